What follows belongs to an exercise in optimizing a design on an open flow for small area; a production flow would make more cautious choices. Only simulation tests tie the RTL to the original design; equivalence was not proved. The runs stand in the order in which they began. Some may have run side by side, so a run need not build on the results above it, and the first need not be the original design. Not every run is shown, and edits may drop behaviour that the tests do not exercise. Power figures rest on the tool's default switching activity, not on a simulated workload.

<file path="design.v">
module ws_sta_4x4x1x4x1(
  input         clock,
                reset,
  input  [7:0]  io_inputA_0,
                io_inputA_1,
                io_inputA_2,
                io_inputA_3,
                io_inputB_0,
                io_inputB_1,
                io_inputB_2,
                io_inputB_3,
                io_inputB_4,
                io_inputB_5,
                io_inputB_6,
                io_inputB_7,
                io_inputB_8,
                io_inputB_9,
                io_inputB_10,
                io_inputB_11,
                io_inputB_12,
                io_inputB_13,
                io_inputB_14,
                io_inputB_15,
  input         io_propagateB_0,
                io_propagateB_1,
                io_propagateB_2,
                io_propagateB_3,
  output [17:0] io_outputC_0,
                io_outputC_1,
                io_outputC_2,
                io_outputC_3,
                io_outputC_4,
                io_outputC_5,
                io_outputC_6,
                io_outputC_7,
                io_outputC_8,
                io_outputC_9,
                io_outputC_10,
                io_outputC_11,
                io_outputC_12,
                io_outputC_13,
                io_outputC_14,
                io_outputC_15
);
  wire [7:0] a_in [0:3];
  wire [7:0] b_in [0:15];
  wire       p_in [0:3];
  wire [17:0] c_out [0:15];
  assign a_in[0] = io_inputA_0;
  assign a_in[1] = io_inputA_1;
  assign a_in[2] = io_inputA_2;
  assign a_in[3] = io_inputA_3;
  assign b_in[0] = io_inputB_0;
  assign b_in[1] = io_inputB_1;
  assign b_in[2] = io_inputB_2;
  assign b_in[3] = io_inputB_3;
  assign b_in[4] = io_inputB_4;
  assign b_in[5] = io_inputB_5;
  assign b_in[6] = io_inputB_6;
  assign b_in[7] = io_inputB_7;
  assign b_in[8] = io_inputB_8;
  assign b_in[9] = io_inputB_9;
  assign b_in[10] = io_inputB_10;
  assign b_in[11] = io_inputB_11;
  assign b_in[12] = io_inputB_12;
  assign b_in[13] = io_inputB_13;
  assign b_in[14] = io_inputB_14;
  assign b_in[15] = io_inputB_15;
  assign p_in[0] = io_propagateB_0;
  assign p_in[1] = io_propagateB_1;
  assign p_in[2] = io_propagateB_2;
  assign p_in[3] = io_propagateB_3;
  assign io_outputC_0 = c_out[0];
  assign io_outputC_1 = c_out[1];
  assign io_outputC_2 = c_out[2];
  assign io_outputC_3 = c_out[3];
  assign io_outputC_4 = c_out[4];
  assign io_outputC_5 = c_out[5];
  assign io_outputC_6 = c_out[6];
  assign io_outputC_7 = c_out[7];
  assign io_outputC_8 = c_out[8];
  assign io_outputC_9 = c_out[9];
  assign io_outputC_10 = c_out[10];
  assign io_outputC_11 = c_out[11];
  assign io_outputC_12 = c_out[12];
  assign io_outputC_13 = c_out[13];
  assign io_outputC_14 = c_out[14];
  assign io_outputC_15 = c_out[15];
  wire [3:0] one [0:3];
  wire [3:0] two [0:3];
  wire [3:0] neg [0:3];
  genvar r, j, k;
  generate
    for (r = 0; r < 4; r = r + 1) begin : g_act
      localparam integer N = (r == 0) ? 9 : 8;
      reg [8*N-1:0] d;
      always @(posedge clock)
        d <= {d[8*N-9:0], reset ? 8'h00 : a_in[r]};
      wire [7:0] x = d[8*N-1 -: 8];
      wire [8:0] xe = {x, 1'b0};
      reg [3:0] one_r, two_r, neg_r;
      for (k = 0; k < 4; k = k + 1) begin : g_dig
        always @(posedge clock) begin
          one_r[k] <= xe[2*k+1] ^ xe[2*k];
          two_r[k] <= (xe[2*k+2] & ~xe[2*k+1] & ~xe[2*k]) | (~xe[2*k+2] & xe[2*k+1] & xe[2*k]);
          neg_r[k] <= xe[2*k+2];
        end
      end
      assign one[r] = one_r;
      assign two[r] = two_r;
      assign neg[r] = neg_r;
    end
    for (r = 0; r < 4; r = r + 1) begin : g_prop
      reg [9-r:0] d;
      always @(posedge clock)
        d <= {d[8-r:0], reset | p_in[r]};
    end
    for (j = 0; j < 16; j = j + 1) begin : g_col
      localparam integer G = j / 4;
      localparam integer NB = 10 - G;
      reg [8*NB-1:0] bd;
      always @(posedge clock)
        bd <= {bd[8*NB-9:0], reset ? 8'h00 : b_in[j]};
      wire p0 = g_prop[0].d[9 - G];
      wire p1 = g_prop[1].d[8 - G];
      wire p2 = g_prop[2].d[7 - G];
      wire p3 = g_prop[3].d[6 - G];
      reg  [7:0] w0, w1, w2, w3;
      wire [7:0] w0n = p0 ? bd[8*NB-1 -: 8] : w0;
      wire [7:0] w1n = p1 ? w0n : w1;
      wire [7:0] w2n = p2 ? w1n : w2;
      wire [7:0] w3n = p3 ? w2n : w3;
      always @(posedge clock) begin
        w0 <= w0n;
        w1 <= w1n;
        w2 <= w2n;
        w3 <= w3n;
      end
      mac_col u_mac (
        .clock (clock),
        .one0 (one[0]), .two0 (two[0]), .neg0 (neg[0]),
        .one1 (one[1]), .two1 (two[1]), .neg1 (neg[1]),
        .one2 (one[2]), .two2 (two[2]), .neg2 (neg[2]),
        .one3 (one[3]), .two3 (two[3]), .neg3 (neg[3]),
        .w0 (w0), .w1n (w1n), .w2n (w2n), .w3n (w3n),
        .c (c_out[j])
      );
    end
  endgenerate
endmodule
module mac_col(
  input         clock,
  input  [3:0]  one0, two0, neg0, one1, two1, neg1,
                one2, two2, neg2, one3, two3, neg3,
  input  [7:0]  w0, w1n, w2n, w3n,
  output [17:0] c
);
  reg [16:0] s0;
  reg [2:0] s0c;
  reg [16:0] s1;
  reg [2:0] s1c;
  reg [17:0] s2;
  reg [2:0] s2c;
  reg [17:0] c_r;
  wire pp1;
  wire pp2;
  wire pp3;
  wire pp4;
  wire pp5;
  wire pp6;
  wire pp7;
  wire pp8;
  wire pp9;
  wire pp10;
  wire pp11;
  wire pp12;
  wire pp13;
  wire pp14;
  wire pp15;
  wire pp16;
  wire pp17;
  wire pp18;
  wire pp19;
  wire pp20;
  wire pp21;
  wire pp22;
  wire pp23;
  wire pp24;
  wire pp25;
  wire pp26;
  wire pp27;
  wire pp28;
  wire pp29;
  wire pp30;
  wire pp31;
  wire pp32;
  wire pp33;
  wire pp34;
  wire pp35;
  wire pp36;
  wire pp37;
  wire pp38;
  wire pp39;
  wire pp40;
  wire pp41;
  wire pp42;
  wire pp43;
  wire pp44;
  wire pp45;
  wire pp46;
  wire pp47;
  wire pp48;
  wire pp49;
  wire pp50;
  wire pp51;
  wire pp52;
  wire pp53;
  wire pp54;
  wire pp55;
  wire pp56;
  wire pp57;
  wire pp58;
  wire pp59;
  wire pp60;
  wire pp61;
  wire pp62;
  wire pp63;
  wire pp64;
  wire pp65;
  wire pp66;
  wire pp67;
  wire pp68;
  wire pp69;
  wire pp70;
  wire pp71;
  wire pp72;
  wire n73;
  wire n74;
  wire n75;
  wire n76;
  wire n77;
  wire n78;
  wire n79;
  wire n80;
  wire n81;
  wire n82;
  wire n83;
  wire n84;
  wire n85;
  wire n86;
  wire n87;
  wire n88;
  wire n89;
  wire n90;
  wire n91;
  wire n92;
  wire n93;
  wire n94;
  wire n95;
  wire n96;
  wire n97;
  wire n98;
  wire n99;
  wire n100;
  wire n101;
  wire n102;
  wire n103;
  wire n104;
  wire n105;
  wire n106;
  wire n107;
  wire n108;
  wire n109;
  wire n110;
  wire n111;
  wire n112;
  wire n113;
  wire n114;
  wire n115;
  wire n116;
  wire n117;
  wire n118;
  wire n119;
  wire n120;
  wire n121;
  wire n122;
  wire n123;
  wire n124;
  wire n125;
  wire n126;
  wire n127;
  wire n128;
  wire n129;
  wire n130;
  wire n131;
  wire n132;
  wire n133;
  wire n134;
  wire n135;
  wire n136;
  wire n137;
  wire n138;
  wire n139;
  wire n140;
  wire n141;
  wire n142;
  wire n143;
  wire n144;
  wire n145;
  wire n146;
  wire n147;
  wire n148;
  wire n149;
  wire n150;
  wire n151;
  wire n152;
  wire n153;
  wire n154;
  wire n155;
  wire n156;
  wire n157;
  wire n158;
  wire n159;
  wire n160;
  wire n161;
  wire n162;
  wire n163;
  wire n164;
  wire n165;
  wire n166;
  wire n167;
  wire n168;
  wire n169;
  wire n170;
  wire n171;
  wire n172;
  wire n173;
  wire n174;
  wire n175;
  wire n176;
  wire n177;
  wire n178;
  wire n179;
  wire n180;
  wire n181;
  wire n182;
  wire n183;
  wire n184;
  wire n185;
  wire n186;
  wire n187;
  wire n188;
  wire n189;
  wire n190;
  wire n191;
  wire n192;
  wire n193;
  wire n194;
  wire n195;
  wire n196;
  wire n197;
  wire n198;
  wire n199;
  wire n200;
  wire n201;
  wire n202;
  wire n203;
  wire n204;
  wire n205;
  wire n206;
  wire n207;
  wire n208;
  wire n209;
  wire n210;
  wire n211;
  wire n212;
  wire n213;
  wire n214;
  wire n215;
  wire n216;
  wire n217;
  wire n218;
  wire n219;
  wire n220;
  wire n221;
  wire n222;
  wire n223;
  wire n224;
  wire n225;
  wire n226;
  wire pp227;
  wire pp228;
  wire pp229;
  wire pp230;
  wire pp231;
  wire pp232;
  wire pp233;
  wire pp234;
  wire pp235;
  wire pp236;
  wire pp237;
  wire pp238;
  wire pp239;
  wire pp240;
  wire pp241;
  wire pp242;
  wire pp243;
  wire pp244;
  wire pp245;
  wire pp246;
  wire pp247;
  wire pp248;
  wire pp249;
  wire pp250;
  wire pp251;
  wire pp252;
  wire pp253;
  wire pp254;
  wire pp255;
  wire pp256;
  wire pp257;
  wire pp258;
  wire pp259;
  wire pp260;
  wire pp261;
  wire pp262;
  wire n263;
  wire n264;
  wire n265;
  wire n266;
  wire n267;
  wire n268;
  wire n269;
  wire n270;
  wire n271;
  wire n272;
  wire n273;
  wire n274;
  wire n275;
  wire n276;
  wire n277;
  wire n278;
  wire n279;
  wire n280;
  wire n281;
  wire n282;
  wire n283;
  wire n284;
  wire n285;
  wire n286;
  wire n287;
  wire n288;
  wire n289;
  wire n290;
  wire n291;
  wire n292;
  wire n293;
  wire n294;
  wire n295;
  wire n296;
  wire n297;
  wire n298;
  wire n299;
  wire n300;
  wire n301;
  wire n302;
  wire n303;
  wire n304;
  wire n305;
  wire n306;
  wire n307;
  wire n308;
  wire n309;
  wire n310;
  wire n311;
  wire n312;
  wire n313;
  wire n314;
  wire n315;
  wire n316;
  wire n317;
  wire n318;
  wire n319;
  wire n320;
  wire n321;
  wire n322;
  wire n323;
  wire n324;
  wire n325;
  wire n326;
  wire n327;
  wire n328;
  wire n329;
  wire n330;
  wire n331;
  wire n332;
  wire n333;
  wire n334;
  wire n335;
  wire n336;
  wire n337;
  wire n338;
  wire n339;
  wire n340;
  wire n341;
  wire n342;
  wire n343;
  wire n344;
  wire n345;
  wire n346;
  wire n347;
  wire n348;
  wire n349;
  wire n350;
  wire n351;
  wire n352;
  wire n353;
  wire n354;
  wire n355;
  wire n356;
  wire n357;
  wire n358;
  wire n359;
  wire n360;
  wire n361;
  wire n362;
  wire n363;
  wire n364;
  wire n365;
  wire n366;
  wire n367;
  wire n368;
  wire n369;
  wire n370;
  wire pp371;
  wire pp372;
  wire pp373;
  wire pp374;
  wire pp375;
  wire pp376;
  wire pp377;
  wire pp378;
  wire pp379;
  wire pp380;
  wire pp381;
  wire pp382;
  wire pp383;
  wire pp384;
  wire pp385;
  wire pp386;
  wire pp387;
  wire pp388;
  wire pp389;
  wire pp390;
  wire pp391;
  wire pp392;
  wire pp393;
  wire pp394;
  wire pp395;
  wire pp396;
  wire pp397;
  wire pp398;
  wire pp399;
  wire pp400;
  wire pp401;
  wire pp402;
  wire pp403;
  wire pp404;
  wire pp405;
  wire pp406;
  wire n407;
  wire n408;
  wire n409;
  wire n410;
  wire n411;
  wire n412;
  wire n413;
  wire n414;
  wire n415;
  wire n416;
  wire n417;
  wire n418;
  wire n419;
  wire n420;
  wire n421;
  wire n422;
  wire n423;
  wire n424;
  wire n425;
  wire n426;
  wire n427;
  wire n428;
  wire n429;
  wire n430;
  wire n431;
  wire n432;
  wire n433;
  wire n434;
  wire n435;
  wire n436;
  wire n437;
  wire n438;
  wire n439;
  wire n440;
  wire n441;
  wire n442;
  wire n443;
  wire n444;
  wire n445;
  wire n446;
  wire n447;
  wire n448;
  wire n449;
  wire n450;
  wire n451;
  wire n452;
  wire n453;
  wire n454;
  wire n455;
  wire n456;
  wire n457;
  wire n458;
  wire n459;
  wire n460;
  wire n461;
  wire n462;
  wire n463;
  wire n464;
  wire n465;
  wire n466;
  wire n467;
  wire n468;
  wire n469;
  wire n470;
  wire n471;
  wire n472;
  wire n473;
  wire n474;
  wire n475;
  wire n476;
  wire n477;
  wire n478;
  wire n479;
  wire n480;
  wire n481;
  wire n482;
  wire n483;
  wire n484;
  wire n485;
  wire n486;
  wire n487;
  wire n488;
  wire n489;
  wire n490;
  wire n491;
  wire n492;
  wire n493;
  wire n494;
  wire n495;
  wire n496;
  wire n497;
  wire n498;
  wire n499;
  wire n500;
  wire n501;
  wire n502;
  wire n503;
  wire n504;
  wire n505;
  wire n506;
  wire n507;
  wire n508;
  wire n509;
  wire n510;
  wire n511;
  wire n512;
  wire n513;
  wire n514;
  wire n515;
  wire n516;
  wire n517;
  wire n518;
  wire n519;
  wire n520;
  wire n521;
  wire n522;
  wire n523;
  wire n524;
  wire n525;
  wire n526;
  wire n527;
  wire n528;
  wire n529;
  wire n530;
  wire n531;
  wire n532;
  wire n533;
  wire n534;
  wire n535;
  wire n536;
  wire n537;
  wire n538;
  wire n539;
  wire n540;
  wire n541;
  wire n542;
  wire n543;
  wire n544;
  assign pp1 = neg0[0] ^ (one0[0] & w0[0]);
  assign pp2 = neg0[0] ^ ((one0[0] & w0[1]) | (two0[0] & w0[0]));
  assign pp3 = neg0[0] ^ ((one0[0] & w0[2]) | (two0[0] & w0[1]));
  assign pp4 = neg0[0] ^ ((one0[0] & w0[3]) | (two0[0] & w0[2]));
  assign pp5 = neg0[0] ^ ((one0[0] & w0[4]) | (two0[0] & w0[3]));
  assign pp6 = neg0[0] ^ ((one0[0] & w0[5]) | (two0[0] & w0[4]));
  assign pp7 = neg0[0] ^ ((one0[0] & w0[6]) | (two0[0] & w0[5]));
  assign pp8 = neg0[0] ^ ((one0[0] & w0[7]) | (two0[0] & w0[6]));
  assign pp9 = ~(neg0[0] ^ ((one0[0] & w0[7]) | (two0[0] & w0[7])));
  assign pp10 = neg0[1] ^ (one0[1] & w0[0]);
  assign pp11 = neg0[1] ^ ((one0[1] & w0[1]) | (two0[1] & w0[0]));
  assign pp12 = neg0[1] ^ ((one0[1] & w0[2]) | (two0[1] & w0[1]));
  assign pp13 = neg0[1] ^ ((one0[1] & w0[3]) | (two0[1] & w0[2]));
  assign pp14 = neg0[1] ^ ((one0[1] & w0[4]) | (two0[1] & w0[3]));
  assign pp15 = neg0[1] ^ ((one0[1] & w0[5]) | (two0[1] & w0[4]));
  assign pp16 = neg0[1] ^ ((one0[1] & w0[6]) | (two0[1] & w0[5]));
  assign pp17 = neg0[1] ^ ((one0[1] & w0[7]) | (two0[1] & w0[6]));
  assign pp18 = ~(neg0[1] ^ ((one0[1] & w0[7]) | (two0[1] & w0[7])));
  assign pp19 = neg0[2] ^ (one0[2] & w0[0]);
  assign pp20 = neg0[2] ^ ((one0[2] & w0[1]) | (two0[2] & w0[0]));
  assign pp21 = neg0[2] ^ ((one0[2] & w0[2]) | (two0[2] & w0[1]));
  assign pp22 = neg0[2] ^ ((one0[2] & w0[3]) | (two0[2] & w0[2]));
  assign pp23 = neg0[2] ^ ((one0[2] & w0[4]) | (two0[2] & w0[3]));
  assign pp24 = neg0[2] ^ ((one0[2] & w0[5]) | (two0[2] & w0[4]));
  assign pp25 = neg0[2] ^ ((one0[2] & w0[6]) | (two0[2] & w0[5]));
  assign pp26 = neg0[2] ^ ((one0[2] & w0[7]) | (two0[2] & w0[6]));
  assign pp27 = ~(neg0[2] ^ ((one0[2] & w0[7]) | (two0[2] & w0[7])));
  assign pp28 = neg0[3] ^ (one0[3] & w0[0]);
  assign pp29 = neg0[3] ^ ((one0[3] & w0[1]) | (two0[3] & w0[0]));
  assign pp30 = neg0[3] ^ ((one0[3] & w0[2]) | (two0[3] & w0[1]));
  assign pp31 = neg0[3] ^ ((one0[3] & w0[3]) | (two0[3] & w0[2]));
  assign pp32 = neg0[3] ^ ((one0[3] & w0[4]) | (two0[3] & w0[3]));
  assign pp33 = neg0[3] ^ ((one0[3] & w0[5]) | (two0[3] & w0[4]));
  assign pp34 = neg0[3] ^ ((one0[3] & w0[6]) | (two0[3] & w0[5]));
  assign pp35 = neg0[3] ^ ((one0[3] & w0[7]) | (two0[3] & w0[6]));
  assign pp36 = ~(neg0[3] ^ ((one0[3] & w0[7]) | (two0[3] & w0[7])));
  assign pp37 = neg1[0] ^ (one1[0] & w1n[0]);
  assign pp38 = neg1[0] ^ ((one1[0] & w1n[1]) | (two1[0] & w1n[0]));
  assign pp39 = neg1[0] ^ ((one1[0] & w1n[2]) | (two1[0] & w1n[1]));
  assign pp40 = neg1[0] ^ ((one1[0] & w1n[3]) | (two1[0] & w1n[2]));
  assign pp41 = neg1[0] ^ ((one1[0] & w1n[4]) | (two1[0] & w1n[3]));
  assign pp42 = neg1[0] ^ ((one1[0] & w1n[5]) | (two1[0] & w1n[4]));
  assign pp43 = neg1[0] ^ ((one1[0] & w1n[6]) | (two1[0] & w1n[5]));
  assign pp44 = neg1[0] ^ ((one1[0] & w1n[7]) | (two1[0] & w1n[6]));
  assign pp45 = ~(neg1[0] ^ ((one1[0] & w1n[7]) | (two1[0] & w1n[7])));
  assign pp46 = neg1[1] ^ (one1[1] & w1n[0]);
  assign pp47 = neg1[1] ^ ((one1[1] & w1n[1]) | (two1[1] & w1n[0]));
  assign pp48 = neg1[1] ^ ((one1[1] & w1n[2]) | (two1[1] & w1n[1]));
  assign pp49 = neg1[1] ^ ((one1[1] & w1n[3]) | (two1[1] & w1n[2]));
  assign pp50 = neg1[1] ^ ((one1[1] & w1n[4]) | (two1[1] & w1n[3]));
  assign pp51 = neg1[1] ^ ((one1[1] & w1n[5]) | (two1[1] & w1n[4]));
  assign pp52 = neg1[1] ^ ((one1[1] & w1n[6]) | (two1[1] & w1n[5]));
  assign pp53 = neg1[1] ^ ((one1[1] & w1n[7]) | (two1[1] & w1n[6]));
  assign pp54 = ~(neg1[1] ^ ((one1[1] & w1n[7]) | (two1[1] & w1n[7])));
  assign pp55 = neg1[2] ^ (one1[2] & w1n[0]);
  assign pp56 = neg1[2] ^ ((one1[2] & w1n[1]) | (two1[2] & w1n[0]));
  assign pp57 = neg1[2] ^ ((one1[2] & w1n[2]) | (two1[2] & w1n[1]));
  assign pp58 = neg1[2] ^ ((one1[2] & w1n[3]) | (two1[2] & w1n[2]));
  assign pp59 = neg1[2] ^ ((one1[2] & w1n[4]) | (two1[2] & w1n[3]));
  assign pp60 = neg1[2] ^ ((one1[2] & w1n[5]) | (two1[2] & w1n[4]));
  assign pp61 = neg1[2] ^ ((one1[2] & w1n[6]) | (two1[2] & w1n[5]));
  assign pp62 = neg1[2] ^ ((one1[2] & w1n[7]) | (two1[2] & w1n[6]));
  assign pp63 = ~(neg1[2] ^ ((one1[2] & w1n[7]) | (two1[2] & w1n[7])));
  assign pp64 = neg1[3] ^ (one1[3] & w1n[0]);
  assign pp65 = neg1[3] ^ ((one1[3] & w1n[1]) | (two1[3] & w1n[0]));
  assign pp66 = neg1[3] ^ ((one1[3] & w1n[2]) | (two1[3] & w1n[1]));
  assign pp67 = neg1[3] ^ ((one1[3] & w1n[3]) | (two1[3] & w1n[2]));
  assign pp68 = neg1[3] ^ ((one1[3] & w1n[4]) | (two1[3] & w1n[3]));
  assign pp69 = neg1[3] ^ ((one1[3] & w1n[5]) | (two1[3] & w1n[4]));
  assign pp70 = neg1[3] ^ ((one1[3] & w1n[6]) | (two1[3] & w1n[5]));
  assign pp71 = neg1[3] ^ ((one1[3] & w1n[7]) | (two1[3] & w1n[6]));
  assign pp72 = ~(neg1[3] ^ ((one1[3] & w1n[7]) | (two1[3] & w1n[7])));
  assign n73 = neg0[3] ^ neg1[3];
  assign n74 = neg0[3] & neg1[3];
  assign n75 = neg0[2] ^ neg1[2] ^ pp5;
  assign n76 = (neg0[2] & neg1[2]) | (pp5 & (neg0[2] ^ neg1[2]));
  assign n77 = pp6 ^ pp13;
  assign n78 = pp6 & pp13;
  assign n79 = n73 ^ pp7 ^ pp14;
  assign n80 = (n73 & pp7) | (pp14 & (n73 ^ pp7));
  assign n81 = pp21 ^ pp28 ^ pp43;
  assign n82 = (pp21 & pp28) | (pp43 & (pp21 ^ pp28));
  assign n83 = n74 ^ pp8 ^ pp15;
  assign n84 = (n74 & pp8) | (pp15 & (n74 ^ pp8));
  assign n85 = pp22 ^ pp29 ^ pp44;
  assign n86 = (pp22 & pp29) | (pp44 & (pp22 ^ pp29));
  assign n87 = pp51 ^ pp58;
  assign n88 = pp51 & pp58;
  assign n89 = pp9 ^ pp16 ^ pp23;
  assign n90 = (pp9 & pp16) | (pp23 & (pp9 ^ pp16));
  assign n91 = pp30 ^ pp45 ^ pp52;
  assign n92 = (pp30 & pp45) | (pp52 & (pp30 ^ pp45));
  assign n93 = pp59 ^ pp66;
  assign n94 = pp59 & pp66;
  assign n95 = pp17 ^ pp24 ^ pp31;
  assign n96 = (pp17 & pp24) | (pp31 & (pp17 ^ pp24));
  assign n97 = pp53 ^ pp60;
  assign n98 = pp53 & pp60;
  assign n99 = pp18 ^ pp25 ^ pp32;
  assign n100 = (pp18 & pp25) | (pp32 & (pp18 ^ pp25));
  assign n101 = neg0[1] ^ neg1[1] ^ pp3;
  assign n102 = (neg0[1] & neg1[1]) | (pp3 & (neg0[1] ^ neg1[1]));
  assign n103 = pp4 ^ pp11;
  assign n104 = pp4 & pp11;
  assign n105 = pp12 ^ pp19 ^ pp41;
  assign n106 = (pp12 & pp19) | (pp41 & (pp12 ^ pp19));
  assign n107 = pp48 ^ pp55;
  assign n108 = pp48 & pp55;
  assign n109 = pp20 ^ pp42 ^ pp49;
  assign n110 = (pp20 & pp42) | (pp49 & (pp20 ^ pp42));
  assign n111 = pp56 ^ n77 ^ n76;
  assign n112 = (pp56 & n77) | (n76 & (pp56 ^ n77));
  assign n113 = pp50 ^ pp57 ^ pp64;
  assign n114 = (pp50 & pp57) | (pp64 & (pp50 ^ pp57));
  assign n115 = n78 ^ n79 ^ n81;
  assign n116 = (n78 & n79) | (n81 & (n78 ^ n79));
  assign n117 = pp65 ^ n80 ^ n83;
  assign n118 = (pp65 & n80) | (n83 & (pp65 ^ n80));
  assign n119 = n87 ^ n82 ^ n85;
  assign n120 = (n87 & n82) | (n85 & (n87 ^ n82));
  assign n121 = n84 ^ n88 ^ n89;
  assign n122 = (n84 & n88) | (n89 & (n84 ^ n88));
  assign n123 = n93 ^ n86 ^ n91;
  assign n124 = (n93 & n86) | (n91 & (n93 ^ n86));
  assign n125 = pp67 ^ n90 ^ n94;
  assign n126 = (pp67 & n90) | (n94 & (pp67 ^ n90));
  assign n127 = n95 ^ n97 ^ n92;
  assign n128 = (n95 & n97) | (n92 & (n95 ^ n97));
  assign n129 = pp54 ^ pp61 ^ pp68;
  assign n130 = (pp54 & pp61) | (pp68 & (pp54 ^ pp61));
  assign n131 = n96 ^ n98 ^ n99;
  assign n132 = (n96 & n98) | (n99 & (n96 ^ n98));
  assign n133 = pp26 ^ pp33 ^ pp62;
  assign n134 = (pp26 & pp33) | (pp62 & (pp26 ^ pp33));
  assign n135 = pp69 ^ n100;
  assign n136 = pp69 & n100;
  assign n137 = pp27 ^ pp34 ^ pp63;
  assign n138 = (pp27 & pp34) | (pp63 & (pp27 ^ pp34));
  assign n139 = neg0[0] ^ neg1[0];
  assign n140 = neg0[0] & neg1[0];
  assign n141 = pp10 ^ pp39;
  assign n142 = pp10 & pp39;
  assign n143 = pp40 ^ pp47 ^ n103;
  assign n144 = (pp40 & pp47) | (n103 & (pp40 ^ pp47));
  assign n145 = n104 ^ n75 ^ n107;
  assign n146 = (n104 & n75) | (n107 & (n104 ^ n75));
  assign n147 = n108 ^ n106 ^ n109;
  assign n148 = (n108 & n106) | (n109 & (n108 ^ n106));
  assign n149 = n110 ^ n113 ^ n112;
  assign n150 = (n110 & n113) | (n112 & (n110 ^ n113));
  assign n151 = n114 ^ n117 ^ n116;
  assign n152 = (n114 & n117) | (n116 & (n114 ^ n117));
  assign n153 = n118 ^ n121 ^ n120;
  assign n154 = (n118 & n121) | (n120 & (n118 ^ n121));
  assign n155 = n122 ^ n125 ^ n124;
  assign n156 = (n122 & n125) | (n124 & (n122 ^ n125));
  assign n157 = n129 ^ n126 ^ n131;
  assign n158 = (n129 & n126) | (n131 & (n129 ^ n126));
  assign n159 = n130 ^ n133 ^ n135;
  assign n160 = (n130 & n133) | (n135 & (n130 ^ n133));
  assign n161 = pp70 ^ n134 ^ n136;
  assign n162 = (pp70 & n134) | (n136 & (pp70 ^ n134));
  assign n163 = pp35 ^ pp71;
  assign n164 = pp35 & pp71;
  assign n165 = n139 ^ pp1;
  assign n166 = n139 & pp1;
  assign n167 = n140 ^ pp2 ^ pp38;
  assign n168 = (n140 & pp2) | (pp38 & (n140 ^ pp2));
  assign n169 = pp46 ^ n101 ^ n141;
  assign n170 = (pp46 & n101) | (n141 & (pp46 ^ n101));
  assign n171 = n142 ^ n102 ^ n143;
  assign n172 = (n142 & n102) | (n143 & (n142 ^ n102));
  assign n173 = n105 ^ n144 ^ n145;
  assign n174 = (n105 & n144) | (n145 & (n105 ^ n144));
  assign n175 = n111 ^ n146 ^ n147;
  assign n176 = (n111 & n146) | (n147 & (n111 ^ n146));
  assign n177 = n148 ^ n115 ^ n149;
  assign n178 = (n148 & n115) | (n149 & (n148 ^ n115));
  assign n179 = n119 ^ n150 ^ n151;
  assign n180 = (n119 & n150) | (n151 & (n119 ^ n150));
  assign n181 = n123 ^ n152 ^ n153;
  assign n182 = (n123 & n152) | (n153 & (n123 ^ n152));
  assign n183 = n127 ^ n154 ^ n155;
  assign n184 = (n127 & n154) | (n155 & (n127 ^ n154));
  assign n185 = n128 ^ n157 ^ n156;
  assign n186 = (n128 & n157) | (n156 & (n128 ^ n157));
  assign n187 = n132 ^ n159 ^ n158;
  assign n188 = (n132 & n159) | (n158 & (n132 ^ n159));
  assign n189 = n137 ^ n161 ^ n160;
  assign n190 = (n137 & n161) | (n160 & (n137 ^ n161));
  assign n191 = n163 ^ n138 ^ n162;
  assign n192 = (n163 & n138) | (n162 & (n163 ^ n138));
  assign n193 = pp36 ^ pp72 ^ n164;
  assign n194 = (pp36 & pp72) | (n164 & (pp36 ^ pp72));
  assign n195 = pp37 ^ n165;
  assign n196 = pp37 & n165;
  assign n197 = n166 ^ n167 ^ n196;
  assign n198 = (n166 & n167) | (n196 & (n166 ^ n167));
  assign n199 = n168 ^ n169 ^ n198;
  assign n200 = (n168 & n169) | (n198 & (n168 ^ n169));
  assign n201 = n170 ^ n171 ^ n200;
  assign n202 = (n170 & n171) | (n200 & (n170 ^ n171));
  assign n203 = n172 ^ n173 ^ n202;
  assign n204 = (n172 & n173) | (n202 & (n172 ^ n173));
  assign n205 = n174 ^ n175 ^ n204;
  assign n206 = (n174 & n175) | (n204 & (n174 ^ n175));
  assign n207 = n176 ^ n177 ^ n206;
  assign n208 = (n176 & n177) | (n206 & (n176 ^ n177));
  assign n209 = n178 ^ n179;
  assign n210 = n178 & n179;
  assign n211 = n180 ^ n181 ^ n210;
  assign n212 = (n180 & n181) | (n210 & (n180 ^ n181));
  assign n213 = n182 ^ n183 ^ n212;
  assign n214 = (n182 & n183) | (n212 & (n182 ^ n183));
  assign n215 = n184 ^ n185;
  assign n216 = n184 & n185;
  assign n217 = n187 ^ n186 ^ n216;
  assign n218 = (n187 & n186) | (n216 & (n187 ^ n186));
  assign n219 = n189 ^ n188 ^ n218;
  assign n220 = (n189 & n188) | (n218 & (n189 ^ n188));
  assign n221 = n191 ^ n190;
  assign n222 = n191 & n190;
  assign n223 = n193 ^ n192 ^ n222;
  assign n224 = (n193 & n192) | (n222 & (n193 ^ n192));
  assign n225 = n194 ^ n224;
  assign n226 = n194 & n224;
  always @(posedge clock) s0 <= {n226, n225, n223, n221, n219, n217, n215, n213, n211, n209, n207, n205, n203, n201, n199, n197, n195};
  always @(posedge clock) s0c <= {n220, n214, n208};
  assign pp227 = neg2[0] ^ (one2[0] & w2n[0]);
  assign pp228 = neg2[0] ^ ((one2[0] & w2n[1]) | (two2[0] & w2n[0]));
  assign pp229 = neg2[0] ^ ((one2[0] & w2n[2]) | (two2[0] & w2n[1]));
  assign pp230 = neg2[0] ^ ((one2[0] & w2n[3]) | (two2[0] & w2n[2]));
  assign pp231 = neg2[0] ^ ((one2[0] & w2n[4]) | (two2[0] & w2n[3]));
  assign pp232 = neg2[0] ^ ((one2[0] & w2n[5]) | (two2[0] & w2n[4]));
  assign pp233 = neg2[0] ^ ((one2[0] & w2n[6]) | (two2[0] & w2n[5]));
  assign pp234 = neg2[0] ^ ((one2[0] & w2n[7]) | (two2[0] & w2n[6]));
  assign pp235 = ~(neg2[0] ^ ((one2[0] & w2n[7]) | (two2[0] & w2n[7])));
  assign pp236 = neg2[1] ^ (one2[1] & w2n[0]);
  assign pp237 = neg2[1] ^ ((one2[1] & w2n[1]) | (two2[1] & w2n[0]));
  assign pp238 = neg2[1] ^ ((one2[1] & w2n[2]) | (two2[1] & w2n[1]));
  assign pp239 = neg2[1] ^ ((one2[1] & w2n[3]) | (two2[1] & w2n[2]));
  assign pp240 = neg2[1] ^ ((one2[1] & w2n[4]) | (two2[1] & w2n[3]));
  assign pp241 = neg2[1] ^ ((one2[1] & w2n[5]) | (two2[1] & w2n[4]));
  assign pp242 = neg2[1] ^ ((one2[1] & w2n[6]) | (two2[1] & w2n[5]));
  assign pp243 = neg2[1] ^ ((one2[1] & w2n[7]) | (two2[1] & w2n[6]));
  assign pp244 = ~(neg2[1] ^ ((one2[1] & w2n[7]) | (two2[1] & w2n[7])));
  assign pp245 = neg2[2] ^ (one2[2] & w2n[0]);
  assign pp246 = neg2[2] ^ ((one2[2] & w2n[1]) | (two2[2] & w2n[0]));
  assign pp247 = neg2[2] ^ ((one2[2] & w2n[2]) | (two2[2] & w2n[1]));
  assign pp248 = neg2[2] ^ ((one2[2] & w2n[3]) | (two2[2] & w2n[2]));
  assign pp249 = neg2[2] ^ ((one2[2] & w2n[4]) | (two2[2] & w2n[3]));
  assign pp250 = neg2[2] ^ ((one2[2] & w2n[5]) | (two2[2] & w2n[4]));
  assign pp251 = neg2[2] ^ ((one2[2] & w2n[6]) | (two2[2] & w2n[5]));
  assign pp252 = neg2[2] ^ ((one2[2] & w2n[7]) | (two2[2] & w2n[6]));
  assign pp253 = ~(neg2[2] ^ ((one2[2] & w2n[7]) | (two2[2] & w2n[7])));
  assign pp254 = neg2[3] ^ (one2[3] & w2n[0]);
  assign pp255 = neg2[3] ^ ((one2[3] & w2n[1]) | (two2[3] & w2n[0]));
  assign pp256 = neg2[3] ^ ((one2[3] & w2n[2]) | (two2[3] & w2n[1]));
  assign pp257 = neg2[3] ^ ((one2[3] & w2n[3]) | (two2[3] & w2n[2]));
  assign pp258 = neg2[3] ^ ((one2[3] & w2n[4]) | (two2[3] & w2n[3]));
  assign pp259 = neg2[3] ^ ((one2[3] & w2n[5]) | (two2[3] & w2n[4]));
  assign pp260 = neg2[3] ^ ((one2[3] & w2n[6]) | (two2[3] & w2n[5]));
  assign pp261 = neg2[3] ^ ((one2[3] & w2n[7]) | (two2[3] & w2n[6]));
  assign pp262 = ~(neg2[3] ^ ((one2[3] & w2n[7]) | (two2[3] & w2n[7])));
  assign n263 = s0[4] ^ neg2[2];
  assign n264 = s0[4] & neg2[2];
  assign n265 = s0[5] ^ pp232;
  assign n266 = s0[5] & pp232;
  assign n267 = s0[6] ^ neg2[3] ^ pp233;
  assign n268 = (s0[6] & neg2[3]) | (pp233 & (s0[6] ^ neg2[3]));
  assign n269 = pp240 ^ pp247;
  assign n270 = pp240 & pp247;
  assign n271 = s0[7] ^ s0c[0] ^ pp234;
  assign n272 = (s0[7] & s0c[0]) | (pp234 & (s0[7] ^ s0c[0]));
  assign n273 = pp241 ^ pp248 ^ pp255;
  assign n274 = (pp241 & pp248) | (pp255 & (pp241 ^ pp248));
  assign n275 = s0[8] ^ pp235 ^ pp242;
  assign n276 = (s0[8] & pp235) | (pp242 & (s0[8] ^ pp235));
  assign n277 = pp249 ^ pp256;
  assign n278 = pp249 & pp256;
  assign n279 = s0[9] ^ pp243 ^ pp250;
  assign n280 = (s0[9] & pp243) | (pp250 & (s0[9] ^ pp243));
  assign n281 = s0[10] ^ s0c[1] ^ pp244;
  assign n282 = (s0[10] & s0c[1]) | (pp244 & (s0[10] ^ s0c[1]));
  assign n283 = s0[2] ^ neg2[1];
  assign n284 = s0[2] & neg2[1];
  assign n285 = s0[3] ^ pp230;
  assign n286 = s0[3] & pp230;
  assign n287 = n263 ^ pp231 ^ pp238;
  assign n288 = (n263 & pp231) | (pp238 & (n263 ^ pp231));
  assign n289 = n264 ^ pp239 ^ pp246;
  assign n290 = (n264 & pp239) | (pp246 & (n264 ^ pp239));
  assign n291 = pp254 ^ n266 ^ n269;
  assign n292 = (pp254 & n266) | (n269 & (pp254 ^ n266));
  assign n293 = n270 ^ n268 ^ n271;
  assign n294 = (n270 & n268) | (n271 & (n270 ^ n268));
  assign n295 = n277 ^ n272 ^ n274;
  assign n296 = (n277 & n272) | (n274 & (n277 ^ n272));
  assign n297 = pp257 ^ n278 ^ n276;
  assign n298 = (pp257 & n278) | (n276 & (pp257 ^ n278));
  assign n299 = pp251 ^ pp258 ^ n280;
  assign n300 = (pp251 & pp258) | (n280 & (pp251 ^ pp258));
  assign n301 = s0[11] ^ pp252 ^ pp259;
  assign n302 = (s0[11] & pp252) | (pp259 & (s0[11] ^ pp252));
  assign n303 = s0[12] ^ pp253;
  assign n304 = s0[12] & pp253;
  assign n305 = s0[13] ^ s0c[2];
  assign n306 = s0[13] & s0c[2];
  assign n307 = s0[0] ^ neg2[0];
  assign n308 = s0[0] & neg2[0];
  assign n309 = s0[1] ^ pp228;
  assign n310 = s0[1] & pp228;
  assign n311 = n283 ^ pp229 ^ pp236;
  assign n312 = (n283 & pp229) | (pp236 & (n283 ^ pp229));
  assign n313 = n284 ^ pp237 ^ n285;
  assign n314 = (n284 & pp237) | (n285 & (n284 ^ pp237));
  assign n315 = pp245 ^ n286 ^ n287;
  assign n316 = (pp245 & n286) | (n287 & (pp245 ^ n286));
  assign n317 = n265 ^ n288 ^ n289;
  assign n318 = (n265 & n288) | (n289 & (n265 ^ n288));
  assign n319 = n290 ^ n267 ^ n291;
  assign n320 = (n290 & n267) | (n291 & (n290 ^ n267));
  assign n321 = n273 ^ n292 ^ n293;
  assign n322 = (n273 & n292) | (n293 & (n273 ^ n292));
  assign n323 = n275 ^ n295 ^ n294;
  assign n324 = (n275 & n295) | (n294 & (n275 ^ n295));
  assign n325 = n279 ^ n296 ^ n297;
  assign n326 = (n279 & n296) | (n297 & (n279 ^ n296));
  assign n327 = n281 ^ n298 ^ n299;
  assign n328 = (n281 & n298) | (n299 & (n281 ^ n298));
  assign n329 = n282 ^ n301 ^ n300;
  assign n330 = (n282 & n301) | (n300 & (n282 ^ n301));
  assign n331 = pp260 ^ n303 ^ n302;
  assign n332 = (pp260 & n303) | (n302 & (pp260 ^ n303));
  assign n333 = n305 ^ pp261 ^ n304;
  assign n334 = (n305 & pp261) | (n304 & (n305 ^ pp261));
  assign n335 = s0[14] ^ n306 ^ pp262;
  assign n336 = (s0[14] & n306) | (pp262 & (s0[14] ^ n306));
  assign n337 = n307 ^ pp227;
  assign n338 = n307 & pp227;
  assign n339 = n308 ^ n309 ^ n338;
  assign n340 = (n308 & n309) | (n338 & (n308 ^ n309));
  assign n341 = n310 ^ n311 ^ n340;
  assign n342 = (n310 & n311) | (n340 & (n310 ^ n311));
  assign n343 = n312 ^ n313 ^ n342;
  assign n344 = (n312 & n313) | (n342 & (n312 ^ n313));
  assign n345 = n314 ^ n315 ^ n344;
  assign n346 = (n314 & n315) | (n344 & (n314 ^ n315));
  assign n347 = n316 ^ n317 ^ n346;
  assign n348 = (n316 & n317) | (n346 & (n316 ^ n317));
  assign n349 = n318 ^ n319 ^ n348;
  assign n350 = (n318 & n319) | (n348 & (n318 ^ n319));
  assign n351 = n320 ^ n321;
  assign n352 = n320 & n321;
  assign n353 = n322 ^ n323 ^ n352;
  assign n354 = (n322 & n323) | (n352 & (n322 ^ n323));
  assign n355 = n324 ^ n325 ^ n354;
  assign n356 = (n324 & n325) | (n354 & (n324 ^ n325));
  assign n357 = n326 ^ n327 ^ n356;
  assign n358 = (n326 & n327) | (n356 & (n326 ^ n327));
  assign n359 = n328 ^ n329;
  assign n360 = n328 & n329;
  assign n361 = n331 ^ n330 ^ n360;
  assign n362 = (n331 & n330) | (n360 & (n331 ^ n330));
  assign n363 = n333 ^ n332 ^ n362;
  assign n364 = (n333 & n332) | (n362 & (n333 ^ n332));
  assign n365 = n335 ^ n334 ^ n364;
  assign n366 = (n335 & n334) | (n364 & (n335 ^ n334));
  assign n367 = s0[15] ^ n336;
  assign n368 = s0[15] & n336;
  assign n369 = s0[16] ^ n368;
  assign n370 = s0[16] & n368;
  always @(posedge clock) s1 <= {n369, n367, n365, n363, n361, n359, n357, n355, n353, n351, n349, n347, n345, n343, n341, n339, n337};
  always @(posedge clock) s1c <= {n366, n358, n350};
  assign pp371 = neg3[0] ^ (one3[0] & w3n[0]);
  assign pp372 = neg3[0] ^ ((one3[0] & w3n[1]) | (two3[0] & w3n[0]));
  assign pp373 = neg3[0] ^ ((one3[0] & w3n[2]) | (two3[0] & w3n[1]));
  assign pp374 = neg3[0] ^ ((one3[0] & w3n[3]) | (two3[0] & w3n[2]));
  assign pp375 = neg3[0] ^ ((one3[0] & w3n[4]) | (two3[0] & w3n[3]));
  assign pp376 = neg3[0] ^ ((one3[0] & w3n[5]) | (two3[0] & w3n[4]));
  assign pp377 = neg3[0] ^ ((one3[0] & w3n[6]) | (two3[0] & w3n[5]));
  assign pp378 = neg3[0] ^ ((one3[0] & w3n[7]) | (two3[0] & w3n[6]));
  assign pp379 = ~(neg3[0] ^ ((one3[0] & w3n[7]) | (two3[0] & w3n[7])));
  assign pp380 = neg3[1] ^ (one3[1] & w3n[0]);
  assign pp381 = neg3[1] ^ ((one3[1] & w3n[1]) | (two3[1] & w3n[0]));
  assign pp382 = neg3[1] ^ ((one3[1] & w3n[2]) | (two3[1] & w3n[1]));
  assign pp383 = neg3[1] ^ ((one3[1] & w3n[3]) | (two3[1] & w3n[2]));
  assign pp384 = neg3[1] ^ ((one3[1] & w3n[4]) | (two3[1] & w3n[3]));
  assign pp385 = neg3[1] ^ ((one3[1] & w3n[5]) | (two3[1] & w3n[4]));
  assign pp386 = neg3[1] ^ ((one3[1] & w3n[6]) | (two3[1] & w3n[5]));
  assign pp387 = neg3[1] ^ ((one3[1] & w3n[7]) | (two3[1] & w3n[6]));
  assign pp388 = ~(neg3[1] ^ ((one3[1] & w3n[7]) | (two3[1] & w3n[7])));
  assign pp389 = neg3[2] ^ (one3[2] & w3n[0]);
  assign pp390 = neg3[2] ^ ((one3[2] & w3n[1]) | (two3[2] & w3n[0]));
  assign pp391 = neg3[2] ^ ((one3[2] & w3n[2]) | (two3[2] & w3n[1]));
  assign pp392 = neg3[2] ^ ((one3[2] & w3n[3]) | (two3[2] & w3n[2]));
  assign pp393 = neg3[2] ^ ((one3[2] & w3n[4]) | (two3[2] & w3n[3]));
  assign pp394 = neg3[2] ^ ((one3[2] & w3n[5]) | (two3[2] & w3n[4]));
  assign pp395 = neg3[2] ^ ((one3[2] & w3n[6]) | (two3[2] & w3n[5]));
  assign pp396 = neg3[2] ^ ((one3[2] & w3n[7]) | (two3[2] & w3n[6]));
  assign pp397 = ~(neg3[2] ^ ((one3[2] & w3n[7]) | (two3[2] & w3n[7])));
  assign pp398 = neg3[3] ^ (one3[3] & w3n[0]);
  assign pp399 = neg3[3] ^ ((one3[3] & w3n[1]) | (two3[3] & w3n[0]));
  assign pp400 = neg3[3] ^ ((one3[3] & w3n[2]) | (two3[3] & w3n[1]));
  assign pp401 = neg3[3] ^ ((one3[3] & w3n[3]) | (two3[3] & w3n[2]));
  assign pp402 = neg3[3] ^ ((one3[3] & w3n[4]) | (two3[3] & w3n[3]));
  assign pp403 = neg3[3] ^ ((one3[3] & w3n[5]) | (two3[3] & w3n[4]));
  assign pp404 = neg3[3] ^ ((one3[3] & w3n[6]) | (two3[3] & w3n[5]));
  assign pp405 = neg3[3] ^ ((one3[3] & w3n[7]) | (two3[3] & w3n[6]));
  assign pp406 = ~(neg3[3] ^ ((one3[3] & w3n[7]) | (two3[3] & w3n[7])));
  assign n407 = s1[4] ^ neg3[2];
  assign n408 = s1[4] & neg3[2];
  assign n409 = s1[5] ^ pp376;
  assign n410 = s1[5] & pp376;
  assign n411 = s1[6] ^ neg3[3] ^ pp377;
  assign n412 = (s1[6] & neg3[3]) | (pp377 & (s1[6] ^ neg3[3]));
  assign n413 = pp384 ^ pp391;
  assign n414 = pp384 & pp391;
  assign n415 = s1[7] ^ s1c[0] ^ pp378;
  assign n416 = (s1[7] & s1c[0]) | (pp378 & (s1[7] ^ s1c[0]));
  assign n417 = pp385 ^ pp392 ^ pp399;
  assign n418 = (pp385 & pp392) | (pp399 & (pp385 ^ pp392));
  assign n419 = s1[8] ^ pp379 ^ pp386;
  assign n420 = (s1[8] & pp379) | (pp386 & (s1[8] ^ pp379));
  assign n421 = pp393 ^ pp400;
  assign n422 = pp393 & pp400;
  assign n423 = s1[9] ^ pp387 ^ pp394;
  assign n424 = (s1[9] & pp387) | (pp394 & (s1[9] ^ pp387));
  assign n425 = s1[10] ^ pp388;
  assign n426 = s1[10] & pp388;
  assign n427 = s1[11] ^ s1c[1];
  assign n428 = s1[11] & s1c[1];
  assign n429 = s1[2] ^ neg3[1];
  assign n430 = s1[2] & neg3[1];
  assign n431 = s1[3] ^ pp374;
  assign n432 = s1[3] & pp374;
  assign n433 = n407 ^ pp375 ^ pp382;
  assign n434 = (n407 & pp375) | (pp382 & (n407 ^ pp375));
  assign n435 = n408 ^ pp383 ^ pp390;
  assign n436 = (n408 & pp383) | (pp390 & (n408 ^ pp383));
  assign n437 = pp398 ^ n410 ^ n413;
  assign n438 = (pp398 & n410) | (n413 & (pp398 ^ n410));
  assign n439 = n414 ^ n412 ^ n415;
  assign n440 = (n414 & n412) | (n415 & (n414 ^ n412));
  assign n441 = n421 ^ n416 ^ n418;
  assign n442 = (n421 & n416) | (n418 & (n421 ^ n416));
  assign n443 = pp401 ^ n422 ^ n420;
  assign n444 = (pp401 & n422) | (n420 & (pp401 ^ n422));
  assign n445 = pp395 ^ pp402 ^ n425;
  assign n446 = (pp395 & pp402) | (n425 & (pp395 ^ pp402));
  assign n447 = n427 ^ pp396 ^ pp403;
  assign n448 = (n427 & pp396) | (pp403 & (n427 ^ pp396));
  assign n449 = s1[12] ^ n428 ^ pp397;
  assign n450 = (s1[12] & n428) | (pp397 & (s1[12] ^ n428));
  assign n451 = s1[0] ^ neg3[0];
  assign n452 = s1[0] & neg3[0];
  assign n453 = s1[1] ^ pp372;
  assign n454 = s1[1] & pp372;
  assign n455 = n429 ^ pp373 ^ pp380;
  assign n456 = (n429 & pp373) | (pp380 & (n429 ^ pp373));
  assign n457 = n430 ^ pp381 ^ n431;
  assign n458 = (n430 & pp381) | (n431 & (n430 ^ pp381));
  assign n459 = pp389 ^ n432 ^ n433;
  assign n460 = (pp389 & n432) | (n433 & (pp389 ^ n432));
  assign n461 = n409 ^ n434 ^ n435;
  assign n462 = (n409 & n434) | (n435 & (n409 ^ n434));
  assign n463 = n436 ^ n411 ^ n437;
  assign n464 = (n436 & n411) | (n437 & (n436 ^ n411));
  assign n465 = n417 ^ n438 ^ n439;
  assign n466 = (n417 & n438) | (n439 & (n417 ^ n438));
  assign n467 = n419 ^ n440 ^ n441;
  assign n468 = (n419 & n440) | (n441 & (n419 ^ n440));
  assign n469 = n423 ^ n442 ^ n443;
  assign n470 = (n423 & n442) | (n443 & (n423 ^ n442));
  assign n471 = n424 ^ n445 ^ n444;
  assign n472 = (n424 & n445) | (n444 & (n424 ^ n445));
  assign n473 = n426 ^ n447 ^ n446;
  assign n474 = (n426 & n447) | (n446 & (n426 ^ n447));
  assign n475 = pp404 ^ n448 ^ n449;
  assign n476 = (pp404 & n448) | (n449 & (pp404 ^ n448));
  assign n477 = s1[13] ^ pp405 ^ n450;
  assign n478 = (s1[13] & pp405) | (n450 & (s1[13] ^ pp405));
  assign n479 = s1[14] ^ pp406;
  assign n480 = s1[14] & pp406;
  assign n481 = s1[15] ^ s1c[2];
  assign n482 = s1[15] & s1c[2];
  assign n483 = n451 ^ pp371;
  assign n484 = n451 & pp371;
  assign n485 = n452 ^ n453 ^ n484;
  assign n486 = (n452 & n453) | (n484 & (n452 ^ n453));
  assign n487 = n454 ^ n455 ^ n486;
  assign n488 = (n454 & n455) | (n486 & (n454 ^ n455));
  assign n489 = n456 ^ n457 ^ n488;
  assign n490 = (n456 & n457) | (n488 & (n456 ^ n457));
  assign n491 = n458 ^ n459 ^ n490;
  assign n492 = (n458 & n459) | (n490 & (n458 ^ n459));
  assign n493 = n460 ^ n461 ^ n492;
  assign n494 = (n460 & n461) | (n492 & (n460 ^ n461));
  assign n495 = n462 ^ n463;
  assign n496 = n462 & n463;
  assign n497 = n464 ^ n465 ^ n496;
  assign n498 = (n464 & n465) | (n496 & (n464 ^ n465));
  assign n499 = n466 ^ n467 ^ n498;
  assign n500 = (n466 & n467) | (n498 & (n466 ^ n467));
  assign n501 = n468 ^ n469 ^ n500;
  assign n502 = (n468 & n469) | (n500 & (n468 ^ n469));
  assign n503 = n470 ^ n471;
  assign n504 = n470 & n471;
  assign n505 = n473 ^ n472 ^ n504;
  assign n506 = (n473 & n472) | (n504 & (n473 ^ n472));
  assign n507 = n475 ^ n474 ^ n506;
  assign n508 = (n475 & n474) | (n506 & (n475 ^ n474));
  assign n509 = n476 ^ n477 ^ n508;
  assign n510 = (n476 & n477) | (n508 & (n476 ^ n477));
  assign n511 = n479 ^ n478;
  assign n512 = n479 & n478;
  assign n513 = n481 ^ n480 ^ n512;
  assign n514 = (n481 & n480) | (n512 & (n481 ^ n480));
  assign n515 = s1[16] ^ n482 ^ n514;
  assign n516 = (s1[16] & n482) | (n514 & (s1[16] ^ n482));
  always @(posedge clock) s2 <= {n516, n515, n513, n511, n509, n507, n505, n503, n501, n499, n497, n495, n493, n491, n489, n487, n485, n483};
  always @(posedge clock) s2c <= {n510, n502, n494};
  assign n517 = 1'b1 ^ s2[10];
  assign n518 = 1'b1 & s2[10];
  assign n519 = 1'b1 ^ s2[11];
  assign n520 = 1'b1 & s2[11];
  assign n521 = s2[6] ^ s2c[0];
  assign n522 = s2[6] & s2c[0];
  assign n523 = s2[7] ^ n522;
  assign n524 = s2[7] & n522;
  assign n525 = s2[8] ^ n524;
  assign n526 = s2[8] & n524;
  assign n527 = s2[9] ^ n526;
  assign n528 = s2[9] & n526;
  assign n529 = s2c[1] ^ n517 ^ n528;
  assign n530 = (s2c[1] & n517) | (n528 & (s2c[1] ^ n517));
  assign n531 = n518 ^ n519 ^ n530;
  assign n532 = (n518 & n519) | (n530 & (n518 ^ n519));
  assign n533 = s2[12] ^ n520 ^ n532;
  assign n534 = (s2[12] & n520) | (n532 & (s2[12] ^ n520));
  assign n535 = 1'b1 ^ s2[13] ^ n534;
  assign n536 = (1'b1 & s2[13]) | (n534 & (1'b1 ^ s2[13]));
  assign n537 = s2[14] ^ s2c[2] ^ n536;
  assign n538 = (s2[14] & s2c[2]) | (n536 & (s2[14] ^ s2c[2]));
  assign n539 = 1'b1 ^ s2[15] ^ n538;
  assign n540 = (1'b1 & s2[15]) | (n538 & (1'b1 ^ s2[15]));
  assign n541 = s2[16] ^ n540;
  assign n542 = s2[16] & n540;
  assign n543 = 1'b1 ^ s2[17] ^ n542;
  assign n544 = (1'b1 & s2[17]) | (n542 & (1'b1 ^ s2[17]));
  always @(posedge clock) c_r <= {n543, n541, n539, n537, n535, n533, n531, n529, n527, n525, n523, n521, s2[5], s2[4], s2[3], s2[2], s2[1], s2[0]};
  assign c = c_r;
endmodule
</file>
<file path="run.sh">
#!/bin/bash
# synth_recipe.tcl (not shown) runs the flow's synth.tcl, then flattens the netlist and writes it again
# the make line also repeats each setting of config.mk as NAME=value (left out here)
make -C /OpenROAD-flow-scripts/flow DESIGN_CONFIG=/design/flow/config.mk WORK_HOME=/design/flow/orfs CLKGATE_MAP_FILE= SYNTH_SCRIPT=/design/flow/synth_recipe.tcl finish
</file>
<file path="config.mk">
export PLATFORM = sky130hd
export DESIGN_NAME = ws_sta_4x4x1x4x1
export DESIGN_NICKNAME = ws_sta_4x4x1x4x1
export VERILOG_FILES = /design/flow/design.v
export SDC_FILE = /design/flow/constraint.sdc
export NUM_CORES = 4
export LEC_CHECK = 0
export CAP_MARGIN = 20
export CORE_MARGIN = 2
export CORE_UTILIZATION = 40
export SLEW_MARGIN = 20
</file>
<file path="constraint.sdc">
create_clock -name core_clock -period 5.5 [get_ports {clock}]
set_input_delay 1.1000 -clock core_clock [delete_from_list [all_inputs] [get_ports {clock}]]
set_output_delay 1.1000 -clock core_clock [all_outputs]
set_load 0.01 [all_outputs]
</file>
==> results of run 1 <==
sequential cells by signal (all words and copies together), names as in the netlist:
signal	cells
g_col.w1	128
g_col.u_mac.s2	288
g_col.u_mac.c_r	288
g_col.w3	128
g_col.w2	128
g_act.d	264
g_col.u_mac.s0	272
g_col.bd	1088
g_act.one_r	16
g_col.u_mac.s2c	48
g_col.u_mac.s1c	48
g_col.u_mac.s1	272
g_col.w0	128
g_act.two_r	16
g_act.neg_r	16
g_col.u_mac.s0c	48
g_prop.d	34
where the power goes:
| part | leakage, nW | switching, mW | internal (mW) |
|---|---|---|---|
| Clock | 6.24 | 10.7 | 15.4 |
| Combinational | 60.2 | 39.6 | 27.7 |
| Sequential | 26.9 | 3.85 | 30.9 |
synthesized netlist by cell type (all sizes together) (3+ instances only):
| cell | count |
|---|---|
| a22oi | 1282 |
| xor2 | 686 |
| a22o | 232 |
| nand3 | 4 |
| a221o | 4 |
| a21oi | 287 |
| xnor2 | 1593 |
| o21a | 14 |
| o22a | 114 |
| o21ai | 256 |
| nor2 | 358 |
| inv | 2987 |
| and2 | 32 |
| mux2 | 344 |
| nand2b | 27 |
| or2 | 18 |
| fa | 2272 |
| and3 | 13 |
| a222oi | 301 |
| nand3b | 12 |
| mux2i | 16 |
| buf | 259 |
| ha | 834 |
| clkbuf | 1098 |
| nor2b | 312 |
| nand2 | 409 |
| a221oi | 75 |
| dfxtp | 3210 |
| o211ai | 3 |
| o21ba | 31 |
worst max-delay path by stage:
stage / slack [ns] / depth (start not counted) / endpoint
floorplan: 0.06 / 15 / g_col[10].u_mac.s0[12]$_DFF_P_
global placement: 0.14 / 16 / g_col[11].u_mac.s1[10]$_DFF_P_
detailed placement: 0.18 / 16 / g_col[11].u_mac.s1[10]$_DFF_P_
CTS: 0.17 / 16 / g_col[11].u_mac.s1[10]$_DFF_P_
global route: 0.003 / 16 / g_col[11].u_mac.s1[10]$_DFF_P_
finish: 0.21 / 17 / g_col[8].u_mac.s1[10]$_DFF_P_
kinds of logic (layout without fill, tap and decap cells):
family / Yosys count / count (layout) / synth area share
compound gates: 2599 / 2599 / 0.1056
xor+xnor: 2279 / 2279 / 0.1073
fa+ha+maj: 3106 / 3106 / 0.3006
buf+inv: 4345 / 4946 / 0.08859
flops: 3210 / 3210 / 0.3455
mux: 360 / 360 / 0.02286
other cells: 0 / 82 / 0
simple gates: 1185 / 1185 / 0.02959
area by class of cell:
| class | instances | area share |
|---|---|---|
| antenna | 82 | 0.0009563 |
| clock buffer | 477 | 0.04718 |
| clock inverter | 188 | 0.01316 |
| inverter | 2988 | 0.05230 |
| multi-input combinational | 9529 | 0.4908 |
| sequential | 3210 | 0.3004 |
| tap | 6174 | 0.03600 |
| timing repair buffer | 1293 | 0.05922 |
timing repair:
item / 4_1_cts / 5_1_grt
setup buffers: 0 / 9
gates resized for setup: 0 / 2
endpoints found under the setup margin: 0 / 2
worst register-to-register path: stages, from the launching register on:
cell and delay (ns):
dfxtp_4 0.42, buf_12 0.19, buf_12 0.16, mux2_4 0.33, mux2_4 0.35, a21oi_2 0.31, inv_1 0.17, a222oi_1 0.37
xnor2_1 0.16, fa_1 0.58, fa_1 0.43, fa_1 0.45, ha_1 0.20, inv_1 0.06, fa_1 0.15, inv_1 0.05
fa_1 0.37, fa_1 0.46
layer usage:
metal / vias up / global-route usage / wire [um]
met3: 896 / 0.1228 / 99040
li1: 54660 / - / -
met1: 62510 / 0.4081 / 292800
met5: - / 0 / 148
met2: 7474 / 0.3212 / 222600
met4: 22 / 0.05917 / 16050
==> run summary, run 1 <==
- Outcome: no timing/DRC/antenna violations
- R2R depth: 17
- Max VDD drop: 0.0003474 V
- Yosys cell types: 39
- Unrepaired setup endpoints after global routing: false
- P&R area growth vs syn: 15.35%
- DRC viols: 0
- Nets: 20,650
- Worst Hold Slack: 0.2895 ns
- Bufs and invs on worst path: 5
- Async set-reset flop share out of synthesis: 0
- WS Path Type: register to register
- Design area: 0.2146 mm^2
- Most frequent cells in the layout: dfxtp_1 (3,150), inv_1 (2,982), fa_1 (2,272)
- Dominant synthesized flop cell: dfxtp_1
- First-pass GRT wire length: 907.4 mm
- I/O Buffers: 453
- Post-synthesis sequential area ratio: 0.3455
- Dpl ws: 0.1781 ns
- RR Endpoint: g_col[8].u_mac.s1[10]$_DFF_P_
- Cell mode on critical path: fa_1
- Commonest non-fill, non-tap cell in the layout: dfxtp_1
- WL/cell: 26.34 um
- Worst Skew: 0.07957 ns
- Slowest-stage cell, CP: fa_1
- Largest net degree at the start of global routing: 129
- Synth top area cells: dfxtp_1 (35%), fa_1 (24%), xnor2_1 (7.5%)
- Maxcap violations: 0
- PwrDens: 597.0 mW/mm^2
- Antenna viol nets, final: 0
- Tcrit/Tclk final: 0.9620
- Clock sinks: 3,210
- Min-delay worst type: register to register
- Io pins: 454
- Initial core utilization: 0.4015
- Routed WL: 630.7 mm
- Crit-path leading delay family: adder cells
- Max frequency: 189.0 MHz
- Startpoint of the worst hold path: g_col[12].u_mac.s2[3]$_DFF_P_
- Finished Core Util: 0.4632
- Die area: 0.4705 mm^2
- Total CTS buffers: 359
- Detail Placement HPWL: 473.6 mm
- Number of synthesized flops with an enable pin: 0
- CP peak stage delay: 0.58 ns
- Pwr Total: 128.1 mW
- Seq cells post-synth: 3,210
- Top cell type's share of synthesized area: 0.3455
- Worst-Margin Slew: 1.184 ns
- Gr usage total: 0.2636
- Placed instance count: 23,180
- CTS tree: built
- Fin crit period: 5.291 ns
- Worst flop-to-flop path startpoint: g_prop[0].d[7]$_DFF_P_
- Hold path cells: 0
- Clk slew on worst S/H paths: 0.06 ns
- Relative slew slack: 0.2075
- Crit path DAT: 6.19 ns
- Setup TNS: 0 ns
- Htree depth: 5
- CP Cell Sequence: buf_12 -> buf_12 -> mux2_4 -> mux2_4 -> a21oi_2 -> inv_1 -> a222oi_1 -> xnor2_1 -> fa_1 -> fa_1 -> fa_1 -> ha_1 -> inv_1 -> fa_1 -> inv_1 -> fa_1 -> fa_1
- Final std cells w/o fill: 23,940
- Hold Violations, Final: 0
- Startpoint Class: register
- Syn. warnings: 2
- Post-layout worst setup margin: 0.2090 ns
- Hold Buf Count CTS: 0
- Syn avg cell area: 10.89 um^2
- Multi-input gate area: 0.1053 mm^2
- Drt pass-1 iters: 17
- Critical Path RT: 6.40 ns
- Via count: 125,600
- Crit path launch: g_prop[0].d[7]$_DFF_P_
- Reg-to-reg slack, setup: 0.21 ns
- Yosys top cell by area: dfxtp_1
- Area post-placement: 0.2013 mm^2
- Clock Latency Late Sink: 1.03 ns
- Global placer's final weighted congestion: 0.9660
- Clk buf depth: 4
- Area of the mapped netlist: 0.1860 mm^2
- CTS root buffer: clkbuf_16
- CP max FO: 13
- Fillers: 42,540
- P_leak: 93.34 nW
- Hold EP: g_col[12].u_mac.c_r[3]$_DFF_P_
- Share of layout cells above drive strength 1: 0.1092
- Final setup vio count: 0
- Sequential Area: 0.06446 mm^2
- CP endpoint kind: register
- Final Max Tran Viols: 0
- Core Region: 0.4633 mm^2
- Vias per cell: 5.244
- Die width: 685.9 um
- Grt ovf: 0
- FP Rows: 250
- Die Span Y: 685.9 um
- DR iter-0 viols: 17,200
- Initial antenna violation count: 50
- Synthesized Nets: 20,360
- Synth Instances: 17,080
- Number of global-route vias before repair: 124,400
==> inputs of run 2 (changes only) <==
--- a/design.v
+++ b/design.v
@@ -87,4 +87,5 @@
   assign io_outputC_14 = c_out[14];
   assign io_outputC_15 = c_out[15];
+  localparam integer XO = 1;
   wire [3:0] one [0:3];
   wire [3:0] two [0:3];
@@ -93,5 +94,5 @@
   generate
     for (r = 0; r < 4; r = r + 1) begin : g_act
-      localparam integer N = (r == 0) ? 9 : 8;
+      localparam integer N = (r == 0) ? 9 + XO : 8 + XO;
       reg [8*N-1:0] d;
       always @(posedge clock)
@@ -112,18 +113,18 @@
     end
     for (r = 0; r < 4; r = r + 1) begin : g_prop
-      reg [9-r:0] d;
+      reg [9+XO-r:0] d;
       always @(posedge clock)
-        d <= {d[8-r:0], reset | p_in[r]};
+        d <= {d[8+XO-r:0], reset | p_in[r]};
     end
     for (j = 0; j < 16; j = j + 1) begin : g_col
       localparam integer G = j / 4;
-      localparam integer NB = 10 - G;
+      localparam integer NB = 10 + XO - G;
       reg [8*NB-1:0] bd;
       always @(posedge clock)
         bd <= {bd[8*NB-9:0], reset ? 8'h00 : b_in[j]};
-      wire p0 = g_prop[0].d[9 - G];
-      wire p1 = g_prop[1].d[8 - G];
-      wire p2 = g_prop[2].d[7 - G];
-      wire p3 = g_prop[3].d[6 - G];
+      wire p0 = g_prop[0].d[9 + XO - G];
+      wire p1 = g_prop[1].d[8 + XO - G];
+      wire p2 = g_prop[2].d[7 + XO - G];
+      wire p3 = g_prop[3].d[6 + XO - G];
       reg  [7:0] w0, w1, w2, w3;
       wire [7:0] w0n = p0 ? bd[8*NB-1 -: 8] : w0;
@@ -162,5 +163,4 @@
   reg [17:0] s2;
   reg [2:0] s2c;
-  reg [17:0] c_r;
   wire pp1;
   wire pp2;
@@ -1135,8 +1135,8 @@
   assign n423 = s1[9] ^ pp387 ^ pp394;
   assign n424 = (s1[9] & pp387) | (pp394 & (s1[9] ^ pp387));
-  assign n425 = s1[10] ^ pp388;
-  assign n426 = s1[10] & pp388;
-  assign n427 = s1[11] ^ s1c[1];
-  assign n428 = s1[11] & s1c[1];
+  assign n425 = 1'b1 ^ s1[10] ^ pp388;
+  assign n426 = (1'b1 & s1[10]) | (pp388 & (1'b1 ^ s1[10]));
+  assign n427 = 1'b1 ^ s1[11] ^ s1c[1];
+  assign n428 = (1'b1 & s1[11]) | (s1c[1] & (1'b1 ^ s1[11]));
   assign n429 = s1[2] ^ neg3[1];
   assign n430 = s1[2] & neg3[1];
@@ -1155,46 +1155,46 @@
   assign n443 = pp401 ^ n422 ^ n420;
   assign n444 = (pp401 & n422) | (n420 & (pp401 ^ n422));
-  assign n445 = pp395 ^ pp402 ^ n425;
-  assign n446 = (pp395 & pp402) | (n425 & (pp395 ^ pp402));
+  assign n445 = pp395 ^ pp402 ^ n424;
+  assign n446 = (pp395 & pp402) | (n424 & (pp395 ^ pp402));
   assign n447 = n427 ^ pp396 ^ pp403;
   assign n448 = (n427 & pp396) | (pp403 & (n427 ^ pp396));
   assign n449 = s1[12] ^ n428 ^ pp397;
   assign n450 = (s1[12] & n428) | (pp397 & (s1[12] ^ n428));
-  assign n451 = s1[0] ^ neg3[0];
-  assign n452 = s1[0] & neg3[0];
-  assign n453 = s1[1] ^ pp372;
-  assign n454 = s1[1] & pp372;
-  assign n455 = n429 ^ pp373 ^ pp380;
-  assign n456 = (n429 & pp373) | (pp380 & (n429 ^ pp373));
-  assign n457 = n430 ^ pp381 ^ n431;
-  assign n458 = (n430 & pp381) | (n431 & (n430 ^ pp381));
-  assign n459 = pp389 ^ n432 ^ n433;
-  assign n460 = (pp389 & n432) | (n433 & (pp389 ^ n432));
-  assign n461 = n409 ^ n434 ^ n435;
-  assign n462 = (n409 & n434) | (n435 & (n409 ^ n434));
-  assign n463 = n436 ^ n411 ^ n437;
-  assign n464 = (n436 & n411) | (n437 & (n436 ^ n411));
-  assign n465 = n417 ^ n438 ^ n439;
-  assign n466 = (n417 & n438) | (n439 & (n417 ^ n438));
-  assign n467 = n419 ^ n440 ^ n441;
-  assign n468 = (n419 & n440) | (n441 & (n419 ^ n440));
-  assign n469 = n423 ^ n442 ^ n443;
-  assign n470 = (n423 & n442) | (n443 & (n423 ^ n442));
-  assign n471 = n424 ^ n445 ^ n444;
-  assign n472 = (n424 & n445) | (n444 & (n424 ^ n445));
-  assign n473 = n426 ^ n447 ^ n446;
-  assign n474 = (n426 & n447) | (n446 & (n426 ^ n447));
-  assign n475 = pp404 ^ n448 ^ n449;
-  assign n476 = (pp404 & n448) | (n449 & (pp404 ^ n448));
-  assign n477 = s1[13] ^ pp405 ^ n450;
-  assign n478 = (s1[13] & pp405) | (n450 & (s1[13] ^ pp405));
-  assign n479 = s1[14] ^ pp406;
-  assign n480 = s1[14] & pp406;
-  assign n481 = s1[15] ^ s1c[2];
-  assign n482 = s1[15] & s1c[2];
-  assign n483 = n451 ^ pp371;
-  assign n484 = n451 & pp371;
-  assign n485 = n452 ^ n453 ^ n484;
-  assign n486 = (n452 & n453) | (n484 & (n452 ^ n453));
+  assign n451 = 1'b1 ^ s1[13];
+  assign n452 = 1'b1 & s1[13];
+  assign n453 = s1[0] ^ neg3[0];
+  assign n454 = s1[0] & neg3[0];
+  assign n455 = s1[1] ^ pp372;
+  assign n456 = s1[1] & pp372;
+  assign n457 = n429 ^ pp373 ^ pp380;
+  assign n458 = (n429 & pp373) | (pp380 & (n429 ^ pp373));
+  assign n459 = n430 ^ pp381 ^ n431;
+  assign n460 = (n430 & pp381) | (n431 & (n430 ^ pp381));
+  assign n461 = pp389 ^ n432 ^ n433;
+  assign n462 = (pp389 & n432) | (n433 & (pp389 ^ n432));
+  assign n463 = n409 ^ n434 ^ n435;
+  assign n464 = (n409 & n434) | (n435 & (n409 ^ n434));
+  assign n465 = n436 ^ n411 ^ n437;
+  assign n466 = (n436 & n411) | (n437 & (n436 ^ n411));
+  assign n467 = n417 ^ n438 ^ n439;
+  assign n468 = (n417 & n438) | (n439 & (n417 ^ n438));
+  assign n469 = n419 ^ n440 ^ n441;
+  assign n470 = (n419 & n440) | (n441 & (n419 ^ n440));
+  assign n471 = n423 ^ n442 ^ n443;
+  assign n472 = (n423 & n442) | (n443 & (n423 ^ n442));
+  assign n473 = n425 ^ n444 ^ n445;
+  assign n474 = (n425 & n444) | (n445 & (n425 ^ n444));
+  assign n475 = n426 ^ n447 ^ n446;
+  assign n476 = (n426 & n447) | (n446 & (n426 ^ n447));
+  assign n477 = pp404 ^ n448 ^ n449;
+  assign n478 = (pp404 & n448) | (n449 & (pp404 ^ n448));
+  assign n479 = n451 ^ pp405 ^ n450;
+  assign n480 = (n451 & pp405) | (n450 & (n451 ^ pp405));
+  assign n481 = s1[14] ^ n452 ^ pp406;
+  assign n482 = (s1[14] & n452) | (pp406 & (s1[14] ^ n452));
+  assign n483 = 1'b1 ^ s1[15] ^ s1c[2];
+  assign n484 = (1'b1 & s1[15]) | (s1c[2] & (1'b1 ^ s1[15]));
+  assign n485 = n453 ^ pp371;
+  assign n486 = n453 & pp371;
   assign n487 = n454 ^ n455 ^ n486;
   assign n488 = (n454 & n455) | (n486 & (n454 ^ n455));
@@ -1205,32 +1205,32 @@
   assign n493 = n460 ^ n461 ^ n492;
   assign n494 = (n460 & n461) | (n492 & (n460 ^ n461));
-  assign n495 = n462 ^ n463;
-  assign n496 = n462 & n463;
-  assign n497 = n464 ^ n465 ^ n496;
-  assign n498 = (n464 & n465) | (n496 & (n464 ^ n465));
+  assign n495 = n462 ^ n463 ^ n494;
+  assign n496 = (n462 & n463) | (n494 & (n462 ^ n463));
+  assign n497 = n464 ^ n465;
+  assign n498 = n464 & n465;
   assign n499 = n466 ^ n467 ^ n498;
   assign n500 = (n466 & n467) | (n498 & (n466 ^ n467));
   assign n501 = n468 ^ n469 ^ n500;
   assign n502 = (n468 & n469) | (n500 & (n468 ^ n469));
-  assign n503 = n470 ^ n471;
-  assign n504 = n470 & n471;
-  assign n505 = n473 ^ n472 ^ n504;
-  assign n506 = (n473 & n472) | (n504 & (n473 ^ n472));
-  assign n507 = n475 ^ n474 ^ n506;
-  assign n508 = (n475 & n474) | (n506 & (n475 ^ n474));
-  assign n509 = n476 ^ n477 ^ n508;
-  assign n510 = (n476 & n477) | (n508 & (n476 ^ n477));
-  assign n511 = n479 ^ n478;
-  assign n512 = n479 & n478;
-  assign n513 = n481 ^ n480 ^ n512;
-  assign n514 = (n481 & n480) | (n512 & (n481 ^ n480));
-  assign n515 = s1[16] ^ n482 ^ n514;
-  assign n516 = (s1[16] & n482) | (n514 & (s1[16] ^ n482));
-  always @(posedge clock) s2 <= {n516, n515, n513, n511, n509, n507, n505, n503, n501, n499, n497, n495, n493, n491, n489, n487, n485, n483};
-  always @(posedge clock) s2c <= {n510, n502, n494};
-  assign n517 = 1'b1 ^ s2[10];
-  assign n518 = 1'b1 & s2[10];
-  assign n519 = 1'b1 ^ s2[11];
-  assign n520 = 1'b1 & s2[11];
+  assign n503 = n470 ^ n471 ^ n502;
+  assign n504 = (n470 & n471) | (n502 & (n470 ^ n471));
+  assign n505 = n472 ^ n473;
+  assign n506 = n472 & n473;
+  assign n507 = n474 ^ n475 ^ n506;
+  assign n508 = (n474 & n475) | (n506 & (n474 ^ n475));
+  assign n509 = n477 ^ n476 ^ n508;
+  assign n510 = (n477 & n476) | (n508 & (n477 ^ n476));
+  assign n511 = n478 ^ n479 ^ n510;
+  assign n512 = (n478 & n479) | (n510 & (n478 ^ n479));
+  assign n513 = n481 ^ n480;
+  assign n514 = n481 & n480;
+  assign n515 = n483 ^ n482 ^ n514;
+  assign n516 = (n483 & n482) | (n514 & (n483 ^ n482));
+  assign n517 = s1[16] ^ n484 ^ n516;
+  assign n518 = (s1[16] & n484) | (n516 & (s1[16] ^ n484));
+  assign n519 = 1'b1 ^ n518;
+  assign n520 = 1'b1 & n518;
+  always @(posedge clock) s2 <= {n519, n517, n515, n513, n511, n509, n507, n505, n503, n501, n499, n497, n495, n493, n491, n489, n487, n485};
+  always @(posedge clock) s2c <= {n512, n504, n496};
   assign n521 = s2[6] ^ s2c[0];
   assign n522 = s2[6] & s2c[0];
@@ -1241,21 +1241,20 @@
   assign n527 = s2[9] ^ n526;
   assign n528 = s2[9] & n526;
-  assign n529 = s2c[1] ^ n517 ^ n528;
-  assign n530 = (s2c[1] & n517) | (n528 & (s2c[1] ^ n517));
-  assign n531 = n518 ^ n519 ^ n530;
-  assign n532 = (n518 & n519) | (n530 & (n518 ^ n519));
-  assign n533 = s2[12] ^ n520 ^ n532;
-  assign n534 = (s2[12] & n520) | (n532 & (s2[12] ^ n520));
-  assign n535 = 1'b1 ^ s2[13] ^ n534;
-  assign n536 = (1'b1 & s2[13]) | (n534 & (1'b1 ^ s2[13]));
+  assign n529 = s2[10] ^ s2c[1] ^ n528;
+  assign n530 = (s2[10] & s2c[1]) | (n528 & (s2[10] ^ s2c[1]));
+  assign n531 = s2[11] ^ n530;
+  assign n532 = s2[11] & n530;
+  assign n533 = s2[12] ^ n532;
+  assign n534 = s2[12] & n532;
+  assign n535 = s2[13] ^ n534;
+  assign n536 = s2[13] & n534;
   assign n537 = s2[14] ^ s2c[2] ^ n536;
   assign n538 = (s2[14] & s2c[2]) | (n536 & (s2[14] ^ s2c[2]));
-  assign n539 = 1'b1 ^ s2[15] ^ n538;
-  assign n540 = (1'b1 & s2[15]) | (n538 & (1'b1 ^ s2[15]));
+  assign n539 = s2[15] ^ n538;
+  assign n540 = s2[15] & n538;
   assign n541 = s2[16] ^ n540;
   assign n542 = s2[16] & n540;
-  assign n543 = 1'b1 ^ s2[17] ^ n542;
-  assign n544 = (1'b1 & s2[17]) | (n542 & (1'b1 ^ s2[17]));
-  always @(posedge clock) c_r <= {n543, n541, n539, n537, n535, n533, n531, n529, n527, n525, n523, n521, s2[5], s2[4], s2[3], s2[2], s2[1], s2[0]};
-  assign c = c_r;
+  assign n543 = s2[17] ^ n542;
+  assign n544 = s2[17] & n542;
+  assign c = {n543, n541, n539, n537, n535, n533, n531, n529, n527, n525, n523, n521, s2[5], s2[4], s2[3], s2[2], s2[1], s2[0]};
 endmodule
==> flow/run.sh (new file) <==
#!/bin/bash
# Standard ORFS layout with three changes:
#  - Yosys's generic "abc -fast" pre-mapping inside "synth" is skipped
#    (synth -noabc), so the full adders written in the RTL reach extract_fa
#    unchanged. The final ABC mapping, flattening and renaming are the standard flow's.
#  - clock tree: clkbuf_8 leaves clustering up to 15 registers, no dummy loads.
#  - port buffers use buf_1.
set -euo pipefail
here=$(pwd)
sed '1s/yosys synth -nofsm -noshare/yosys synth -nofsm -noshare -noabc/' synth_recipe.tcl > "$here/flow_synth.tcl"
grep -q -- '-noabc' "$here/flow_synth.tcl"
sed "s#SYNTH_SCRIPT=[^ ]*#SYNTH_SCRIPT=$here/flow_synth.tcl#" standard.sh > "$here/flow_standard.sh"
bash "$here/flow_standard.sh" \
  "CTS_ARGS=-sink_clustering_enable -repair_clock_nets -buf_list sky130_fd_sc_hd__clkbuf_8 -dont_use_dummy_load -sink_clustering_size 15 -sink_clustering_max_diameter 55 -sink_buffer_max_cap_derate 0.5" \
  "BUFFER_PORTS_ARGS=-buffer_cell sky130_fd_sc_hd__buf_1" \
  finish > "$here/flow_make.log" 2>&1
==> standard.sh (new file) <==
#!/bin/bash
# synth_recipe.tcl (not shown) runs the flow's synth.tcl, then flattens the netlist and writes it again
# the make line also repeats each setting of config.mk as NAME=value (left out here)
make -C /OpenROAD-flow-scripts/flow DESIGN_CONFIG=/design/flow/config.mk WORK_HOME=/design/flow/orfs CLKGATE_MAP_FILE= SYNTH_SCRIPT=/design/flow/synth_recipe.tcl "${@:-finish}"
--- a/config.mk
+++ b/config.mk
@@ -7,4 +7,6 @@
 export LEC_CHECK = 0
 export CAP_MARGIN = 20
+export CELL_PAD_IN_SITES_DETAIL_PLACEMENT = 1
+export CELL_PAD_IN_SITES_GLOBAL_PLACEMENT = 1
 export CORE_MARGIN = 2
 export CORE_UTILIZATION = 40
removed: run.sh
==> run summary, run 2 <==
- CP endpoint kind: register
- Syn. warnings: 2
- Dominant synthesized flop cell: dfxtp_1
- Most frequent cells in the layout: dfxtp_1 (3,020), fa_1 (2,192), xnor2_1 (2,028)
- Crit path DAT: 6.49 ns
- Pwr Total: 114.4 mW
- Share of layout cells above drive strength 1: 0.1432
- Clk buf depth: 4
- CTS tree: built
- Drt pass-1 iters: 14
- P&R area growth vs syn: 10.58%
- Number of synthesized flops with an enable pin: 0
- Initial core utilization: 0.4009
- Reg-to-reg slack, setup: 0.05 ns
- Antenna viol nets, final: 0
- RR Endpoint: g_col[11].u_mac.s1[10]$_DFF_P_
- Total CTS buffers: 387
- R2R depth: 14
- Worst flop-to-flop path startpoint: g_prop[0].d[8]$_DFF_P_
- Gr usage total: 0.2810
- Final setup vio count: 0
- Most frequent cell after synthesis: dfxtp_1
- Grt ovf: 0
- Syn avg cell area: 12.02 um^2
- Synth Instances: 14,570
- Area of the mapped netlist: 0.1752 mm^2
- Max reg flops: 1,216
- Post-synthesis sequential area ratio: 0.3527
- Global placer's final weighted congestion: 0.9325
- Die area: 0.4432 mm^2
- Max frequency: 183.5 MHz
- Detail Placement HPWL: 484.4 mm
- Crit path launch: g_prop[0].d[8]$_DFF_P_
- Vias per cell: 5.513
- WS Path Type: register to register
- Clk slew on worst S/H paths: 0.09 ns
- Die width: 665.7 um
- Top cell type's share of synthesized area: 0.3527
- Io pins: 454
- Number of global-route vias before repair: 118,900
- Startpoint Class: register
- I/O Buffers: 453
- Relative slew slack: 0.2329
- Max VDD drop: 0.0004754 V
- Largest net degree at the start of global routing: 129
- Fin crit period: 5.449 ns
- Routed WL: 631.0 mm
- Hold Violations, Final: 0
- Synth top area cells: dfxtp_1 (35%), fa_1 (26%), xnor2_1 (10%)
- Seq cells post-synth: 3,086
- Worst Skew: 0.1310 ns
- CP max FO: 8
- Core Region: 0.4369 mm^2
- Async set-reset flop share out of synthesis: 0
- First-pass GRT wire length: 898.7 mm
- Die Span Y: 665.7 um
- Nets: 18,230
- Outcome: no timing/DRC/antenna violations
- Final std cells w/o fill: 20,730
- Worst-Margin Slew: 1.147 ns
- Critical Path RT: 6.54 ns
- Final Max Tran Viols: 0
- Clock Latency Late Sink: 1.18 ns
- PwrDens: 590.9 mW/mm^2
- FP Rows: 243
- CTS root buffer: clkbuf_8
- Worst Hold Slack: 0.1655 ns
- Initial antenna violation count: 73
- Via count: 114,300
- P_leak: 78.68 nW
- Tcrit/Tclk final: 0.9908
- Commonest non-fill, non-tap cell in the layout: dfxtp_1
- Synthesized Nets: 17,860
- Clock sinks: 3,086
- Yosys cell types: 34
- Htree depth: 5
- Top reg by flops: g_col.bd
- Yosys top cell by area: dfxtp_1
- Worst setup path endpoint: g_col[11].u_mac.s1[10]$_DFF_P_
- DR iter-0 viols: 15,910
- Biggest regs: g_col.bd x1216, g_act.d x296, g_col.u_mac.s2 x288
- Placed instance count: 20,290
- DRC viols: 0
- Maxcap violations: 0
- Post-synth top cells: dfxtp_1 (3,086), fa_1 (2,256), xnor2_1 (2,028)
- WL/cell: 30.43 um
- Min-delay worst type: input port to register
## run 2: how the worst min path moves through the flow
stage	from	to	slack, ns	depth (start not counted)
finish	io_inputB_12[4]	g_col[12].bd[4]$_SDFF_PP0_	0.17	2
global placement	g_col[3].bd[30]$_DFF_P_	g_col[3].bd[38]$_DFF_P_	0.31	0
global route	io_inputB_12[1]	g_col[12].bd[1]$_SDFF_PP0_	0.07	2
detailed placement	g_col[6].bd[40]$_DFF_P_	g_col[6].bd[48]$_DFF_P_	0.31	0
CTS	io_inputA_3[7]	g_act[3].d[7]$_SDFF_PP0_	0.001	2
floorplan	g_act[0].d[2]$_SDFF_PP0_	g_act[0].d[10]$_DFF_P_	0.31	0
## run 2: cell type report
class / count / area [um^2]
clock buffers: 387 / 5326
fillers: 45440 / 243200
diodes: 34 / 85.08
multi-input cells: 9153 / 103900
repair buffers: 1575 / 12360
flip-flops and latches: 3086 / 61990
well taps: 5757 / 7203
inverters: 740 / 2785
## run 2: cell families after synthesis
logic type,after synthesis,share of synthesized area
AO/OA/AOI/OAI,2321,0.1037
XOR/XNOR,2364,0.1182
adder cells (fa/ha/maj),3122,0.3197
buffers and inverters,2334,0.05771
flip-flops,3086,0.3527
multiplexers,288,0.01978
AND/OR/NAND/NOR,1058,0.02819
## run 2: metal layers
layer	wire length, um	vias to the layer above	global-route usage
li1	-	48580	-
met1	311200	58990	0.4543
met2	210600	5974	0.3195
met3	98470	711	0.1403
met4	10480	34	0.04772
met5	218	-	0
## run 2: critical path, cell delays in order, from the launching register on
cell      delay, ns
dfxtp_4        0.37
buf_12         0.13
buf_12         0.14
mux2_4         0.31
mux2_2         0.34
mux2_4         0.31
a222oi_1       0.50
xnor2_1        0.17
fa_1           0.43
fa_1           0.48
fa_1           0.49
ha_1           0.23
fa_1           0.45
fa_1           0.46
fa_1           0.49
## run 2: power breakdown
part | internal, mW | leakage (nW) | switching [mW]
clock network | 6.17 | 2.78 | 8.12
logic | 28.3 | 50.0 | 39.0
registers | 28.9 | 25.9 | 3.98
## run 2: timing repair
item,4_1_cts,5_1_grt
resized for setup,148,75
setup buffers,7,10
hold buffers,5,0
setup endpoints to repair,49,78
pin swaps,42,80
endpoints found under the hold margin,5,0
## run 2: through the flow
stage / setup WS (ns) / setup TNS [ns] / util / instance area (um^2)
after floorplan: 0.06181 / 0 / - / 175200
after global placement: -0.1320 / -0.2984 / 0.4288 / 187300
after detailed placement: -0.1276 / -0.3097 / 0.4288 / 187300
after CTS: -0.02264 / -0.02264 / 0.4423 / 193200
after global routing: -0.005196 / -0.005196 / 0.4431 / 193600
final: 0.05066 / 0 / 0.4433 / 193700
==> inputs of run 3 (changes only) <==
--- a/flow/run.sh
+++ b/flow/run.sh
@@ -6,8 +6,20 @@
 #  - clock tree: clkbuf_8 leaves clustering up to 15 registers, no dummy loads.
 #  - port buffers use buf_1.
+#  - the final ABC mapping uses ORFS's speed script without its buffer/upsize/
+#    downsize steps (flow/abc_noup.script); OpenROAD sizes cells after placement.
 set -euo pipefail
 here=$(pwd)
 sed '1s/yosys synth -nofsm -noshare/yosys synth -nofsm -noshare -noabc/' synth_recipe.tcl > "$here/flow_synth.tcl"
 grep -q -- '-noabc' "$here/flow_synth.tcl"
+{ sed -n 1p "$here/flow_synth.tcl"
+  cat <<EOT
+proc abc {args} {
+  set i [lsearch -exact \$args -script]
+  if {\$i >= 0} { lset args [expr {\$i + 1}] $here/flow/abc_noup.script }
+  yosys abc {*}\$args
+}
+EOT
+  sed -n '2,$p' "$here/flow_synth.tcl"; } > "$here/flow_synth2.tcl"
+mv "$here/flow_synth2.tcl" "$here/flow_synth.tcl"
 sed "s#SYNTH_SCRIPT=[^ ]*#SYNTH_SCRIPT=$here/flow_synth.tcl#" standard.sh > "$here/flow_standard.sh"
 bash "$here/flow_standard.sh" \
==> flow/abc_noup.script (new file) <==
&get -n
&st
&dch
&nf
&st
&syn2
&if -g -K 6
&synch2
&nf
&st
&syn2
&if -g -K 6
&synch2
&nf
&st
&syn2
&if -g -K 6
&synch2
&nf
&st
&syn2
&if -g -K 6
&synch2
&nf
&st
&syn2
&if -g -K 6
&synch2
&nf
&put
topo
stime -c
--- a/config.mk
+++ b/config.mk
@@ -7,7 +7,5 @@
 export LEC_CHECK = 0
 export CAP_MARGIN = 20
-export CELL_PAD_IN_SITES_DETAIL_PLACEMENT = 1
-export CELL_PAD_IN_SITES_GLOBAL_PLACEMENT = 1
 export CORE_MARGIN = 2
-export CORE_UTILIZATION = 40
+export CORE_UTILIZATION = 50
 export SLEW_MARGIN = 20
==> run summary, run 3 <==
- CP endpoint kind: register
- Startpoint of the worst hold path: io_inputB_6[6]
- I/O Buffers: 453
- Number of synthesized flops with an enable pin: 0
- Critical Path RT: 6.47 ns
- Number of global-route vias before repair: 122,700
- Dominant synthesized flop cell: dfxtp_1
- Antenna viol nets, final: 0
- Final setup vio count: 0
- Syn. warnings: 2
- PwrDens: 540.4 mW/mm^2
- Crit path DAT: 6.37 ns
- P_leak: 75.11 nW
- Worst Skew: 0.1226 ns
- Synthesized Nets: 16,560
- Biggest regs: g_col.bd x1216, g_act.d x296, g_col.u_mac.s2 x288
- Global placer's final weighted congestion: 0.9140
- Top reg by flops: g_col.bd
- Crit path launch: g_prop[0].d[9]$_DFF_P_
- Top cell type's share of synthesized area: 0.3642
- Min-delay worst type: input port to register
- Hold Violations, Final: 0
- Syn avg cell area: 12.79 um^2
- Clk slew on worst S/H paths: 0.09 ns
- WL/cell: 27.78 um
- Placed instance count: 18,950
- Most frequent cell after synthesis: dfxtp_1
- Worst flop-to-flop path startpoint: g_prop[0].d[9]$_DFF_P_
- Clock sinks: 3,086
- Outcome: no timing/DRC/antenna violations
- WS Path Type: register to register
- Max reg flops: 1,216
- Unrepaired setup endpoints after global routing: true
- Slowest-stage cell, CP: nor2_1
- Final std cells w/o fill: 19,320
- First-pass GRT wire length: 800.6 mm
- Yosys top cell by area: dfxtp_1
- Most frequent cells in the layout: dfxtp_1 (3,017), fa_1 (2,067), xnor2_1 (2,028)
- Post-synthesis sequential area ratio: 0.3642
- CP max FO: 11
- Clock Latency Late Sink: 1.14 ns
- Via count: 113,100
- Pwr Total: 103.1 mW
- DR iter-0 viols: 12,670
- Cell mode on critical path: fa_1
- Share of layout cells above drive strength 1: 0.1224
- Detail Placement HPWL: 389.8 mm
- Seq cells post-synth: 3,086
- CP peak stage delay: 0.69 ns
- Crit-path leading delay family: adder cells
- Die area: 0.3439 mm^2
- CP Cell Sequence: buf_12 -> buf_6 -> buf_4 -> mux2_1 -> nor2_1 -> nor2_1 -> a222oi_1 -> xnor2_1 -> fa_1 -> fa_1 -> fa_1 -> ha_1 -> fa_1 -> fa_1 -> fa_1
- Hold Buf Count CTS: 0
- Synth Instances: 13,270
- Routed WL: 536.8 mm
- Htree depth: 5
- Initial core utilization: 0.5031
- Io pins: 454
- Final Max Tran Viols: 0
- Bufs and invs on worst path: 3
- Tcrit/Tclk final: 0.9820
- Die Span Y: 586.4 um
- Fin crit period: 5.401 ns
- Gr usage total: 0.3129
- Initial antenna violation count: 28
- Worst Hold Slack: 0.1586 ns
- Maxcap violations: 0
- Commonest non-fill, non-tap cell in the layout: dfxtp_1
- Async set-reset flop share out of synthesis: 0
- Area of the mapped netlist: 0.1696 mm^2
- Drt pass-1 iters: 14
- Nets: 18,090
- Max frequency: 185.2 MHz
- Startpoint Class: register
- Synth top area cells: dfxtp_1 (36%), fa_1 (27%), xnor2_1 (10%)
- Core Region: 0.3371 mm^2
- CTS tree: built
- Die width: 586.4 um
- P&R area growth vs syn: 12.42%
- Yosys cell types: 23
- Fillers: 28,190
- DRC viols: 0
- Post-synth top cells: dfxtp_1 (3,086), fa_1 (2,256), xnor2_1 (2,028)
- Relative slew slack: 0.1708
- Clk buf depth: 4
- FP Rows: 213
- CTS root buffer: clkbuf_8
- Max VDD drop: 0.0003738 V
- Total CTS buffers: 341
- Largest net degree at the start of global routing: 129
- Worst-Margin Slew: 1.244 ns
- Grt ovf: 0
- Vias per cell: 5.853
[run 3: cell types whose count changed after synthesis, moves of 112 or more]
cell / previous run / this run
clkinv_1: 0 / 740
mux2_2: 229 / 0
clkbuf_1: 975 / 0
buf_1: 199 / 0
inv_1: 735 / 0
buf_2: 112 / 0
mux2_1: 0 / 288
[run 3: power breakdown]
part / internal (mW) / switching [mW]
sequential: 28.9 / 2.59
clock: 5.48 / 7.62
combinational: 26.4 / 32.2
total: 60.7 / 42.4
[run 3: metal layers]
metal	wire length [um]	track usage	part of all wire	vias to the layer above
li1	-	-	-	48310
met3	49280	0.06689	0.092	1278
met1	215200	0.4155	0.40	57760
met5	100	0	0.00019	-
met4	28470	0.1410	0.053	14
met2	243700	0.4917	0.45	5739
[run 3: cells by family (layout without fill, tap and decap cells)]
family	after synthesis	after routing	share of synthesized area
flip-flops	3086	3086	0.3642
adder cells (fa/ha/maj)	3122	3122	0.3301
other	0	10	0
AND/OR/NAND/NOR	1058	1058	0.02911
buffers and inverters	1028	2558	0.02912
XOR/XNOR	2364	2364	0.1221
AO/OA/AOI/OAI	2321	2321	0.1062
multiplexers	288	288	0.01912
[run 3: final cells by class]
type / instances / area (um^2) / area share
diodes: 10 / 25.02 / 0.0001312
clock buffers: 341 / 4693 / 0.02461
inverters: 740 / 2781 / 0.01459
multi-input cells: 9153 / 103800 / 0.5446
flip-flops and latches: 3086 / 62010 / 0.3252
well taps: 4515 / 5649 / 0.02962
repair buffers: 1477 / 11690 / 0.06130
[run 3: worst paths after layout]
path	depth (start not counted)	slack, ns	end
max	15	0.1	g_col[6].u_mac.s1[14]$_DFF_P_
min reg2reg	0	0.26	g_col[7].bd[55]$_DFF_P_
max reg2reg	15	0.1	g_col[6].u_mac.s1[14]$_DFF_P_
min	2	0.16	g_col[6].bd[6]$_SDFF_PP0_
[run 3: through the flow]
step	util	cell area, um^2	TNS [ns]	setup slack (ns)
floorplan	-	170200	-0.2102	-0.1103
global placement	0.5491	185100	-0.1505	-0.05478
detailed placement	0.5491	185100	-0.09096	-0.04870
CTS	0.5641	190200	0	0.001984
global route	0.5656	190700	-0.2064	-0.06784
finish	0.5656	190700	0	0.09900
[run 3: timing repair]
| item | in CTS | in global routing |
|---|---|---|
| cloned | 0 | 3 |
| setup buffers | 3 | 14 |
| gates resized for setup | 118 | 114 |
| setup endpoints to repair | 37 | 88 |
| pin swaps | 26 | 119 |
==> inputs of run 4 (changes only) <==
--- a/config.mk
+++ b/config.mk
@@ -9,3 +9,4 @@
 export CORE_MARGIN = 2
 export CORE_UTILIZATION = 50
+export SETUP_SLACK_MARGIN = 0.1
 export SLEW_MARGIN = 20
==> run summary, run 4 <==
- Worst-Margin Slew: 1.199 ns
- Fillers: 28,130
- Bufs and invs on worst path: 3
- Synthesized Nets: 16,560
- Total CTS buffers: 335
- Max VDD drop: 0.0004034 V
- P_sw: 42.48 mW
- Clock sinks: 3,086
- Syn. warnings: 2
- Tcrit/Tclk final: 0.9649
- CP max FO: 6
- Synth top area cells: dfxtp_1 (36%), fa_1 (27%), xnor2_1 (10%)
- Multi-input gate area: 0.1043 mm^2
- Top cell type's share of synthesized area: 0.3642
- Number of global-route vias before repair: 121,400
- RR Endpoint: g_col[1].u_mac.s1[10]$_DFF_P_
- Most frequent cells in the layout: dfxtp_1 (3,015), xnor2_1 (2,028), fa_1 (2,022)
- CP endpoint kind: register
- Startpoint Class: register
- CP peak stage delay: 0.52 ns
- Initial antenna violation count: 46
- Levels on crit path: 15
- Post-synthesis sequential area ratio: 0.3642
- Yosys cell types: 23
- Maxcap violations: 0
- P_leak: 74.99 nW
- Synth Instances: 13,270
- CP Cell Sequence: buf_4 -> buf_12 -> buf_12 -> mux2_1 -> o21ba_1 -> mux2_1 -> a222oi_1 -> xnor2_1 -> fa_1 -> fa_1 -> fa_1 -> ha_1 -> fa_1 -> fa_2 -> fa_1
- Cell mode on critical path: fa_1
- Commonest non-fill, non-tap cell in the layout: dfxtp_1
- Internal Pwr Total: 60.74 mW
- Initial core utilization: 0.5031
- Hold path cells: 2
- Design area: 0.1911 mm^2
- Drt pass-1 iters: 13
- Area of the mapped netlist: 0.1696 mm^2
- Unrepaired setup endpoints after global routing: true
- Antenna viol nets, final: 0
- Die area: 0.3439 mm^2
- Vias per cell: 5.837
- CTS root buffer: clkbuf_8
- Htree depth: 5
- Sequential Area: 0.06201 mm^2
- Crit-path leading delay family: adder cells
- Worst flop-to-flop path startpoint: g_prop[0].d[10]$_DFF_P_
- Outcome: no timing/DRC/antenna violations
- Share of layout cells above drive strength 1: 0.1300
- Dpl ws: 0.05312 ns
- Dominant synthesized flop cell: dfxtp_1
- Biggest regs: g_col.bd x1216, g_act.d x296, g_col.u_mac.s2 x288
- Die width: 586.4 um
- Global placer's final weighted congestion: 0.9523
- Net Sw Frac: 0.4115
- Crit path DAT: 6.29 ns
- Seq cells post-synth: 3,086
- Placed instance count: 18,950
- Via count: 113,100
- Final setup vio count: 0
- WS Path Type: register to register
- CTS tree: built
- Relative slew slack: 0.1991
- Pwr Total: 103.2 mW
- WL/cell: 27.84 um
- First-pass GRT wire length: 800.2 mm
- Detail Placement HPWL: 395.8 mm
- Worst Skew: 0.1198 ns
- Nets: 18,090
- Reg power frac: 0.306
- Hold EP: g_act[1].d[6]$_SDFF_PP0_
- Async set-reset flop share out of synthesis: 0
- Final std cells w/o fill: 19,380
- Core Region: 0.3371 mm^2
- Max reg flops: 1,216
- Die Span Y: 586.4 um
- Clock Latency Late Sink: 1.16 ns
- Largest net degree at the start of global routing: 129
- Critical Path RT: 6.49 ns
- P&R area growth vs syn: 12.69%
- Clk slew on worst S/H paths: 0.08 ns
- Hold Violations, Final: 0
- Startpoint of the worst hold path: io_inputA_1[6]
- Syn avg cell area: 12.79 um^2
- Clk buf depth: 4
- FP Rows: 213
- Grt ovf: 0
- Routed WL: 539.4 mm
- Gr usage total: 0.3147
- Min-delay worst type: input port to register
- Final Max Tran Viols: 0
- I/O Buffers: 453
- Max frequency: 188.4 MHz
- Post-synth top cells: dfxtp_1 (3,086), fa_1 (2,256), xnor2_1 (2,028)
- R2R depth: 15
- Post-layout worst setup margin: 0.1929 ns
- Fin crit period: 5.307 ns
- PwrDens: 540.1 mW/mm^2
- Slowest-stage cell, CP: fa_1
- Gate power share: 0.569
- Io pins: 454
- DR iter-0 viols: 13,860
- DRC viols: 0
- Worst Hold Slack: 0.1359 ns
- Area post-placement: 0.1850 mm^2
- Reg-to-reg slack, setup: 0.19 ns
- Most frequent cell after synthesis: dfxtp_1
- Yosys top cell by area: dfxtp_1
- Top reg by flops: g_col.bd
- Clk network pwr share: 0.125
- Number of synthesized flops with an enable pin: 0
[run 4: cell counts after synthesis]
No cell type changed its count.
[run 4: worst reg2reg max path, stage by stage (launching register included)]
cell and delay, ns:
dfxtp_4 0.37, buf_4 0.15, buf_12 0.14, buf_12 0.14
mux2_1 0.35, o21ba_1 0.19, mux2_1 0.32, a222oi_1 0.41
xnor2_1 0.15, fa_1 0.43, fa_1 0.52, fa_1 0.49
ha_1 0.24, fa_1 0.46, fa_2 0.41, fa_1 0.47
[run 4: power groups by stage]
| stage | sequential (mW) | combinational, mW | clock, mW |
|---|---|---|---|
| final | 31.6 | 58.7 | 12.9 |
| after global routing | 32.0 | 67.7 | 14.2 |
| after CTS | 31.6 | 59.6 | 13.4 |
| after detailed placement | 32.0 | 58.6 | 0 |
| after global placement | 32.0 | 57.7 | 0 |
| after floorplan | 31.5 | 39.6 | 0 |
[run 4: logic make-up (layout without fill, tap and decap cells)]
| family | after synthesis | after routing | synth area share |
|---|---|---|---|
| compound gates | 2321 | 2321 | 0.1062 |
| xor+xnor | 2364 | 2364 | 0.1221 |
| fa+ha+maj | 3122 | 3122 | 0.3301 |
| buf+inv | 1028 | 2565 | 0.02912 |
| flops | 3086 | 3086 | 0.3642 |
| mux | 288 | 288 | 0.01912 |
| other cells | 0 | 56 | 0 |
| simple gates | 1058 | 1058 | 0.02911 |
[run 4: timing repair]
item                       CTS  global route
setup endpoints to repair   47           108
resized for setup          170           164
pin swaps                   57           160
hold buffers                 0             0
cloned                       0             1
setup buffers                0            34
[run 4: stage by stage]
| stage | setup TNS [ns] | util |
|---|---|---|
| after floorplan | -0.1535 | - |
| after global placement | 0 | 0.5488 |
| after detailed placement | 0 | 0.5488 |
| after CTS | 0 | 0.5642 |
| after global routing | 0 | 0.5668 |
| final | 0 | 0.5670 |
[run 4: layout make-up]
| type | instances | area share |
|---|---|---|
| repair buffers | 1490 | 0.06065 |
| multi-input cells | 9153 | 0.5459 |
| clock buffers | 335 | 0.02412 |
| diodes | 56 | 0.0007332 |
| flip-flops and latches | 3086 | 0.3244 |
| well taps | 4515 | 0.02956 |
| inverters | 740 | 0.01464 |
[run 4: how the worst max path moves through the flow]
stage,from,to,slack [ns]
CTS,g_col[6].u_mac.s2c[0]$_DFF_P_,io_outputC_6[17],0.04
finish,g_prop[0].d[10]$_DFF_P_,g_col[1].u_mac.s1[10]$_DFF_P_,0.19
floorplan,g_act[0].neg_r[3]$_DFF_P_,g_col[0].u_mac.s0[9]$_DFF_P_,-0.04
global placement,g_prop[0].d[10]$_DFF_P_,g_col[1].u_mac.s1[10]$_DFF_P_,0.10
detailed placement,g_prop[0].d[9]$_DFF_P_,g_col[5].u_mac.s1[6]$_DFF_P_,0.05
global route,g_prop[0].d[10]$_DFF_P_,g_col[1].u_mac.s1[10]$_DFF_P_,0.03
[run 4: metal layers]
layer | vias up | track usage | part of all wire
met2 | 5891 | 0.4770 | 0.44
met1 | 57570 | 0.4231 | 0.41
met3 | 1268 | 0.06653 | 0.090
li1 | 48350 | - | -
met4 | 8 | 0.1681 | 0.060
met5 | - | 0 | 0.00010

static timing again, ports no longer ideal:
No port has a modelled driver above. Below, the same layouts with a new extraction and two added sets of constraints.
Step 1: set_driving_cell puts a clkbuf_16 on clock and a buf_2 on each other input, an assumption about the parent block.
Step 2 adds t to the input delays and takes it off the output delays; t is the mean of the earliest and latest rising clock arrival at the registers after step 1. Input paths then give back, and output paths get back, about the clock's delay inside the block.
a / b / c = ideal ports / drivers / drivers and shift; a / b = the first two.
| run | t, ns | setup slack, ns | latest minus earliest clock arrival (ns) | worst data-port slew with drivers (ns) | pins driven straight from the clock port |
|---|---|---|---|---|---|
| run 1 | 1.119 | 0.209 / 0.209 / 0.209 | 0.093 / 0.093 | 0.08 | 1 |
| run 2 | 1.225 | 0.051 / 0.001 / 0.051 | 0.148 / 0.147 | 0.06 | 1 |
| run 3 | 1.192 | 0.099 / 0.032 / 0.099 | 0.122 / 0.123 | 0.07 | 1 |
| run 4 | 1.196 | 0.193 / 0.127 / 0.193 | 0.135 / 0.135 | 0.13 | 1 |
After both steps setup and hold are still met in every run listed.
